From an optimization exercise on the open Yosys and OpenROAD flow, aimed at small area; shortcuts taken in it are not production practice. RTL that was checked went through simulation tests only; none was proved equivalent to the original. Runs are listed by start time; runs that overlapped did not see each other's results, and the first one shown may already differ from the original design. The series may have gaps, and a smaller design here may also do less where the tests do not look. For runs 1 to 4, only the layout was checked, not whether the RTL still works. The flow treats the clock pin as an ideal source, which a real chip does not have. Power is estimated from default activity; no workload was simulated.

## flow/design.v

```verilog
module Counter #(
		parameter WIDTH = 16
	) (
		input enable,
		input reset,
		input clk,
		output reg[WIDTH-1:0] result
		);
	always @(posedge clk) begin
		if (reset) begin
			result <= {WIDTH{1'b0}};
			end
		else if (enable) begin
			result <= result + 1;
			end
		end
	endmodule
module EdgeDetector(
		input sig,
		input clk,
		output rise,
		output fall
		);
	reg prev;  
	always @(posedge clk) begin
		prev <= sig;
		end
	assign rise = sig > prev;
	assign fall = sig < prev;
	endmodule	
module LighthouseTimer #(
		parameter COUNTER_WIDTH = 32,
		parameter CLOCKS_PER_US = 16
	) (
		input envelope,
		input data,
		input clk,
		input reset,
		output reg [COUNTER_WIDTH-1:0] sync_A_time,
		output reg [COUNTER_WIDTH-1:0] sync_B_time,
		output reg [COUNTER_WIDTH-1:0] sweep_time,
		output reg complete
		);
	localparam TIMEOUT_SYNC_A = 32'd4300*CLOCKS_PER_US;
	localparam TIMEOUT_SYNC_B = 32'd600*CLOCKS_PER_US;
	localparam TIMEOUT_SWEEP = 32'd7000*CLOCKS_PER_US;
	localparam SYNC_PULSE_MIN = 32'd62*CLOCKS_PER_US;
	localparam PULSE_SYNC_A = 2'b01;
	localparam PULSE_SYNC_B = 2'b10;
	localparam PULSE_SWEEP = 2'b11;
	localparam PHASE_WAIT = 2'b00;
	localparam PHASE_TIME_PULSE = 2'b01;
	localparam PHASE_PULSE_COMPLETE = 2'b10;
	localparam PHASE_TIMEOUT = 2'b11;
	reg [1:0] pulse;
	reg [1:0] phase;
	reg [COUNTER_WIDTH-1:0] timeout;
	wire riseDetected;
	wire fallDetected;
	EdgeDetector envelopeEdge(
		.sig(envelope),
		.clk(clk),
		.rise(riseDetected),
		.fall(fallDetected)
		);
	reg delayTimerEnable;
	reg delayTimerReset;
	wire [COUNTER_WIDTH-1:0] delayTimerResult;
	Counter #(.WIDTH(COUNTER_WIDTH)) delayTimer(
		.enable(delayTimerEnable),
		.reset(delayTimerReset),
		.clk(clk),
		.result(delayTimerResult)
		);
	reg pulseTimerEnable;
	reg pulseTimerReset;
	wire [COUNTER_WIDTH-1:0] pulseTimerResult;
	Counter #(.WIDTH(COUNTER_WIDTH)) pulseTimer(
		.enable(pulseTimerEnable),
		.reset(pulseTimerReset),
		.clk(clk),
		.result(pulseTimerResult)
		);
	always @(posedge clk) begin
		if( reset ) begin
			resetTask();
		end
		else begin
			runTask();
		end
	end
	task runTask; begin
		case (phase)
			PHASE_WAIT: begin
				if( delayTimerReset == 1 ) begin
					delayTimerReset <= 0;
					delayTimerEnable <= 1;
					end
				if( fallDetected ) begin
					if (pulse == PULSE_SYNC_A) begin
						resetTask();
						delayTimerEnable <= 1;
						end
					pulseTimerReset <= 0;
					pulseTimerEnable <= 1;
					phase <= PHASE_TIME_PULSE;
					end
				if( delayTimerResult > timeout ) begin
					phase <= PHASE_TIMEOUT;
					end
				end
			PHASE_TIME_PULSE: begin
				if ( delayTimerReset == 1) begin
					delayTimerReset <= 0;
					end
				if( riseDetected ) begin
					pulseTimerEnable <= 0;
					phase <= PHASE_PULSE_COMPLETE;
					end
				end
			PHASE_PULSE_COMPLETE: begin
				case (pulse)
					PULSE_SYNC_A: begin
						if( pulseTimerResult < SYNC_PULSE_MIN ) begin
							resetTask();
							end
						else begin
							sync_A_time <= pulseTimerResult;
							timeout <= TIMEOUT_SYNC_B;
							pulse <= PULSE_SYNC_B;
							end
						end
					PULSE_SYNC_B: begin
						if( pulseTimerResult < SYNC_PULSE_MIN ) begin
							resetTask();
							end
						else begin
							sync_B_time <= pulseTimerResult;
							pulse <= PULSE_SWEEP;
							timeout <= TIMEOUT_SWEEP;
							end
						end
					PULSE_SWEEP: begin
						sweep_time <= delayTimerResult - (pulseTimerResult >> 1);
						complete <= 1;
						delayTimerReset <= 1;
						pulse <= PULSE_SYNC_A;
						end
					endcase
				pulseTimerReset <= 1;
				phase <= PHASE_WAIT;
				end
			PHASE_TIMEOUT: begin
				case (pulse)
					PULSE_SYNC_A: begin
						resetTask();
						end
					PULSE_SYNC_B: begin
						sync_B_time <= 0;
						timeout <= TIMEOUT_SWEEP;
						pulse <= PULSE_SWEEP;
						phase <= PHASE_WAIT;
						end
					PULSE_SWEEP: begin
						resetTask();
						end
					endcase
				end
			endcase
		end
	endtask
	task resetTask; begin
		complete <= 0;
		sync_A_time <= 0;
		sync_B_time <= 0;
		sweep_time <= 0;
		delayTimerEnable <= 0;
		delayTimerReset <= 1;
		pulseTimerEnable <= 0;
		pulseTimerReset <= 1;
		phase <= PHASE_WAIT;
		pulse <= PULSE_SYNC_A;
		timeout <= TIMEOUT_SYNC_A;
		end
	endtask
endmodule
```

## flow/run.sh

```bash
#!/bin/bash
# synth_recipe.tcl (not shown) runs the flow's synth.tcl, then flattens the netlist and writes it again
# the make line also repeats each setting of config.mk as NAME=value (left out here)
make -C /OpenROAD-flow-scripts/flow DESIGN_CONFIG=/design/flow/config.mk WORK_HOME=/design/flow/orfs CLKGATE_MAP_FILE= SYNTH_SCRIPT=/design/flow/synth_recipe.tcl finish
```

## flow/config.mk

```make
export PLATFORM = sky130hd
export DESIGN_NAME = LighthouseTimer
export DESIGN_NICKNAME = LighthouseTimer
export VERILOG_FILES = /design/flow/design.v
export SDC_FILE = /design/flow/constraint.sdc
export NUM_CORES = 4
export LEC_CHECK = 0
export CAP_MARGIN = 20
export CORE_MARGIN = 2
export CORE_UTILIZATION = 40
export SLEW_MARGIN = 20
```

## flow/constraint.sdc

```tcl
create_clock -name core_clock -period 10.0 [get_ports {clk}]
set_input_delay 2.0000 -clock core_clock [delete_from_list [all_inputs] [get_ports {clk}]]
set_output_delay 2.0000 -clock core_clock [all_outputs]
set_load 0.01 [all_outputs]
```

==> results.json, run 1 <==
{
  "whs_path_depth": 1,
  "dpl_cell_area_um2": 10100,
  "slowest_stage": "a31o_2",
  "firstDrtPassIters": 5,
  "antenna_found_initial": 0,
  "async_reset_ff_share_pct": 0,
  "core-area_um2": 21800,
  "finalCoreUtilization_pct": 49.1,
  "cp_max_fo": 32,
  "arrival_ns": 4.70,
  "dieWidth_um": 153,
  "gp_congestion": 0.870,
  "path_buf_inv": 1,
  "path_common_cell": "nor2b_1",
  "syn_inst": 1088,
  "reg2reg_from": "delayTimer.result[0]",
  "grt_usage_pct": 20.5,
  "ant_nets": 0,
  "yosysWarnings": 3,
  "die_area_um2": 23500,
  "cap_viol_max_count": 0,
  "drt_iter0_markers": 410,
  "reg2reg_setup_slack_ns": 6.65,
  "finClkSkew_ns": 0.0169,
  "avgRoutedWirePerCell_um": 16.5,
  "finalSetupViolations": 0,
  "cts_made_buffers": 17,
  "initial_core_util_pct": 40.9,
  "antennaDiodeCount": 0,
  "clockBufferDepth": 2,
  "area_delta_synth_final_pct": 20.1,
  "vias": 7741,
  "drive_gt1_share_pct": 6.15,
  "io_buffer_count": 99,
  "cpLargestDelayFamily": "simple AND/OR/NAND/NOR gates",
  "rsz0062_at_grt": "false",
  "grt_pass1_wl_um": 39400,
  "critPathLaunchType": "input pin",
  "routed_via_density": 5.33,
  "root_buffer": "clkbuf_16",
  "ctsResizeCount": 0,
  "crit_chain": "clkdlybuf4s50_1 -> nor2b_1 -> nor2b_1 -> nand2_1 -> nor2_1 -> a31o_2 -> nand3_1 -> a21oi_1",
  "cp.required_ns": 10.36,
  "synth_cell_types": 66,
  "seq_area_frac_synth_pct": 39.1,
  "final_cell_area_um2": 10700,
  "finalCriticalPeriod_ns": 4.34,
  "clock_sinks": 174,
  "cp-end-kind": "flip-flop",
  "place_hpwl_um": 16800,
  "tns_ns": 0,
  "ir_drop_mv": 0.103,
  "synth-edff-count": 0,
  "totalWireLength_um": 23900,
  "setup_ws_ns": 5.66,
  "status": "no timing/DRC/antenna violations",
  "grt_pass1_vias": 7407,
  "ctsHoldBuffers": 0,
  "dp_slack_ns": 5.25,
  "hold_path_class": "reg2reg",
  "cts_setup_buffers": 0,
  "clk_pin_slew_worst_paths_ns": 0.07,
  "nNetsFinal": 1208,
  "synth_ff_type": "dfxtp_1",
  "clk_latency_ns": 0.44,
  "tightest_slew_ns": 0.946,
  "hold_viol_final": 0,
  "ios": 101,
  "num-fill-cells": 2169,
  "slew_viol_final": 0,
  "r2r-end": "sweep_time[30]",
  "synth_nets": 1138,
  "ys_seq_elements": 174,
  "die_height_um": 153,
  "reg2regPathDepth": 11,
  "grt_start_max_net_pins": 76,
  "fmax_mhz": 230,
  "power_leakage_nw": 4.05,
  "grt_overflow": 0,
  "synth_area_um2": 8920,
  "cts_tree": "yes",
  "postSynthAreaPerCell_um2": 8.20,
  "min_from": "complete",
  "min_to": "complete",
  "drc_errors": 0,
  "max_slew_margin_pct": 36.8,
  "period_share_pct": 43.4,
  "fp-row-count": 54,
  "power_density_nw_per_um2": 133,
  "ctsHtreeMaxLevel": 4,
  "critPathKind": "in2reg",
  "cp_slowest_stage_delay_ns": 0.66
}
cell families after synthesis:
group	after synthesis	share of synthesized area, %
buffers and inverters	109	4.80
multiplexers	4	0.449
AND/OR/NAND/NOR	415	22.3
XOR/XNOR	82	8.05
AO/OA/AOI/OAI	258	18.8
flip-flops	174	39.1
adder cells (fa/ha/maj)	46	6.54
where the power goes:
group	leakage, nW	internal (W)	switching (W)
combinational	2.36	0.0000185	0.0000507
sequential	1.40	0.000696	0.00000621
clock	0.285	0.000339	0.000318
total	4.05	0.00105	0.000375
how the worst max path moves through the flow:
stage                         from               to  slack, ns  cells after the start
after CTS                 envelope   sync_B_time[3]       5.68                      8
after global routing      envelope  sync_B_time[13]       5.39                      8
final                     envelope   sync_B_time[3]       5.66                      8
after global placement    envelope  sync_B_time[19]       5.25                      8
after floorplan           envelope   sync_B_time[0]       6.55                      8
after detailed placement  envelope   sync_B_time[3]       5.25                      8
state kept, by name, indices dropped and copies added (netlist names), 2 cells and up:
name / flops
delayTimer.result: 32
phase: 2
pulse: 2
pulseTimer.result: 32
sweep_time: 32
sync_A_time: 32
sync_B_time: 32
timeout: 4
per-layer routing:
metal	track usage (%)	up-vias	part of all wire, %
li1	-	3952	-
met1	30.2	3575	51
met2	30.2	199	42
met3	5.13	15	6.1
met4	4.54	0	0.88
met5	0	-	0
cells in the final DEF, fill, tap and decap left out, types with 17 or more instances in the layout:
master	netlist	layout
ha_1	45	45
o21ai_0	34	34
nor2_1	92	90
nand2_1	124	124
inv_1	51	51
a21o_1	25	25
clkdlybuf4s50_1	0	98
xnor2_1	48	48
clkbuf_16	0	17
nand3_1	98	98
a22o_1	31	31
dfxtp_1	174	174
a21oi_1	112	112
xor2_1	34	34
area by class of cell:
type                       instances  area (um^2)  share of cell area, %
multi-input combinational        805         5050                   47.2
inverter                          53          199                   1.86
tap                              280          350                   3.27
timing repair buffer             107         1050                   9.77
sequential                       174         3480                   32.5
clock buffer                      18          439                   4.10
clock inverter                    14          143                   1.33
synthesized netlist by cell type (2+ instances only):
cell	count	area, um^2
nand2b_1	4	25.0
dfxtp_1	174	3480
a211o_1	4	35.0
clkbuf_1	35	131
o21ai_0	34	170
mux2i_1	4	40.0
a22o_1	31	272
nand3b_1	2	15.0
o221a_2	2	22.5
a211oi_1	2	15.0
a21oi_1	112	561
and2_1	4	25.0
and3_1	14	87.6
a21boi_0	2	15.0
inv_1	51	191
nor2_1	92	345
o21bai_1	5	37.5
o31ai_1	3	22.5
o21a_1	7	52.6
nor3b_1	3	22.5
nand3_2	2	20.0
or2_2	4	25.0
ha_1	45	563
xor2_1	34	298
nor2b_1	5	31.3
a211oi_2	3	37.5
o211ai_1	3	22.5
or3_1	10	62.6
o2111ai_1	2	17.5
a21o_1	25	188
nor4_1	13	81.3
buf_2	15	75.1
nand4_1	14	87.6
nor3_1	13	65.1
a2bb2oi_1	2	17.5
nand3_1	98	490
and4_1	3	26.3
xnor2_1	48	420
nand2_1	124	465
buf_1	6	22.5
a31oi_1	8	50.1
a31o_2	2	17.5
per-stage QoR:
step	power, W	hold WS, ns	cells
floorplan	0.000768	0.441	1088
global placement	0.000788	0.432	1419
detailed placement	0.000788	0.439	1419
CTS	0.00144	0.456	1451
global route	0.00148	0.473	1451
finish	0.00143	0.450	1451
==> inputs of run 2 (changes only) <==
==> flow/design.v (replaced) <==
module Counter #(
		parameter WIDTH = 16
	) (
		input enable,
		input reset,
		input clk,
		output reg[WIDTH-1:0] result
		);
	always @(posedge clk) begin
		if (reset) begin
			result <= {WIDTH{1'b0}};
			end
		else if (enable) begin
			result <= result + 1;
			end
		end
	endmodule
module EdgeDetector(
		input sig,
		input clk,
		output rise,
		output fall
		);
	reg prev;  
	always @(posedge clk) begin
		prev <= sig;
		end
	assign rise = sig > prev;
	assign fall = sig < prev;
	endmodule	
module LighthouseTimer #(
		parameter COUNTER_WIDTH = 32,
		parameter CLOCKS_PER_US = 16
	) (
		input envelope,
		input data,
		input clk,
		input reset,
		output [COUNTER_WIDTH-1:0] sync_A_time,
		output [COUNTER_WIDTH-1:0] sync_B_time,
		output [COUNTER_WIDTH-1:0] sweep_time,
		output reg complete
		);
	localparam DW = 18;
	localparam PW = 16;
	localparam TIMEOUT_SYNC_A = 4300*CLOCKS_PER_US;
	localparam TIMEOUT_SYNC_B = 600*CLOCKS_PER_US;
	localparam TIMEOUT_SWEEP = 7000*CLOCKS_PER_US;
	localparam SYNC_PULSE_MIN = 62*CLOCKS_PER_US;
	localparam PULSE_SYNC_A = 2'b01;
	localparam PULSE_SYNC_B = 2'b10;
	localparam PULSE_SWEEP = 2'b11;
	localparam PHASE_WAIT = 2'b00;
	localparam PHASE_TIME_PULSE = 2'b01;
	localparam PHASE_PULSE_COMPLETE = 2'b10;
	localparam PHASE_TIMEOUT = 2'b11;
	reg [1:0] pulse;
	reg [1:0] phase;
	reg prev;
	wire riseDetected = envelope & ~prev;
	wire fallDetected = ~envelope & prev;
	reg [DW-1:0] delay;
	reg delayReset;
	reg [DW-1:0] track;
	reg [PW-1:0] widthA;
	reg [PW-1:0] widthB;
	reg pulseRun;
	reg pulseOdd;
	wire [DW-1:0] delayNext = delay + 1'b1;
	wire isA = pulse == PULSE_SYNC_A;
	wire isB = pulse == PULSE_SYNC_B;
	wire isS = pulse == PULSE_SWEEP;
	wire timedOut = isB ? (delay > TIMEOUT_SYNC_B) :
		(isS | complete) ? (delay > TIMEOUT_SWEEP) : (delay > TIMEOUT_SYNC_A);
	wire shortA = delay < SYNC_PULSE_MIN - 1;
	wire shortB = widthB < SYNC_PULSE_MIN;
	wire restart = reset |
		(phase == PHASE_WAIT & fallDetected & isA) |
		(phase == PHASE_PULSE_COMPLETE & ((isA & shortA) | (isB & shortB))) |
		(phase == PHASE_TIMEOUT & ~isB);
	wire sweepDone = phase == PHASE_PULSE_COMPLETE & isS;
	assign sync_A_time = {{(COUNTER_WIDTH-PW){1'b0}}, widthA};
	assign sync_B_time = {{(COUNTER_WIDTH-PW){1'b0}}, widthB & {PW{isS | complete}}};
	assign sweep_time = {{(COUNTER_WIDTH-DW){1'b0}}, track & {DW{complete}}};
	always @(posedge clk) begin
		prev <= envelope;
		delay <= delayReset ? {DW{1'b0}} : delayNext;
		if (delayReset & ~complete)
			track <= {DW{1'b0}};
		else if (~(complete | (isS & (pulseOdd | phase == PHASE_PULSE_COMPLETE))))
			track <= track + 1'b1;
		pulseOdd <= pulseRun & ~pulseOdd;
		if (isB) begin
			if (phase == PHASE_TIME_PULSE)
				widthB <= widthB + 1'b1;
			else if (phase != PHASE_PULSE_COMPLETE)
				widthB <= {PW{1'b0}};
		end
		if (restart)
			widthA <= {PW{1'b0}};
		else if (phase == PHASE_PULSE_COMPLETE & isA)
			widthA <= delayNext[PW-1:0];
		if (restart)
			complete <= 1'b0;
		else if (sweepDone)
			complete <= 1'b1;
		delayReset <= restart | sweepDone;
		if (reset)
			pulseRun <= 1'b0;
		else if (phase == PHASE_WAIT & fallDetected)
			pulseRun <= 1'b1;
		else if (phase == PHASE_TIME_PULSE & riseDetected)
			pulseRun <= 1'b0;
		else if (restart)
			pulseRun <= 1'b0;
		if (reset)
			phase <= PHASE_WAIT;
		else case (phase)
			PHASE_WAIT:
				if (timedOut)
					phase <= PHASE_TIMEOUT;
				else if (fallDetected)
					phase <= PHASE_TIME_PULSE;
			PHASE_TIME_PULSE:
				if (riseDetected)
					phase <= PHASE_PULSE_COMPLETE;
			default:
				phase <= PHASE_WAIT;
		endcase
		if (restart)
			pulse <= PULSE_SYNC_A;
		else if (phase == PHASE_PULSE_COMPLETE)
			pulse <= isA ? PULSE_SYNC_B : isB ? PULSE_SWEEP : PULSE_SYNC_A;
		else if (phase == PHASE_TIMEOUT)
			pulse <= PULSE_SWEEP;
	end
endmodule
==> flow/flow/run.sh (new file) <==
#!/bin/bash
set -euo pipefail
export SKIP_REPAIR_TIE_FANOUT=1
bash standard.sh > standard.log 2>&1
==> flow/standard.sh (new file) <==
#!/bin/bash
# synth_recipe.tcl (not shown) runs the flow's synth.tcl, then flattens the netlist and writes it again
# the make line also repeats each setting of config.mk as NAME=value (left out here)
make -C /OpenROAD-flow-scripts/flow DESIGN_CONFIG=/design/flow/config.mk WORK_HOME=/design/flow/orfs CLKGATE_MAP_FILE= SYNTH_SCRIPT=/design/flow/synth_recipe.tcl "${@:-finish}"
removed: flow/run.sh
==> results.json, run 2 <==
{
  "ctsHoldBuffers": 0,
  "slew_viol_final": 0,
  "die_height_um": 107,
  "dieWidth_um": 107,
  "synth_ff_type": "dfxtp_1",
  "io_buffer_count": 53,
  "grt_start_max_net_pins": 47,
  "whs_ns": 0.469,
  "mostFrequentLayoutCell": "nor2_1",
  "largestRegisters": "delay: 18 flops, track: 18 flops",
  "firstDrtPassIters": 4,
  "cts_tree": "yes",
  "grt_pass1_vias": 2863,
  "yosysWarnings": 1,
  "finClkSkew_ns": 0.00803,
  "finalSetupViolations": 0,
  "place_hpwl_um": 5750,
  "seq_area_frac_synth_pct": 39.9,
  "clock_sinks": 77,
  "drive_gt1_share_pct": 6.68,
  "clk_latency_ns": 0.35,
  "synth_xor_area_share_pct": 7.80,
  "gp_congestion": 0.881,
  "cp-end-kind": "primary output",
  "finalCriticalPeriod_ns": 4.33,
  "final_cell_mix": "nor2_1, dfxtp_1, clkdlybuf4s50_1, xor2_1",
  "ir_drop_mv": 0.0664,
  "antennaDiodeCount": 0,
  "drt_iter0_markers": 154,
  "postSynthAreaPerCell_um2": 8.91,
  "cpLargestDelayFamily": "flip-flops",
  "yosys-top-cells-area": "dfxtp_1, edfxtp_1, buf_4, nor2_1, xor2_1",
  "ios": 101,
  "synth_adder_area_share_pct": 2.29,
  "cts_made_buffers": 9,
  "async_reset_ff_share_pct": 0,
  "core-area_um2": 10300,
  "ant_nets": 0,
  "path_buf_inv": 1,
  "critPathLaunchType": "flip-flop",
  "vias": 3153,
  "status": "no timing/DRC/antenna violations",
  "totalWireLength_um": 8250,
  "ctsResizeCount": 0,
  "finalCoreUtilization_pct": 45.8,
  "nNetsFinal": 485,
  "clk_pin_slew_worst_paths_ns": 0.07,
  "power_leakage_nw": 1.57,
  "synth_cell_types": 55,
  "fp-row-count": 37,
  "syn_inst": 479,
  "hold_path_class": "reg2reg",
  "root_buffer": "clkbuf_8",
  "synthSimpleGateAreaFrac_pct": 27.7,
  "slowest_stage": "dfxtp_1",
  "grt_usage_pct": 15.1,
  "yosysTopAreaCell": "dfxtp_1",
  "power_density_nw_per_um2": 126,
  "clockBufferDepth": 2,
  "synth-edff-count": 16,
  "tightest_slew_ns": 0.873,
  "ctsHtreeMaxLevel": 3,
  "period_share_pct": 43.3,
  "cp_max_fo": 33,
  "drc_errors": 0,
  "cp_slowest_stage_delay_ns": 0.88,
  "rsz0062_at_grt": "false",
  "avgRoutedWirePerCell_um": 13.4,
  "synth_most_common_cell": "nor2_1",
  "initial_core_util_pct": 41.3,
  "num-fill-cells": 999,
  "synth_compound_area_share_pct": 10.1,
  "arrival_ns": 2.33,
  "tns_ns": 0,
  "hold_viol_final": 0,
  "cts_setup_buffers": 0,
  "synth_nets": 490,
  "yosys-top-cells-count": "nor2_1, dfxtp_1, buf_4",
  "muxShareOfSynthArea_pct": 0.469,
  "crit_chain": "nor2_2 -> nor2b_1 -> clkdlybuf4s50_1",
  "cp.required_ns": 8.00,
  "routed_via_density": 5.13,
  "critPathKind": "reg2out",
  "cap_viol_max_count": 0,
  "die_area_um2": 11500,
  "grt_pass1_wl_um": 14000,
  "yosysTopAreaCellShare_pct": 28.6,
  "grt_overflow": 0,
  "max_slew_margin_pct": 41.7,
  "synth_area_um2": 4270,
  "synth_top_family_by_area": "simple AND/OR/NAND/NOR gates",
  "area_delta_synth_final_pct": 10.8,
  "fmax_mhz": 231,
  "antenna_found_initial": 0,
  "ys_seq_elements": 77,
  "power_w": 0.000595
}
## run 2: cell types whose count changed after synthesis, sizes merged, moves of 31 or more
cell / before / now
buf: 21 / 59
dfxtp: 174 / 61
xnor2: 48 / 14
nand3: 100 / 20
a21oi: 113 / 12
nand2: 124 / 20
a22o: 31 / 0
inv: 52 / 10
ha: 45 / 7
## run 2: logic make-up after synthesis
kind of cell / count (synthesis)
XOR/XNOR: 38
AND/OR/NAND/NOR: 213
buffers and inverters: 80
AO/OA/AOI/OAI: 60
adder cells (fa/ha/maj): 8
multiplexers: 2
flip-flops: 77
other: 1
## run 2: layer usage
layer / vias up / wire, um / track usage [%]
met2: 65 / 3700 / 22.8
met5: - / 0 / 0
met4: 0 / 143 / 6.49
met3: 13 / 416 / 3.69
li1: 1598 / - / -
met1: 1477 / 3990 / 20.3
## run 2: layout make-up
cell class                 count  area (um^2)  area share, %
multi-input combinational    322         2070           43.9
sequential                    77         1700           36.0
timing repair buffer          54          538           11.4
clock buffer                  14          194           4.10
tap                          136          170           3.60
inverter                      10         37.5          0.794
clock inverter                 2         12.5          0.265
## run 2: path summary, 6_finish.rpt
| check | from | to | slack [ns] | depth (start not counted) |
|---|---|---|---|---|
| worst min register to register | pulseRun | pulseOdd | 0.47 | 1 |
| worst max register to register | delay[0] | pulseRun | 7.67 | 5 |
| worst max-delay path | complete | sync_B_time[9] | 5.67 | 3 |
| worst min-delay path | pulseRun | pulseOdd | 0.47 | 1 |
## run 2: power by group
part	switching, W	internal (W)	leakage [nW]
Sequential	0.00000677	0.000320	0.641
Clock	0.000111	0.000125	0.104
Combinational	0.0000212	0.0000101	0.824
## run 2: metrics by stage
step / setup WS, ns / std cells / cell area, um^2
after floorplan: 6.67 / 479 / 4270
after global placement: 5.78 / 599 / 4510
after detailed placement: 5.98 / 599 / 4520
after CTS: 5.56 / 615 / 4730
after global routing: 5.38 / 615 / 4730
final: 5.67 / 615 / 4730
==> inputs of run 3 (changes only) <==
==> flow/flow/run.sh (replaced) <==
#!/bin/bash
# The standard layout (standard.sh: the standard synthesis and ORFS flow), with three
# placement/CTS choices changed:
#  - the tie-low cell is not duplicated per load (one conb_1 drives the constant-zero outputs);
#  - every input and output port still gets its own buffer, but a buf_1 rather than the
#    resizer's default pick;
#  - CTS inserts no dummy load cells.
# ORFS writes each step's full log under orfs/logs; make's own output goes to standard.log.
set -euo pipefail
export SKIP_REPAIR_TIE_FANOUT=1
export BUFFER_PORTS_ARGS="-buffer_cell sky130_fd_sc_hd__buf_1"
export CTS_ARGS="-sink_clustering_enable -repair_clock_nets -dont_use_dummy_load"
bash standard.sh > standard.log 2>&1
==> results.json, run 3 <==
{
  "status": "no timing/DRC/antenna violations",
  "io_buffer_count": 53,
  "async_reset_ff_share_pct": 0,
  "finalSetupViolations": 0,
  "gr-usage-met3_pct": 3.63,
  "yosysWarnings": 1,
  "power_density_nw_per_um2": 124,
  "seq_area_frac_synth_pct": 39.9,
  "grt_start_max_net_pins": 47,
  "nNetsFinal": 487,
  "grt_usage_pct": 14.9,
  "cts_setup_buffers": 0,
  "grt_overflow": 0,
  "met2_usage_pct": 22.5,
  "mostFrequentLayoutCell": "nor2_1",
  "ctsHtreeMaxLevel": 3,
  "synth_most_common_cell": "nor2_1",
  "path_common_cell": "nor2_1",
  "finClkSkew_ns": 0.0157,
  "final_cell_mix": "nor2_1, dfxtp_1, buf_1, xor2_1",
  "comb_power_share_pct": 5.6,
  "seqPwrFrac_pct": 60.9,
  "grt.busiest_layer": "met2",
  "yosysTopAreaCell": "dfxtp_1",
  "clockBufferDepth": 2,
  "area_delta_synth_final_pct": 1.32,
  "startpoint": "complete",
  "critPathKind": "reg2out",
  "synth_nets": 490,
  "r2r-end": "pulseRun",
  "reg2regPathDepth": 5,
  "crit_chain": "nor2_1 -> buf_4 -> nor2_1 -> buf_1",
  "clk_latency_ns": 0.34,
  "cp_slowest_stage_delay_ns": 0.83,
  "switchingPower_w": 0.000128,
  "drc_errors": 0,
  "slew_viol_final": 0,
  "cap_viol_max_count": 0,
  "firstDrtPassIters": 5,
  "ctsHoldBuffers": 0,
  "cts_tree": "yes",
  "grt.met1_usage_pct": 20.6,
  "num-fill-cells": 1061,
  "slowest_stage": "dfxtp_1",
  "place_hpwl_um": 5720,
  "hold_path_class": "reg2reg",
  "hold_viol_final": 0,
  "rsz0062_at_grt": "false",
  "avgRoutedWirePerCell_um": 13.4,
  "drt_iter0_markers": 271,
  "critPathCapture": "sync_B_time[5]",
  "multi_input_area_um2": 2070,
  "switching_share_pct": 23.8,
  "initial_core_util_pct": 41.3,
  "antenna_found_initial": 0,
  "synth_ff_type": "dfxtp_1",
  "tightest_slew_ns": 0.872,
  "cp-end-kind": "primary output",
  "grt_pass1_wl_um": 13700,
  "ios": 101,
  "seq_area_um2": 1700,
  "dp_cells": 601,
  "finalCriticalPeriod_ns": 4.12,
  "dieWidth_um": 107,
  "die_area_um2": 11500,
  "postSynthAreaPerCell_um2": 8.91,
  "fp-row-count": 37,
  "cp.required_ns": 8.00,
  "final_cell_area_um2": 4320,
  "yosys-top-cells-area": "dfxtp_1, edfxtp_1, buf_4, nor2_1, xor2_1",
  "p_int_w": 0.000409,
  "reg2reg_setup_slack_ns": 7.68,
  "ir_drop_mv": 0.0554,
  "antennaDiodeCount": 0,
  "ant_nets": 0,
  "grt_pass1_vias": 2829,
  "dpl_cell_area_um2": 4200,
  "period_share_pct": 41.2,
  "ys_seq_elements": 77,
  "fmax_mhz": 243,
  "root_buffer": "clkbuf_8",
  "critPathLaunchType": "flip-flop",
  "synth-edff-count": 16,
  "tns_ns": 0,
  "cts_made_buffers": 9,
  "p_clk_share_pct": 33.5,
  "clk_pin_slew_worst_paths_ns": 0.07,
  "max_slew_margin_pct": 41.7,
  "power_leakage_nw": 1.42,
  "die_height_um": 107,
  "core-area_um2": 10300,
  "ctsResizeCount": 0,
  "gp_congestion": 0.885,
  "finalCoreUtilization_pct": 41.9,
  "clock_sinks": 77,
  "drive_gt1_share_pct": 5.49,
  "totalWireLength_um": 8190,
  "arrival_ns": 2.12,
  "synth_area_um2": 4270,
  "routed_via_density": 5.13,
  "vias": 3131,
  "synth_cell_types": 55,
  "largestRegisters": "delay: 18 flops, track: 18 flops",
  "reg2reg_from": "delay[0]",
  "syn_inst": 479,
  "final_cells": 610,
  "yosysTopAreaCellShare_pct": 28.6,
  "yosys-top-cells-count": "nor2_1, dfxtp_1, buf_4",
  "cp_max_fo": 33
}
-- run 3: per-layer routing --
layer / wire length (um) / vias to the layer above / share of wire (%)
li1: - / 1593 / -
met1: 4050 / 1466 / 49
met2: 3680 / 63 / 45
met3: 353 / 9 / 4.3
met4: 108 / 0 / 1.3
met5: 0 / - / 0
-- run 3: how the worst min path moves through the flow --
stage / slack, ns / cells past startpoint / endpoint / from
global route: 0.49 / 1 / pulseOdd / pulseRun
global placement: 0.46 / 1 / pulseOdd / pulseOdd
CTS: 0.47 / 1 / pulseOdd / pulseRun
detailed placement: 0.46 / 1 / pulseOdd / pulseRun
finish: 0.46 / 1 / pulseOdd / pulseRun
floorplan: 0.43 / 1 / pulseOdd / pulseRun
-- run 3: stage by stage --
step	setup WS, ns	power, W	hold slack [ns]
finish	5.88	0.000537	0.463
global route	5.62	0.000565	0.494
CTS	5.82	0.000548	0.465
detailed placement	6.21	0.000364	0.464
global placement	6.16	0.000364	0.459
floorplan	6.67	0.000371	0.432
-- run 3: power by group through the flow --
| stage | clock [W] | sequential (W) | combinational, W |
|---|---|---|---|
| after floorplan | 0 | 0.000330 | 0.0000408 |
| after global placement | 0 | 0.000334 | 0.0000294 |
| after detailed placement | 0 | 0.000334 | 0.0000302 |
| after CTS | 0.000190 | 0.000327 | 0.0000302 |
| after global routing | 0.000203 | 0.000328 | 0.0000338 |
| final | 0.000180 | 0.000327 | 0.0000299 |
-- run 3: critical path: cells and delay by family (launching register included) --
kind | cells | cell delay, ns
and+or+nand+nor | 2 | 0.50
buffers and inverters | 2 | 0.45
DFF | 1 | 0.83
-- run 3: cell families after synthesis --
kind of cell    count (synthesis)  share of synthesized area, %
compound gates                 60                          10.1
xor+xnor                       38                          7.80
fa+ha+maj                       8                          2.29
buf+inv                        80                          11.7
flops                          77                          39.9
mux                             2                         0.469
other cells                     1                        0.0879
simple gates                  213                          27.7
-- run 3: layout make-up --
type / instances / share of cell area [%]
flip-flops and latches: 77 / 39.4
well taps: 136 / 3.94
clock buffers: 9 / 2.87
multi-input cells: 322 / 47.8
repair buffers: 56 / 5.12
inverters: 10 / 0.868
==> inputs of run 4 (changes only) <==
--- a/flow/flow/run.sh
+++ b/flow/flow/run.sh
@@ -10,4 +10,4 @@
 export SKIP_REPAIR_TIE_FANOUT=1
 export BUFFER_PORTS_ARGS="-buffer_cell sky130_fd_sc_hd__buf_1"
-export CTS_ARGS="-sink_clustering_enable -repair_clock_nets -dont_use_dummy_load"
+export CTS_ARGS="-sink_clustering_enable -repair_clock_nets -dont_use_dummy_load -buf_list sky130_fd_sc_hd__clkbuf_4 -sink_clustering_size 30 -sink_clustering_max_diameter 100"
 bash standard.sh > standard.log 2>&1
--- a/flow/config.mk
+++ b/flow/config.mk
@@ -8,4 +8,5 @@
 export CAP_MARGIN = 20
 export CORE_MARGIN = 2
-export CORE_UTILIZATION = 40
+export CORE_UTILIZATION = 70
+export PLACE_DENSITY = 0.8
 export SLEW_MARGIN = 20
==> results.json, run 4 <==
{
  "period_share_pct": 40.4,
  "initial_core_util_pct": 72.1,
  "cap_viol_max_count": 0,
  "firstDrtPassIters": 5,
  "switching_share_pct": 24.2,
  "io_buffer_count": 53,
  "clk_pin_slew_worst_paths_ns": 0.10,
  "mostFrequentLayoutCell": "nor2_1",
  "syn_inst": 479,
  "synth_cell_types": 55,
  "clockBufferDepth": 2,
  "drt_iter0_markers": 157,
  "grt_start_max_net_pins": 47,
  "ctsHtreeMaxLevel": 3,
  "critPathLaunchType": "flip-flop",
  "finClkSkew_ns": 0.0349,
  "slew_viol_final": 0,
  "cp.required_ns": 8.00,
  "avgRoutedWirePerCell_um": 14.0,
  "yosysWarnings": 1,
  "final_cell_mix": "nor2_1, dfxtp_1, buf_1, xor2_1, and2_1",
  "synth_most_common_cell": "nor2_1",
  "grt_overflow": 0,
  "finalCriticalPeriod_ns": 4.04,
  "seqPwrFrac_pct": 66.9,
  "dp_slack_ns": 6.09,
  "ctsHoldBuffers": 0,
  "fmax_mhz": 248,
  "hold_viol_final": 0,
  "seq_area_um2": 1700,
  "setup_ws_ns": 5.96,
  "yosysTopAreaCellShare_pct": 28.6,
  "multi_input_area_um2": 2070,
  "area_delta_synth_final_pct": -2.05,
  "clock_sinks": 77,
  "startpoint": "complete",
  "arrival_ns": 2.04,
  "finalSetupViolations": 0,
  "comb_power_share_pct": 6.0,
  "largestRegisters": "delay: 18 flops, track: 18 flops",
  "die_area_um2": 6740,
  "totalWireLength_um": 7660,
  "r2r-end": "phase[0]",
  "clk_latency_ns": 0.42,
  "gp_congestion": 0.842,
  "postSynthAreaPerCell_um2": 8.91,
  "p_int_w": 0.000370,
  "reg2reg_from": "complete",
  "ys_seq_elements": 77,
  "antennaDiodeCount": 0,
  "min_from": "track[17]",
  "ant_nets": 0,
  "ir_drop_mv": 0.0865,
  "switchingPower_w": 0.000118,
  "power_w": 0.000489,
  "rsz0062_at_grt": "false",
  "cp_max_fo": 33,
  "synth_area_um2": 4270,
  "yosys-top-cells-count": "nor2_1, dfxtp_1, buf_4",
  "root_buffer": "clkbuf_4",
  "yosys-top-cells-area": "dfxtp_1, edfxtp_1, buf_4, nor2_1, xor2_1",
  "place_hpwl_um": 5400,
  "hold_path_class": "reg2reg",
  "antenna_found_initial": 0,
  "num-fill-cells": 486,
  "grt_pass1_wl_um": 12600,
  "critPathKind": "reg2out",
  "tightest_slew_ns": 1.08,
  "fp-row-count": 28,
  "tns_ns": 0,
  "synth_ff_type": "dfxtp_1",
  "yosysTopAreaCell": "dfxtp_1",
  "seq_area_frac_synth_pct": 39.9,
  "whs_ns": 0.486,
  "dieWidth_um": 82.1,
  "cp-end-kind": "primary output",
  "routed_via_density": 5.82,
  "status": "no timing/DRC/antenna violations",
  "dpl_cell_area_um2": 4110,
  "reg2regPathDepth": 5,
  "critPathCapture": "sync_B_time[9]",
  "p_clk_share_pct": 27.1,
  "ios": 101,
  "nNetsFinal": 485,
  "die_height_um": 82.1,
  "reg2reg_setup_slack_ns": 7.72,
  "core-area_um2": 5920,
  "synth_nets": 490,
  "cts_made_buffers": 9,
  "power_density_nw_per_um2": 117,
  "max_slew_margin_pct": 28.0,
  "grt_usage_pct": 24.0,
  "drc_errors": 0,
  "vias": 3186,
  "cts_setup_buffers": 0,
  "drive_gt1_share_pct": 5.30,
  "cts_tree": "yes",
  "final_cell_area_um2": 4180,
  "grt_pass1_vias": 2802,
  "async_reset_ff_share_pct": 0,
  "synth-edff-count": 16,
  "power_leakage_nw": 1.39,
  "ctsResizeCount": 0
}
-- run 4: layer usage --
| layer | global-route usage [%] | up-vias | part of all wire (%) |
|---|---|---|---|
| met2 | 38.9 | 100 | 47 |
| met1 | 31.3 | 1473 | 45 |
| met3 | 4.29 | 14 | 5.4 |
| met4 | 10.7 | 0 | 1.7 |
| li1 | - | 1599 | - |
| met5 | 0 | - | 0 |
-- run 4: worst max-delay path, cell delays in order, from the launching register on --
cell     delay, ns
dfxtp_1       0.90
nor2_2        0.33
nor2b_1       0.23
buf_1         0.17
-- run 4: layout make-up --
cell class	count	share of cell area [%]
sequential	77	40.7
multi-input combinational	322	49.6
timing repair buffer	54	4.94
tap	75	2.25
clock buffer	9	1.62
inverter	10	0.898
-- run 4: power by group through the flow --
stage	logic, W	clock network, W	registers [W]
after floorplan	0.0000408	0	0.000330
final	0.0000293	0.000132	0.000327
after global routing	0.0000331	0.000149	0.000328
after CTS	0.0000295	0.000136	0.000327
after global placement	0.0000286	0	0.000334
after detailed placement	0.0000294	0	0.000334
-- run 4: worst min-delay path by stage --
stage | cells past startpoint | to | slack [ns]
6_report | 2 | track[17] | 0.49
2_1_floorplan | 1 | pulseOdd | 0.43
4_1_cts | 1 | pulseOdd | 0.49
3_3_place_gp | 1 | pulseOdd | 0.45
5_1_grt | 1 | pulseOdd | 0.49
3_5_place_dp | 1 | pulseOdd | 0.47
-- run 4: per-stage QoR --
step	utilization (%)	instances
2_1_floorplan	-	479
3_3_place_gp	69.4	538
3_5_place_dp	69.4	538
4_1_cts	70.5	547
5_1_grt	70.6	547
6_report	70.6	547
-- run 4: cell families (layout without fill, tap and decap cells) --
| family | after synthesis | after routing | share of synthesized area (%) |
|---|---|---|---|
| muxes | 2 | 2 | 0.469 |
| DFF | 77 | 77 | 39.9 |
| and+or+nand+nor | 213 | 213 | 27.7 |
| AOI/OAI and AO/OA | 60 | 60 | 10.1 |
| other | 1 | 1 | 0.0879 |
| xor gates and xnor gates | 38 | 38 | 7.80 |
| buffers and inverters | 80 | 73 | 11.7 |
| adders and majority gates | 8 | 8 | 2.29 |
==> inputs of run 5 (changes only) <==
--- a/flow/design.v
+++ b/flow/design.v
@@ -44,8 +44,13 @@
 	localparam DW = 18;
 	localparam PW = 16;
+	localparam LW = 17;
 	localparam TIMEOUT_SYNC_A = 4300*CLOCKS_PER_US;
 	localparam TIMEOUT_SYNC_B = 600*CLOCKS_PER_US;
 	localparam TIMEOUT_SWEEP = 7000*CLOCKS_PER_US;
 	localparam SYNC_PULSE_MIN = 62*CLOCKS_PER_US;
+	function [LW-1:0] lfsrStep(input [LW-1:0] s);
+		lfsrStep = {s[LW-2:0], ~(s[16] ^ s[13])};
+	endfunction
+	localparam [LW-1:0] AT_SWEEP = 17'h175f5;
 	localparam PULSE_SYNC_A = 2'b01;
 	localparam PULSE_SYNC_B = 2'b10;
@@ -60,6 +65,7 @@
 	wire riseDetected = envelope & ~prev;
 	wire fallDetected = ~envelope & prev;
-	reg [DW-1:0] delay;
+	reg [LW-1:0] delay;
 	reg delayReset;
+	reg pastSweep;
 	reg [DW-1:0] track;
 	reg [PW-1:0] widthA;
@@ -67,11 +73,12 @@
 	reg pulseRun;
 	reg pulseOdd;
-	wire [DW-1:0] delayNext = delay + 1'b1;
 	wire isA = pulse == PULSE_SYNC_A;
 	wire isB = pulse == PULSE_SYNC_B;
 	wire isS = pulse == PULSE_SWEEP;
-	wire timedOut = isB ? (delay > TIMEOUT_SYNC_B) :
-		(isS | complete) ? (delay > TIMEOUT_SWEEP) : (delay > TIMEOUT_SYNC_A);
-	wire shortA = delay < SYNC_PULSE_MIN - 1;
+	wire timedOut = isB ? track > TIMEOUT_SYNC_B :
+		(isS | complete) ? pastSweep : (pastSweep | track > TIMEOUT_SYNC_A);
+	wire trackHold = complete | (isS & (pulseOdd | phase == PHASE_PULSE_COMPLETE));
+	wire [DW-1:0] trackNext = track + {{(DW-1){1'b0}}, ~trackHold};
+	wire shortA = track < SYNC_PULSE_MIN - 1;
 	wire shortB = widthB < SYNC_PULSE_MIN;
 	wire restart = reset |
@@ -81,24 +88,28 @@
 	wire sweepDone = phase == PHASE_PULSE_COMPLETE & isS;
 	assign sync_A_time = {{(COUNTER_WIDTH-PW){1'b0}}, widthA};
-	assign sync_B_time = {{(COUNTER_WIDTH-PW){1'b0}}, widthB & {PW{isS | complete}}};
+	assign sync_B_time = {{(COUNTER_WIDTH-PW){1'b0}}, widthB & {PW{~isB}}};
 	assign sweep_time = {{(COUNTER_WIDTH-DW){1'b0}}, track & {DW{complete}}};
 	always @(posedge clk) begin
 		prev <= envelope;
-		delay <= delayReset ? {DW{1'b0}} : delayNext;
-		if (delayReset & ~complete)
+		if (delayReset) begin
+			delay <= {LW{1'b0}};
+			pastSweep <= 1'b0;
+		end else begin
+			delay <= lfsrStep(delay);
+			if (delay == AT_SWEEP) pastSweep <= 1'b1;
+		end
+		if ((delayReset & ~complete) | (restart & complete))
 			track <= {DW{1'b0}};
-		else if (~(complete | (isS & (pulseOdd | phase == PHASE_PULSE_COMPLETE))))
-			track <= track + 1'b1;
+		else
+			track <= trackNext;
 		pulseOdd <= pulseRun & ~pulseOdd;
-		if (isB) begin
-			if (phase == PHASE_TIME_PULSE)
-				widthB <= widthB + 1'b1;
-			else if (phase != PHASE_PULSE_COMPLETE)
-				widthB <= {PW{1'b0}};
-		end
+		if (restart)
+			widthB <= {PW{1'b0}};
+		else if (isB & phase == PHASE_TIME_PULSE)
+			widthB <= widthB + 1'b1;
 		if (restart)
 			widthA <= {PW{1'b0}};
 		else if (phase == PHASE_PULSE_COMPLETE & isA)
-			widthA <= delayNext[PW-1:0];
+			widthA <= trackNext[PW-1:0];
 		if (restart)
 			complete <= 1'b0;
--- a/flow/flow/run.sh
+++ b/flow/flow/run.sh
@@ -10,4 +10,4 @@
 export SKIP_REPAIR_TIE_FANOUT=1
 export BUFFER_PORTS_ARGS="-buffer_cell sky130_fd_sc_hd__buf_1"
-export CTS_ARGS="-sink_clustering_enable -repair_clock_nets -dont_use_dummy_load -buf_list sky130_fd_sc_hd__clkbuf_4 -sink_clustering_size 30 -sink_clustering_max_diameter 100"
+export CTS_ARGS="-sink_clustering_enable -repair_clock_nets -dont_use_dummy_load"
 bash standard.sh > standard.log 2>&1
==> results.json, run 5 <==
{
  "status": "no timing/DRC/antenna violations",
  "finalCriticalPeriod_ns": 3.63,
  "die_height_um": 77.4,
  "clk_pin_slew_worst_paths_ns": 0.07,
  "reg2regPathDepth": 7,
  "critPathKind": "reg2out",
  "period_share_pct": 36.3,
  "multi_input_area_um2": 1760,
  "grt_usage_pct": 24.0,
  "seqPwrFrac_pct": 60.9,
  "drc_errors": 0,
  "hold_viol_final": 0,
  "critPathLaunchType": "flip-flop",
  "synth_nets": 439,
  "avgRoutedWirePerCell_um": 13.5,
  "ctsHtreeMaxLevel": 3,
  "largestRegisters": "track: 18 flops, delay: 17 flops",
  "routed_via_density": 5.50,
  "power_leakage_nw": 1.34,
  "comb_power_share_pct": 5.2,
  "gp_congestion": 0.815,
  "whs_path_depth": 1,
  "finClkSkew_ns": 0.0237,
  "tns_ns": 0,
  "switching_share_pct": 23.4,
  "grt_pass1_wl_um": 11600,
  "rsz0062_at_grt": "false",
  "die_area_um2": 6000,
  "max_slew_margin_pct": 51.8,
  "cts_tree": "yes",
  "firstDrtPassIters": 4,
  "yosysTopAreaCellShare_pct": 40.8,
  "cpLargestDelayFamily": "adder cells",
  "hold_path_class": "reg2reg",
  "dp_slack_ns": 6.45,
  "slew_viol_final": 0,
  "final_cell_mix": "dfxtp_1, nor2_1, buf_1, nor2b_1, xor2_1",
  "ys_seq_elements": 77,
  "seq_area_frac_synth_pct": 40.8,
  "cts_made_buffers": 9,
  "yosys-top-cells-area": "dfxtp_1, buf_4, nor2_1, nor2b_1, xor2_1",
  "crit_cells": 4,
  "ctsResizeCount": 0,
  "ir_drop_mv": 0.0820,
  "drive_gt1_share_pct": 5.18,
  "drt_iter0_markers": 120,
  "final_cells": 495,
  "arrival_ns": 1.63,
  "slowest_stage": "ha_1",
  "grt_pass1_vias": 2518,
  "cap_viol_max_count": 0,
  "regMostFlops": "track",
  "clock_sinks": 77,
  "cp_slowest_stage_delay_ns": 0.62,
  "ant_nets": 0,
  "finalCoreUtilization_pct": 72.3,
  "core-area_um2": 5170,
  "dieWidth_um": 77.4,
  "grt_overflow": 0,
  "largest_reg_flops": 18,
  "ctsHoldBuffers": 0,
  "dp_cells": 486,
  "place_hpwl_um": 4740,
  "cts_setup_buffers": 0,
  "synth_cell_types": 52,
  "vias": 2722,
  "path_buf_inv": 2,
  "ios": 101,
  "power_density_nw_per_um2": 139,
  "async_reset_ff_share_pct": 0,
  "yosys-top-cells-count": "dfxtp_1, nor2_1, buf_4",
  "area_delta_synth_final_pct": -0.928,
  "final_cell_area_um2": 3740,
  "yosysWarnings": 1,
  "totalWireLength_um": 6700,
  "cp_max_fo": 22,
  "io_buffer_count": 53,
  "clockBufferDepth": 2,
  "cp-end-kind": "primary output",
  "synth_ff_type": "dfxtp_1",
  "syn_inst": 429,
  "p_clk_share_pct": 33.9,
  "setup_ws_ns": 6.37,
  "finalSetupViolations": 0,
  "grt_start_max_net_pins": 47,
  "initial_core_util_pct": 73.0,
  "num-fill-cells": 415,
  "fp-row-count": 26,
  "fmax_mhz": 275,
  "nNetsFinal": 437,
  "synth_area_um2": 3780,
  "cp.required_ns": 8.00,
  "mostFrequentLayoutCell": "dfxtp_1",
  "antenna_found_initial": 0,
  "synth_most_common_cell": "dfxtp_1",
  "clk_latency_ns": 0.35,
  "postSynthAreaPerCell_um2": 8.80,
  "crit_chain": "inv_1 -> ha_1 -> nor2b_1 -> buf_1",
  "synth-edff-count": 0,
  "antennaDiodeCount": 0,
  "tightest_slew_ns": 0.723,
  "switchingPower_w": 0.000121,
  "p_int_w": 0.000398,
  "seq_area_um2": 1540,
  "dpl_cell_area_um2": 3620,
  "yosysTopAreaCell": "dfxtp_1",
  "root_buffer": "clkbuf_8"
}
==> run 5: changes by cell type after synthesis, moves of 5 or more <==
| cell | change |
|---|---|
| and3_1 | -6 |
| nor2b_1 | +15 |
| dfxtp_1 | +16 |
| o21ai_0 | -9 |
| a21oi_1 | -8 |
| xor2_1 | -5 |
| edfxtp_1 | -16 |
| or3_1 | -12 |
| nand3_1 | -9 |
==> run 5: cells by family (layout without fill, tap and decap cells) <==
group                    Yosys count  count (layout)  synth area share [%]
AND/OR/NAND/NOR                  199             199                  29.0
flip-flops                        77              77                  40.8
buffers and inverters             74              70                  12.6
AO/OA/AOI/OAI                     38              38                  7.55
XOR/XNOR                          32              32                  7.42
adder cells (fa/ha/maj)            6               6                  1.99
multiplexers                       2               2                 0.530
other                              1               1                0.0993
==> run 5: final cells by class <==
cell class	instances	area share, %
repair buffers	53	5.32
inverters	8	0.803
multi-input cells	278	47.0
clock buffers	9	3.31
well taps	70	2.34
flip-flops and latches	77	41.2
==> run 5: layer usage <==
metal	part of all wire (%)	GRT usage, %	routed length (um)
met1	46	30.1	3090
met2	47	39.5	3170
met3	5.3	7.91	354
met4	1.1	6.79	77
met5	0	0	0
==> run 5: through the flow <==
stage / hold slack [ns] / power, W
after global placement: 0.405 / 0.000349
after detailed placement: 0.411 / 0.000350
after CTS: 0.423 / 0.000524
after floorplan: 0.392 / 0.000360
final: 0.419 / 0.000519
after global routing: 0.452 / 0.000538
==> run 5: worst paths after layout <==
path	endpoint	slack, ns	start
setup / recovery	sync_B_time[10]	6.37	pulse[0]
hold reg to reg	pulseOdd	0.42	pulseOdd
hold / removal	pulseOdd	0.42	pulseOdd
setup reg to reg	track[10]	7.27	pulse[0]
==> run 5: power groups by stage <==
| stage | Clock (W) | Combinational (W) | Sequential, W |
|---|---|---|---|
| after floorplan | 0 | 0.0000392 | 0.000320 |
| after global placement | 0 | 0.0000265 | 0.000323 |
| final | 0.000176 | 0.0000271 | 0.000316 |
| after global routing | 0.000191 | 0.0000306 | 0.000317 |
| after detailed placement | 0 | 0.0000273 | 0.000323 |
| after CTS | 0.000180 | 0.0000272 | 0.000316 |
==> inputs of run 6 (changes only) <==
--- a/flow/design.v
+++ b/flow/design.v
@@ -53,7 +53,7 @@
 	endfunction
 	localparam [LW-1:0] AT_SWEEP = 17'h175f5;
-	localparam PULSE_SYNC_A = 2'b01;
-	localparam PULSE_SYNC_B = 2'b10;
-	localparam PULSE_SWEEP = 2'b11;
+	localparam PULSE_SYNC_A = 2'b00;
+	localparam PULSE_SYNC_B = 2'b01;
+	localparam PULSE_SWEEP = 2'b10;
 	localparam PHASE_WAIT = 2'b00;
 	localparam PHASE_TIME_PULSE = 2'b01;
@@ -79,5 +79,19 @@
 		(isS | complete) ? pastSweep : (pastSweep | track > TIMEOUT_SYNC_A);
 	wire trackHold = complete | (isS & (pulseOdd | phase == PHASE_PULSE_COMPLETE));
-	wire [DW-1:0] trackNext = track + {{(DW-1){1'b0}}, ~trackHold};
+	wire [DW:0] trackCarry;
+	assign trackCarry[0] = ~trackHold;
+	wire [DW-1:0] trackNext;
+	genvar gi;
+	generate for (gi = 0; gi < DW; gi = gi + 1) begin : tinc
+		assign trackNext[gi] = track[gi] ^ trackCarry[gi];
+		assign trackCarry[gi+1] = track[gi] & trackCarry[gi];
+	end endgenerate
+	wire [PW:0] bCarry;
+	assign bCarry[0] = isB & phase == PHASE_TIME_PULSE;
+	wire [PW-1:0] widthBNext;
+	generate for (gi = 0; gi < PW; gi = gi + 1) begin : binc
+		assign widthBNext[gi] = widthB[gi] ^ bCarry[gi];
+		assign bCarry[gi+1] = widthB[gi] & bCarry[gi];
+	end endgenerate
 	wire shortA = track < SYNC_PULSE_MIN - 1;
 	wire shortB = widthB < SYNC_PULSE_MIN;
@@ -106,6 +120,6 @@
 		if (restart)
 			widthB <= {PW{1'b0}};
-		else if (isB & phase == PHASE_TIME_PULSE)
-			widthB <= widthB + 1'b1;
+		else
+			widthB <= widthBNext;
 		if (restart)
 			widthA <= {PW{1'b0}};
==> flow/flow/run.sh (replaced) <==
#!/bin/bash
# The standard layout (standard.sh: the standard synthesis and ORFS flow), with these
# placement/CTS choices changed:
#  - the tie-low cell is not duplicated per load (one conb_1 drives the constant-zero outputs);
#  - every input and output port still gets its own buffer, but a buf_1 rather than the
#    resizer's default pick;
#  - after global placement, logic cells are sized down to the smallest drive of their
#    family (flow/downsize.tcl); the resizer's repair_design then fixes any slew or
#    capacitance this breaks, and later repair_timing any timing;
#  - CTS inserts no dummy load cells.
# ORFS writes each step's full log under orfs/logs; make's own output goes to standard.log.
set -euo pipefail
export SKIP_REPAIR_TIE_FANOUT=1
export BUFFER_PORTS_ARGS="-buffer_cell sky130_fd_sc_hd__buf_1"
export POST_GLOBAL_PLACE_TCL="$PWD/flow/downsize.tcl"
export CTS_ARGS="-sink_clustering_enable -repair_clock_nets -dont_use_dummy_load"
bash standard.sh > standard.log 2>&1
==> flow/flow/downsize.tcl (new file) <==
# Gate sizing for area: replace each logic cell by the smallest cell of its family
# (same name up to the drive-strength suffix, e.g. nand4_4 -> nand4_1). Registers,
# clock cells, tie cells, tap/fill cells and port buffers are left as they are.
set db [ord::get_db]
set block [ord::get_db_block]
set dont_use {}
if {[info exists ::env(DONT_USE_CELLS)]} { set dont_use $::env(DONT_USE_CELLS) }
proc is_dont_use {name} {
  global dont_use
  foreach p $dont_use { if {[string match $p $name]} { return 1 } }
  return 0
}
set n 0
set saved 0.0
foreach inst [$block getInsts] {
  set m [$inst getMaster]
  set name [$m getName]
  if {![regexp {^(sky130_fd_sc_hd__[a-z0-9]+)_([0-9]+)$} $name -> base drive]} { continue }
  if {[regexp {__(df|edf|sdf|sedf|dl|clk|conb|tap|fill|decap|diode|lpflow|probe|bufbuf|dly)} $base]} { continue }
  if {[string match "input*" [$inst getName]] || [string match "output*" [$inst getName]]} { continue }
  set best $m
  set barea [expr {[$m getWidth] * [$m getHeight]}]
  foreach d {0 1 2} {
    set c [$db findMaster ${base}_$d]
    if {$c eq "NULL" || $c eq ""} { continue }
    if {[is_dont_use ${base}_$d]} { continue }
    set a [expr {[$c getWidth] * [$c getHeight]}]
    if {$a < $barea} { set best $c; set barea $a }
  }
  if {$best ne $m} {
    set saved [expr {$saved + ([$m getWidth] * [$m getHeight] - $barea) / 1e6}]
    $inst swapMaster $best
    incr n
  }
}
puts "downsize: swapped $n cells, saved [format %.1f $saved] um2"
==> results.json, run 6 <==
{
  "status": "stopped before the end",
  "stop_stage": "global placement (3_3_place_gp)",
  "error_line": "Error: global_place.tcl, 78 can't read \"dont_use\": no such variable",
  "yosysTopAreaCell": "dfxtp_1",
  "yosysTopAreaCellShare_pct": 42.9,
  "die_height_um": 75.6,
  "synth_ff_type": "dfxtp_1",
  "synth_most_common_cell": "dfxtp_1",
  "yosys-top-cells-area": "dfxtp_1, and2_1, ha_1, buf_4, nand2_1",
  "syn_inst": 381,
  "dieWidth_um": 75.6,
  "ios": 101,
  "yosys-top-cells-count": "dfxtp_1, and2_1, buf_4",
  "fp-row-count": 26,
  "io_buffer_count": 53,
  "synth_compound_area_share_pct": 6.69,
  "yosysWarnings": 1,
  "async_reset_ff_share_pct": 0,
  "synth_adder_area_share_pct": 11.1,
  "synth_cell_types": 45,
  "muxShareOfSynthArea_pct": 0,
  "initial_core_util_pct": 71.2,
  "synth_top_family_by_area": "simple AND/OR/NAND/NOR gates",
  "postSynthAreaPerCell_um2": 9.43,
  "seq_area_frac_synth_pct": 42.9,
  "ys_seq_elements": 77,
  "synthSimpleGateAreaFrac_pct": 26.8,
  "synth-edff-count": 0,
  "synth_area_um2": 3590,
  "synth_xor_area_share_pct": 0.731,
  "synth_nets": 417
}
-- run 6: cell count changes after synthesis, sizes merged, moves of 7 or more --
cell and change:
a211oi -15, a21oi +13, and2 +48, buf -9, ha +26, nand2 +18
nand3 -8, nand4 -7, nor2 -56, nor2b -14, xnor2 -12, xor2 -17
-- run 6: cells by family after synthesis --
kind of cell / after synthesis
flops: 77
xor+xnor: 3
other cells: 1
buf+inv: 62
compound gates: 38
fa+ha+maj: 32
simple gates: 168
==> inputs of run 7 (changes only) <==
==> flow/flow/downsize.tcl (replaced) <==
# Gate sizing for area: replace each logic cell by the smallest cell of its family
# (same name up to the drive-strength suffix, e.g. nand4_4 -> nand4_1). Registers,
# clock cells, tie cells, tap/fill cells and port buffers are left as they are.
proc ds_is_dont_use {name patterns} {
  foreach p $patterns { if {[string match $p $name]} { return 1 } }
  return 0
}
proc ds_downsize {} {
  set db [ord::get_db]
  set block [ord::get_db_block]
  set patterns {}
  if {[info exists ::env(DONT_USE_CELLS)]} { set patterns $::env(DONT_USE_CELLS) }
  set n 0
  set saved 0.0
  foreach inst [$block getInsts] {
    set m [$inst getMaster]
    set name [$m getName]
    if {![regexp {^(sky130_fd_sc_hd__[a-z0-9]+)_([0-9]+)$} $name -> base drive]} { continue }
    if {[regexp {__(df|edf|sdf|sedf|dl|clk|conb|tap|fill|decap|diode|lpflow|probe|bufbuf|dly)} $base]} { continue }
    if {[string match "input*" [$inst getName]] || [string match "output*" [$inst getName]]} { continue }
    set best $m
    set barea [expr {[$m getWidth] * [$m getHeight]}]
    foreach d {0 1 2} {
      set c [$db findMaster ${base}_$d]
      if {$c eq "NULL" || $c eq ""} { continue }
      if {[ds_is_dont_use ${base}_$d $patterns]} { continue }
      set a [expr {[$c getWidth] * [$c getHeight]}]
      if {$a < $barea} { set best $c; set barea $a }
    }
    if {$best ne $m} {
      set saved [expr {$saved + ([$m getWidth] * [$m getHeight] - $barea) / 1e6}]
      $inst swapMaster $best
      incr n
    }
  }
  puts "downsize: swapped $n cells, saved [format %.1f $saved] um2"
}
ds_downsize
==> results.json, run 7 <==
{
  "place_hpwl_um": 4260,
  "ir_drop_mv": 0.108,
  "antenna_found_initial": 0,
  "clockBufferDepth": 2,
  "final_cell_mix": "dfxtp_1, and2_1, buf_1, nand2_1, ha_1",
  "avgRoutedWirePerCell_um": 12.9,
  "io_buffer_count": 53,
  "status": "no timing/DRC/antenna violations",
  "slowest_stage": "dfxtp_1",
  "largestRegisters": "track: 18 flops, delay: 17 flops",
  "finalCriticalPeriod_ns": 4.59,
  "vias": 2391,
  "critPathLaunchType": "flip-flop",
  "hold_path_class": "reg2reg",
  "regMostFlops": "track",
  "period_share_pct": 45.9,
  "critPathKind": "reg2reg",
  "yosys-top-cells-area": "dfxtp_1, and2_1, ha_1, buf_4, nand2_1",
  "cp_max_fo": 13,
  "path_common_cell": "ha_1",
  "grt_pass1_wl_um": 9560,
  "dpl_cell_area_um2": 3470,
  "drt_iter0_markers": 89,
  "crit_chain": "nor2b_1 -> o21a_1 -> nor2_1 -> ha_1 -> ha_1 -> ha_1 -> ha_1 -> ha_1 -> ha_1 -> ha_1 -> ha_1 -> ha_1 -> ha_1 -> ha_1 -> ha_1 -> ha_1 -> ha_1 -> ha_1 -> ha_1 -> ha_1 -> xor2_1 -> and2_1",
  "num-fill-cells": 421,
  "yosysWarnings": 1,
  "syn_inst": 381,
  "nNetsFinal": 424,
  "cp-end-kind": "flip-flop",
  "dp_slack_ns": 5.48,
  "drive_gt1_share_pct": 3.11,
  "clk_pin_slew_worst_paths_ns": 0.08,
  "die_area_um2": 5720,
  "cp.required_ns": 10.24,
  "die_height_um": 75.6,
  "root_buffer": "clkbuf_8",
  "fp-row-count": 26,
  "totalWireLength_um": 5870,
  "area_delta_synth_final_pct": 0.0349,
  "synth_ff_type": "dfxtp_1",
  "cts_setup_buffers": 0,
  "grt_overflow": 0,
  "ctsHoldBuffers": 0,
  "max_slew_margin_pct": 43.2,
  "routed_via_density": 5.24,
  "ios": 101,
  "grt_start_max_net_pins": 47,
  "drc_errors": 0,
  "mostFrequentLayoutCell": "dfxtp_1",
  "tightest_slew_ns": 0.849,
  "largest_reg_flops": 18,
  "setup_ws_ns": 5.41,
  "ys_seq_elements": 77,
  "final_cell_area_um2": 3590,
  "clock_sinks": 77,
  "synth_cell_types": 45,
  "power_density_nw_per_um2": 141,
  "hold_viol_final": 0,
  "synth_nets": 417,
  "yosysTopAreaCell": "dfxtp_1",
  "cap_viol_max_count": 0,
  "synth_area_um2": 3590,
  "tns_ns": 0,
  "ctsHtreeMaxLevel": 3,
  "slew_viol_final": 0,
  "grt_pass1_vias": 2201,
  "synth-edff-count": 0,
  "cp_slowest_stage_delay_ns": 0.55,
  "async_reset_ff_share_pct": 0,
  "antennaDiodeCount": 0,
  "yosysTopAreaCellShare_pct": 42.9,
  "cts_tree": "yes",
  "dieWidth_um": 75.6,
  "clk_latency_ns": 0.34,
  "final_cells": 456,
  "ctsResizeCount": 0,
  "cts_made_buffers": 9,
  "ant_nets": 0,
  "finalCoreUtilization_pct": 71.3,
  "yosys-top-cells-count": "dfxtp_1, and2_1, buf_4",
  "postSynthAreaPerCell_um2": 9.43,
  "firstDrtPassIters": 4,
  "arrival_ns": 4.83,
  "dp_cells": 447,
  "rsz0062_at_grt": "false",
  "grt_usage_pct": 22.5,
  "initial_core_util_pct": 71.2,
  "finClkSkew_ns": 0.0300,
  "finalSetupViolations": 0,
  "core-area_um2": 5040,
  "fmax_mhz": 218,
  "synth_most_common_cell": "dfxtp_1",
  "seq_area_frac_synth_pct": 42.9,
  "power_leakage_nw": 1.56
}
run 7: cell counts after synthesis:
Identical to the previous run, type by type.
run 7: path summary, 6_finish.rpt:
| kind | start | to | slack, ns | depth (start not counted) |
|---|---|---|---|---|
| setup reg to reg | phase[1] | track[17] | 5.41 | 22 |
| hold reg to reg | pulseOdd | pulseOdd | 0.43 | 1 |
| hold / removal | pulseOdd | pulseOdd | 0.43 | 1 |
| setup / recovery | phase[1] | track[17] | 5.41 | 22 |
run 7: power breakdown:
group	switching, W	total [W]	internal (W)
Sequential	0.00000455	0.000315	0.000310
Combinational	0.0000176	0.0000226	0.00000507
Clock	0.0000908	0.000171	0.0000802
Total	0.000113	0.000508	0.000396
run 7: cells by family (layout without fill, tap and decap cells):
logic type | Yosys count | in the layout | share of synthesized area [%]
buffers and inverters | 62 | 67 | 11.6
XOR/XNOR | 3 | 3 | 0.732
other | 1 | 1 | 0.104
adder cells (fa/ha/maj) | 32 | 32 | 11.1
flip-flops | 77 | 77 | 42.9
AND/OR/NAND/NOR | 168 | 168 | 26.8
AO/OA/AOI/OAI | 38 | 38 | 6.69
run 7: final cells by class:
cell class                      count  area [um^2]  area share [%]
Multi-Input combinational cell    242         1620            45.0
Sequential cell                    77         1540            42.9
Clock buffer                        9          124            3.45
Inverter                            3         11.3           0.313
Timing Repair Buffer               55          211            5.88
Tap cell                           70         87.6            2.44
run 7: through the flow:
stage,total power [W],hold WS [ns]
after floorplan,0.000354,0.392
after global placement,0.000344,0.422
after detailed placement,0.000344,0.420
after CTS,0.000515,0.431
after global routing,0.000533,0.468
final,0.000508,0.435
run 7: worst max-delay path: cells and delay by family (launching register included):
family,cells,cell delay [ns]
xor+xnor,1,0.14
compound gates,1,0.15
fa+ha+maj,17,3.20
simple gates,3,0.46
flops,1,0.55
run 7: per-layer routing:
metal / GRT usage, % / up-vias / routed length, um
li1: - / 1234 / -
met2: 37.8 / 56 / 2860
met1: 26.8 / 1087 / 2600
met5: 0 / - / 0
met3: 5.82 / 14 / 270
met4: 11.1 / 0 / 136
==> inputs of run 8 (changes only) <==
--- a/flow/flow/run.sh
+++ b/flow/flow/run.sh
@@ -8,5 +8,6 @@
 #    family (flow/downsize.tcl); the resizer's repair_design then fixes any slew or
 #    capacitance this breaks, and later repair_timing any timing;
-#  - CTS inserts no dummy load cells.
+#  - CTS inserts no dummy load cells, and after CTS each clock buffer is made as small as
+#    keeps every register clock pin's slew at or under 100 ps (flow/clk_downsize.tcl).
 # ORFS writes each step's full log under orfs/logs; make's own output goes to standard.log.
 set -euo pipefail
@@ -15,3 +16,4 @@
 export POST_GLOBAL_PLACE_TCL="$PWD/flow/downsize.tcl"
 export CTS_ARGS="-sink_clustering_enable -repair_clock_nets -dont_use_dummy_load"
+export POST_CTS_TCL="$PWD/flow/clk_downsize.tcl"
 bash standard.sh > standard.log 2>&1
==> flow/flow/clk_downsize.tcl (new file) <==
proc cds_max_clk_slew {} {
  set m 0.0
  foreach p [get_pins -hierarchical */CLK] {
    set s [get_property $p slew_max]
    if {$s > $m} { set m $s }
  }
  return $m
}
proc cds_run {} {
  set limit 0.100
  set block [ord::get_db_block]
  estimate_parasitics -placement
  set before [cds_max_clk_slew]
  set n 0
  # leaf buffers (driving registers) first, then the buffers above them
  set leaves {}
  set upper {}
  foreach inst [$block getInsts] {
    set mname [[$inst getMaster] getName]
    if {![regexp {^sky130_fd_sc_hd__clkbuf_([0-9]+)$} $mname]} { continue }
    set net [[$inst findITerm X] getNet]
    set leaf 0
    foreach it [$net getITerms] {
      if {[[$it getMTerm] getName] eq "CLK"} { set leaf 1; break }
    }
    if {$leaf} { lappend leaves $inst } else { lappend upper $inst }
  }
  foreach inst [concat $leaves $upper] {
    set mname [[$inst getMaster] getName]
    regexp {^sky130_fd_sc_hd__clkbuf_([0-9]+)$} $mname -> d
    foreach smaller {2 4} {
      if {$smaller >= $d} { continue }
      set cell sky130_fd_sc_hd__clkbuf_$smaller
      replace_cell [$inst getName] $cell
      if {[cds_max_clk_slew] <= $limit} {
        incr n
        break
      }
      replace_cell [$inst getName] $mname
    }
  }
  puts "clock buffer sizing: $n buffers made smaller, worst clock pin slew [format %.1f [expr {$before*1000}]] -> [format %.1f [expr {[cds_max_clk_slew]*1000}]] ps"
}
cds_run
==> results.json, run 8 <==
{
  "vias": 2398,
  "yosys-top-cells-area": "dfxtp_1, and2_1, ha_1, buf_4, nand2_1",
  "seq_area_um2": 1540,
  "initial_core_util_pct": 71.2,
  "regMostFlops": "track",
  "syn_inst": 381,
  "power_density_nw_per_um2": 135,
  "grt_usage_pct": 22.6,
  "grt_pass1_vias": 2200,
  "ant_nets": 0,
  "power_w": 0.000480,
  "synth_most_common_cell": "dfxtp_1",
  "io_buffer_count": 53,
  "fmax_mhz": 218,
  "yosys-top-cells-count": "dfxtp_1, and2_1, buf_4",
  "yosysTopAreaCell": "dfxtp_1",
  "status": "no timing/DRC/antenna violations",
  "mostFrequentLayoutCell": "dfxtp_1",
  "num-fill-cells": 423,
  "cts_tree": "yes",
  "ios": 101,
  "tightest_slew_ns": 0.836,
  "drc_errors": 0,
  "drt_iter0_markers": 102,
  "finalSetupViolations": 0,
  "finClkSkew_ns": 0.0405,
  "place_hpwl_um": 4260,
  "slew_viol_final": 0,
  "largest_reg_flops": 18,
  "avgRoutedWirePerCell_um": 12.8,
  "hold_viol_final": 0,
  "fp-row-count": 26,
  "min_from": "pulseOdd",
  "reg2reg_from": "phase[1]",
  "nNetsFinal": 424,
  "synth_cell_types": 45,
  "grt_overflow": 0,
  "clk_latency_ns": 0.49,
  "grt_pass1_wl_um": 9580,
  "synth_ff_type": "dfxtp_1",
  "dpl_cell_area_um2": 3470,
  "finalCriticalPeriod_ns": 4.58,
  "totalWireLength_um": 5850,
  "antennaDiodeCount": 0,
  "critPathKind": "reg2reg",
  "rsz0062_at_grt": "false",
  "firstDrtPassIters": 4,
  "async_reset_ff_share_pct": 0,
  "setup_ws_ns": 5.42,
  "max_slew_margin_pct": 44.1,
  "dp_slack_ns": 5.48,
  "clock_sinks": 77,
  "die_height_um": 75.6,
  "ir_drop_mv": 0.0979,
  "core-area_um2": 5040,
  "cap_viol_max_count": 0,
  "hold_path_class": "reg2reg",
  "die_area_um2": 5720,
  "postSynthAreaPerCell_um2": 9.43,
  "critPathLaunchType": "flip-flop",
  "clk_pin_slew_worst_paths_ns": 0.10,
  "power_leakage_nw": 1.55,
  "yosysWarnings": 1,
  "arrival_ns": 4.95,
  "yosysTopAreaCellShare_pct": 42.9,
  "multi_input_area_um2": 1620,
  "tns_ns": 0,
  "grt_start_max_net_pins": 47,
  "ys_seq_elements": 77,
  "synth-edff-count": 0,
  "seq_area_frac_synth_pct": 42.9,
  "cp_max_fo": 13,
  "period_share_pct": 45.8,
  "cp-end-kind": "flip-flop",
  "area_delta_synth_final_pct": -0.975,
  "startpoint": "phase[1]",
  "cp.required_ns": 10.37,
  "synth_nets": 417,
  "final_cell_area_um2": 3560,
  "largestRegisters": "track: 18 flops, delay: 17 flops",
  "dieWidth_um": 75.6,
  "final_cell_mix": "dfxtp_1, and2_1, buf_1, nand2_1, ha_1",
  "antenna_found_initial": 0,
  "drive_gt1_share_pct": 3.11,
  "routed_via_density": 5.26,
  "synth_area_um2": 3590
}
==> run 8: kinds of logic (layout without fill, tap and decap cells) <==
family | after synthesis | after routing | share of synthesized area, %
AOI/OAI and AO/OA | 38 | 38 | 6.69
other | 1 | 1 | 0.104
adders and majority gates | 32 | 32 | 11.1
xor gates and xnor gates | 3 | 3 | 0.732
buffers and inverters | 62 | 67 | 11.6
DFF | 77 | 77 | 42.9
and+or+nand+nor | 168 | 168 | 26.8
==> run 8: final cells by class <==
class | count | area share (%)
timing repair buffer | 55 | 5.94
tap | 70 | 2.46
sequential | 77 | 43.3
clock buffer | 9 | 2.46
multi-input combinational | 242 | 45.5
inverter | 3 | 0.317
==> run 8: per-stage QoR <==
stage               util [%]  cells  hold slack (ns)
global route            70.5    456            0.477
finish                  70.5    456            0.440
floorplan                  -    381            0.392
global placement        68.9    445            0.422
detailed placement      68.8    447            0.420
==> run 8: where the power goes <==
part           internal (W)  leakage (nW)  switching (W)   total, W
clock             0.0000540        0.0509      0.0000885   0.000142
sequential         0.000310         0.622     0.00000453   0.000315
combinational    0.00000507         0.877      0.0000175  0.0000226
total              0.000369          1.55       0.000111   0.000480
==> run 8: per-layer routing <==
layer  track usage [%]  up-vias  part of all wire, %
met4              11.1        0                  2.4
met5                 0        -                    0
li1                  -     1235                    -
met3              5.82       20                  4.3
met2              37.9       53                   49
met1              26.8     1090                   44
==> run 8: final timing paths <==
kind                            cells past startpoint        end  slack (ns)
worst max-delay path                               22  track[17]        5.42
worst min-delay path                                1   pulseOdd        0.44
worst max register to register                     22  track[17]        5.42
worst min register to register                      1   pulseOdd        0.44
==> run 8: worst max-delay path, stage by stage (launching register included) <==
cell	delay [ns]
dfxtp_1	0.55
nor2b_1	0.26
o21a_1	0.15
nor2_1	0.04
ha_1	0.21
ha_1	0.19
ha_1	0.19
ha_1	0.18
ha_1	0.18
ha_1	0.18
ha_1	0.18
ha_1	0.18
ha_1	0.18
ha_1	0.19
ha_1	0.18
ha_1	0.20
ha_1	0.22
ha_1	0.19
ha_1	0.18
ha_1	0.18
ha_1	0.19
xor2_1	0.14
and2_1	0.15
==> inputs of run 9 (changes only) <==
--- a/flow/design.v
+++ b/flow/design.v
@@ -40,5 +40,5 @@
 		output [COUNTER_WIDTH-1:0] sync_B_time,
 		output [COUNTER_WIDTH-1:0] sweep_time,
-		output reg complete
+		output complete
 		);
 	localparam DW = 18;
@@ -53,7 +53,8 @@
 	endfunction
 	localparam [LW-1:0] AT_SWEEP = 17'h175f5;
-	localparam PULSE_SYNC_A = 2'b00;
-	localparam PULSE_SYNC_B = 2'b01;
-	localparam PULSE_SWEEP = 2'b10;
+	localparam PULSE_SYNC_A = 2'b10;
+	localparam PULSE_SYNC_B = 2'b11;
+	localparam PULSE_SWEEP = 2'b01;
+	localparam PULSE_SYNC_A_DONE = 2'b00;
 	localparam PHASE_WAIT = 2'b00;
 	localparam PHASE_TIME_PULSE = 2'b01;
@@ -74,4 +75,6 @@
 	reg pulseOdd;
 	wire isA = pulse == PULSE_SYNC_A;
+	wire isAc = pulse == PULSE_SYNC_A_DONE;
+	assign complete = isAc;
 	wire isB = pulse == PULSE_SYNC_B;
 	wire isS = pulse == PULSE_SWEEP;
@@ -97,5 +100,5 @@
 	wire shortB = widthB < SYNC_PULSE_MIN;
 	wire restart = reset |
-		(phase == PHASE_WAIT & fallDetected & isA) |
+		(phase == PHASE_WAIT & fallDetected & (isA | isAc)) |
 		(phase == PHASE_PULSE_COMPLETE & ((isA & shortA) | (isB & shortB))) |
 		(phase == PHASE_TIMEOUT & ~isB);
@@ -126,8 +129,4 @@
 		else if (phase == PHASE_PULSE_COMPLETE & isA)
 			widthA <= trackNext[PW-1:0];
-		if (restart)
-			complete <= 1'b0;
-		else if (sweepDone)
-			complete <= 1'b1;
 		delayReset <= restart | sweepDone;
 		if (reset)
@@ -156,5 +155,5 @@
 			pulse <= PULSE_SYNC_A;
 		else if (phase == PHASE_PULSE_COMPLETE)
-			pulse <= isA ? PULSE_SYNC_B : isB ? PULSE_SWEEP : PULSE_SYNC_A;
+			pulse <= isA ? PULSE_SYNC_B : isB ? PULSE_SWEEP : PULSE_SYNC_A_DONE;
 		else if (phase == PHASE_TIMEOUT)
 			pulse <= PULSE_SWEEP;
==> results.json, run 9 <==
{
  "clk_latency_ns": 0.50,
  "muxShareOfSynthArea_pct": 0,
  "yosysWarnings": 1,
  "fmax_mhz": 233,
  "largest_reg_flops": 18,
  "seqPwrFrac_pct": 64.3,
  "comb_power_share_pct": 5.6,
  "dieWidth_um": 75.3,
  "fp-row-count": 25,
  "finalSetupViolations": 0,
  "final_cell_mix": "dfxtp_1, and2_1, buf_1, nand2_1, ha_1",
  "place_hpwl_um": 4450,
  "avgRoutedWirePerCell_um": 13.7,
  "tns_ns": 0,
  "reg2regPathDepth": 22,
  "critPathKind": "reg2reg",
  "whs_path_depth": 1,
  "power_leakage_nw": 1.53,
  "grt_overflow": 0,
  "p_int_w": 0.000369,
  "synth_cell_types": 45,
  "cp-end-kind": "flip-flop",
  "clock_sinks": 76,
  "postSynthAreaPerCell_um2": 9.39,
  "grt_start_max_net_pins": 47,
  "path_common_cell": "ha_1",
  "yosysTopAreaCellShare_pct": 42.8,
  "yosysTopAreaCell": "dfxtp_1",
  "dp_cells": 440,
  "num-fill-cells": 401,
  "routed_via_density": 5.34,
  "async_reset_ff_share_pct": 0,
  "cts_tree": "yes",
  "tightest_slew_ns": 0.832,
  "cap_viol_max_count": 0,
  "antennaDiodeCount": 0,
  "cp_slowest_stage_delay_ns": 0.48,
  "crit_chain": "nand2b_1 -> nand3b_1 -> nand2_1 -> ha_1 -> ha_1 -> ha_1 -> ha_1 -> ha_1 -> ha_1 -> ha_1 -> ha_1 -> ha_1 -> ha_1 -> ha_1 -> ha_1 -> ha_1 -> ha_1 -> ha_1 -> ha_1 -> ha_1 -> xor2_1 -> and2_1",
  "ir_drop_mv": 0.112,
  "core-area_um2": 4820,
  "hold_viol_final": 0,
  "synth_top_family_by_area": "simple AND/OR/NAND/NOR gates",
  "slew_viol_final": 0,
  "ys_seq_elements": 76,
  "finalCriticalPeriod_ns": 4.28,
  "arrival_ns": 4.69,
  "synth_ff_type": "dfxtp_1",
  "switchingPower_w": 0.000116,
  "synthSimpleGateAreaFrac_pct": 27.4,
  "critPathLaunchType": "flip-flop",
  "finClkSkew_ns": 0.0341,
  "final_cells": 450,
  "firstDrtPassIters": 4,
  "nNetsFinal": 421,
  "mostFrequentLayoutCell": "dfxtp_1",
  "yosys-top-cells-area": "dfxtp_1, and2_1, ha_1, buf_4, nand2_1",
  "synth_adder_area_share_pct": 11.3,
  "largestRegisters": "track: 18 flops, delay: 17 flops",
  "switching_share_pct": 23.9,
  "initial_core_util_pct": 73.9,
  "grt_pass1_wl_um": 9700,
  "synth_compound_area_share_pct": 5.73,
  "clk_pin_slew_worst_paths_ns": 0.10,
  "vias": 2401,
  "status": "no timing/DRC/antenna violations",
  "multi_input_area_um2": 1600,
  "finalCoreUtilization_pct": 72.9,
  "cp_max_fo": 9,
  "hold_path_class": "reg2reg",
  "die_area_um2": 5670,
  "cp.required_ns": 10.40,
  "regMostFlops": "track",
  "path_buf_inv": 0,
  "period_share_pct": 42.8,
  "io_buffer_count": 53,
  "yosys-top-cells-count": "dfxtp_1, and2_1, buf_4",
  "rsz0062_at_grt": "false",
  "max_slew_margin_pct": 44.2,
  "drc_errors": 0,
  "seq_area_frac_synth_pct": 42.8,
  "crit_cells": 22,
  "ios": 101,
  "synth_xor_area_share_pct": 0.738,
  "synth_area_um2": 3560,
  "syn_inst": 379,
  "ant_nets": 0,
  "die_height_um": 75.3,
  "synth_most_common_cell": "dfxtp_1",
  "grt_pass1_vias": 2201,
  "antenna_found_initial": 0,
  "totalWireLength_um": 6190,
  "synth-edff-count": 0,
  "p_clk_share_pct": 30.1,
  "power_w": 0.000485,
  "drive_gt1_share_pct": 2.61,
  "power_density_nw_per_um2": 138,
  "seq_area_um2": 1520,
  "slowest_stage": "dfxtp_1",
  "synth_nets": 415,
  "grt_usage_pct": 23.1,
  "cpLargestDelayFamily": "adder cells",
  "area_delta_synth_final_pct": -1.30,
  "drt_iter0_markers": 75
}
[run 9: cell types whose count changed in the layout (fill, tap and decap cells not counted), moves of 2 or more]
cell / delta
and2_1: -2
and3b_1: +2
o21a_1: -2
a31oi_1: -4
a311oi_1: +2
nand2_1: +3
nor4_1: -3
nor3_1: +6
[run 9: logic make-up after synthesis]
family / Yosys count
xor+xnor: 3
simple gates: 173
flops: 76
fa+ha+maj: 32
compound gates: 32
buf+inv: 62
other cells: 1
[run 9: path summary, 6_finish.rpt]
kind                            startpoint   endpoint  slack [ns]
worst min-delay path              pulseOdd   pulseOdd        0.43
worst max register to register    phase[1]  track[17]        5.72
worst min register to register    pulseOdd   pulseOdd        0.43
worst max-delay path              phase[1]  track[17]        5.72
[run 9: area by class of cell]
| type | count | share of cell area [%] |
|---|---|---|
| clock buffers | 9 | 2.57 |
| multi-input cells | 241 | 45.5 |
| flip-flops and latches | 76 | 43.3 |
| repair buffers | 55 | 5.99 |
| inverters | 2 | 0.214 |
| well taps | 67 | 2.39 |
[run 9: routing by layer]
layer,share of wire (%),routed length [um],GRT usage [%],vias up
met1,45,2810,29.2,1107
li1,-,-,-,1231
met5,0,0,0,-
met2,48,2980,36.6,55
met3,5.2,320,8.47,8
met4,1.3,82,8.38,0
[run 9: metrics by stage]
| stage | instance area, um^2 | hold WS (ns) | setup WS [ns] |
|---|---|---|---|
| finish | 3510 | 0.434 | 5.72 |
| global route | 3510 | 0.470 | 5.50 |
| detailed placement | 3410 | 0.422 | 5.71 |
| global placement | 3430 | 0.398 | 5.79 |
| floorplan | 3560 | 0.383 | 6.02 |
[run 9: power groups by stage]
stage | sequential (W) | clock (W) | combinational, W
6_report | 0.000312 | 0.000146 | 0.0000272
5_1_grt | 0.000312 | 0.000163 | 0.0000319
3_5_place_dp | 0.000319 | 0 | 0.0000269
3_3_place_gp | 0.000318 | 0 | 0.0000265
2_1_floorplan | 0.000316 | 0 | 0.0000384
==> inputs of run 10 (changes only) <==
--- a/flow/config.mk
+++ b/flow/config.mk
@@ -8,5 +8,5 @@
 export CAP_MARGIN = 20
 export CORE_MARGIN = 2
-export CORE_UTILIZATION = 70
-export PLACE_DENSITY = 0.8
+export CORE_UTILIZATION = 90
+export PLACE_DENSITY = 0.95
 export SLEW_MARGIN = 20
==> results.json, run 10 <==
{
  "stop_stage": "global placement without I/O (3_1_place_gp_skip_io)",
  "postSynthAreaPerCell_um2": 9.39,
  "synth_compound_area_share_pct": 5.73,
  "synth_nets": 415,
  "synth_cell_types": 45,
  "synthSimpleGateAreaFrac_pct": 27.4,
  "status": "stopped before the end",
  "fp-row-count": 22,
  "synth-edff-count": 0,
  "synth_area_um2": 3560,
  "synth_ff_type": "dfxtp_1",
  "error_line": "[ERROR GPL-0301] Utilization 105.563 % exceeds 100%.",
  "syn_inst": 379,
  "dieWidth_um": 66.9,
  "synth_xor_area_share_pct": 0.738,
  "seq_area_frac_synth_pct": 42.8,
  "initial_core_util_pct": 95.1,
  "yosysTopAreaCellShare_pct": 42.8,
  "synth_top_family_by_area": "simple AND/OR/NAND/NOR gates",
  "synth_most_common_cell": "dfxtp_1",
  "yosysWarnings": 1,
  "ys_seq_elements": 76,
  "die_height_um": 66.9,
  "yosysTopAreaCell": "dfxtp_1",
  "async_reset_ff_share_pct": 0,
  "muxShareOfSynthArea_pct": 0,
  "yosys-top-cells-area": "dfxtp_1, and2_1, ha_1, buf_4, nand2_1",
  "yosys-top-cells-count": "dfxtp_1, and2_1, buf_4",
  "synth_adder_area_share_pct": 11.3
}
run 10: kinds of logic after synthesis:
family / Yosys count
xor gates and xnor gates: 3
and+or+nand+nor: 173
AOI/OAI and AO/OA: 32
buffers and inverters: 62
DFF: 76
adders and majority gates: 32
other: 1
==> inputs of run 11 (changes only) <==
--- a/flow/config.mk
+++ b/flow/config.mk
@@ -8,5 +8,5 @@
 export CAP_MARGIN = 20
 export CORE_MARGIN = 2
-export CORE_UTILIZATION = 90
-export PLACE_DENSITY = 0.95
+export CORE_UTILIZATION = 85
+export PLACE_DENSITY = 0.92
 export SLEW_MARGIN = 20
==> results.json, run 11 <==
{
  "tightest_slew_ns": 1.05,
  "power_leakage_nw": 1.52,
  "drc_errors": 0,
  "status": "no timing/DRC/antenna violations",
  "grt_usage_pct": 31.2,
  "async_reset_ff_share_pct": 0,
  "synth-edff-count": 0,
  "critPathLaunchType": "flip-flop",
  "nNetsFinal": 420,
  "finalSetupViolations": 0,
  "firstDrtPassIters": 4,
  "mostFrequentLayoutCell": "dfxtp_1",
  "routed_via_density": 5.74,
  "finClkSkew_ns": 0.0277,
  "period_share_pct": 43.5,
  "syn_inst": 379,
  "fmax_mhz": 230,
  "die_height_um": 68.7,
  "vias": 2478,
  "yosys-top-cells-count": "dfxtp_1, and2_1, buf_4",
  "initial_core_util_pct": 88.3,
  "clock_sinks": 76,
  "power_w": 0.000473,
  "largest_reg_flops": 18,
  "path_common_cell": "ha_1",
  "final_cell_mix": "dfxtp_1, and2_1, buf_1, nand2_1, ha_1",
  "synth_nets": 415,
  "hold_viol_final": 0,
  "fp-row-count": 23,
  "hold_path_class": "reg2reg",
  "io_buffer_count": 53,
  "grt_start_max_net_pins": 47,
  "yosysTopAreaCellShare_pct": 42.8,
  "tns_ns": 0,
  "crit_chain": "nand2b_1 -> nand3b_1 -> nand2_1 -> ha_1 -> ha_1 -> ha_1 -> ha_1 -> ha_1 -> ha_1 -> ha_1 -> ha_1 -> ha_1 -> ha_1 -> ha_1 -> ha_1 -> ha_1 -> ha_1 -> ha_1 -> ha_1 -> ha_1 -> xor2_1 -> and2_1",
  "cp_slowest_stage_delay_ns": 0.50,
  "grt_overflow": 0,
  "synth_area_um2": 3560,
  "clk_pin_slew_worst_paths_ns": 0.09,
  "ir_drop_mv": 0.106,
  "ios": 101,
  "ant_nets": 0,
  "max_slew_margin_pct": 29.5,
  "regMostFlops": "track",
  "synth_ff_type": "dfxtp_1",
  "slowest_stage": "dfxtp_1",
  "yosysTopAreaCell": "dfxtp_1",
  "rsz0062_at_grt": "false",
  "yosys-top-cells-area": "dfxtp_1, and2_1, ha_1, buf_4, nand2_1",
  "drt_iter0_markers": 188,
  "avgRoutedWirePerCell_um": 15.7,
  "reg2reg_setup_slack_ns": 5.65,
  "dieWidth_um": 68.7,
  "grt_pass1_wl_um": 10500,
  "core-area_um2": 4030,
  "cp-end-kind": "flip-flop",
  "cp_max_fo": 9,
  "die_area_um2": 4720,
  "finalCriticalPeriod_ns": 4.35,
  "critPathKind": "reg2reg",
  "synth_most_common_cell": "dfxtp_1",
  "slew_viol_final": 0,
  "area_delta_synth_final_pct": -2.46,
  "drive_gt1_share_pct": 2.36,
  "yosysWarnings": 1,
  "power_density_nw_per_um2": 136,
  "arrival_ns": 4.72,
  "totalWireLength_um": 6790,
  "synth_cell_types": 45,
  "cap_viol_max_count": 0,
  "seq_area_frac_synth_pct": 42.8,
  "antenna_found_initial": 0,
  "finalCoreUtilization_pct": 86.1,
  "antennaDiodeCount": 0,
  "postSynthAreaPerCell_um2": 9.39,
  "ys_seq_elements": 76,
  "clk_latency_ns": 0.48,
  "grt_pass1_vias": 2312,
  "largestRegisters": "track: 18 flops, delay: 17 flops",
  "cp.required_ns": 10.37,
  "place_hpwl_um": 4750,
  "cts_tree": "yes"
}
run 11: cell counts after synthesis:
No cell type changed its count.
run 11: logic make-up (layout without fill, tap and decap cells):
family                   after synthesis  in the layout  synth area share [%]
XOR/XNOR                               3              3                 0.739
AO/OA/AOI/OAI                         32             32                  5.73
other                                  1              1                 0.105
buffers and inverters                 62             65                  12.0
flip-flops                            76             76                  42.8
adder cells (fa/ha/maj)               32             32                  11.3
AND/OR/NAND/NOR                      173            173                  27.4
run 11: power by group:
part           internal [W]   total, W  switching [W]
Combinational    0.00000671  0.0000276      0.0000209
Sequential         0.000306   0.000312     0.00000531
Clock             0.0000476   0.000134      0.0000864
Total              0.000361   0.000473       0.000113
run 11: cell type report:
type                            count  area, um^2
Timing Repair Buffer               54         203
Fill cell                         230         558
Sequential cell                    76        1520
Multi-Input combinational cell    241        1600
Tap cell                           50        62.6
Inverter                            2        7.51
Clock buffer                        9        77.6
run 11: final timing paths:
| path | from | to | cells after the start |
|---|---|---|---|
| hold / removal | pulseOdd | pulseOdd | 1 |
| hold reg to reg | pulseOdd | pulseOdd | 1 |
| setup reg to reg | phase[1] | track[17] | 22 |
| setup / recovery | phase[1] | track[17] | 22 |
run 11: critical path: cells and delay by family (launching register included):
kind | cells | cell delay (ns)
adder cells (fa/ha/maj) | 17 | 3.12
flip-flops | 1 | 0.50
AND/OR/NAND/NOR | 4 | 0.49
XOR/XNOR | 1 | 0.14
run 11: per-layer routing:
metal	wire (um)	global-route usage, %
met1	2650	35.3
met2	3510	54.9
met3	549	10.4
met4	80	10.3
met5	0	0
run 11: per-stage QoR:
stage / area [um^2] / setup WS [ns] / hold WS, ns / cells
global placement: 3410 / 5.82 / 0.398 / 423
detailed placement: 3390 / 5.71 / 0.400 / 423
floorplan: 3560 / 6.02 / 0.383 / 379
global route: 3470 / 5.35 / 0.444 / 432
finish: 3470 / 5.65 / 0.411 / 432

separate check: timing with driven ports:
The flow's constraints put no driver on any port. The routed layouts listed below were extracted and timed again, unchanged, in two steps. Step 1, drivers: a clkbuf_16 drives clk and a buf_2 each remaining input, both assumed. Step 2 adds t to the input delays and takes it off the output delays; t is the mean of the earliest and latest rising clock arrival at the registers after step 1. Input paths then give back, and output paths get back, about the clock's delay inside the block. Slacks: ideal ports / drivers / drivers and shift; pairs: ideal ports / drivers.
run | t (ns) | slack for setup (ns) | hold slack, ns | worst register clock-pin slew, ns | worst slew at a driven data input, ns
run 1 | 0.476 | 5.660 / 5.686 / 5.210 | 0.450 / 0.450 / 0.450 | 0.08 / 0.08 | 0.03
run 2 | 0.377 | 5.669 / 5.637 / 6.014 | 0.469 / 0.469 / 0.469 | 0.08 / 0.08 | 0.04
run 3 | 0.370 | 5.882 / 5.847 / 6.217 | 0.463 / 0.463 / 0.463 | 0.08 / 0.08 | 0.05
run 4 | 0.424 | 5.963 / 5.937 / 6.361 | 0.486 / 0.486 / 0.486 | 0.12 / 0.12 | 0.03
run 5 | 0.368 | 6.370 / 6.343 / 6.475 | 0.419 / 0.419 / 0.419 | 0.09 / 0.09 | 0.03
run 7 | 0.352 | 5.408 / 5.408 / 5.408 | 0.435 / 0.435 / 0.435 | 0.08 / 0.08 | 0.04
run 8 | 0.493 | 5.420 / 5.420 / 5.420 | 0.440 / 0.440 / 0.440 | 0.10 / 0.10 | 0.04
run 9 | 0.506 | 5.716 / 5.716 / 5.716 | 0.434 / 0.434 / 0.434 | 0.10 / 0.10 | 0.03
run 11 | 0.490 | 5.653 / 5.653 / 5.653 | 0.411 / 0.411 / 0.411 | 0.10 / 0.10 | 0.03
After both steps setup and hold are still met in every run listed. The setup slack of run 1, which loses most, moves by +0.026 ns with the drivers and by -0.450 ns with both steps.
